This design comes from an exercise in tuning for small area on the open sky130 flow, not from production work. RTL that was checked went through simulation tests only; none was proved equivalent to the original. The runs stand in the order in which they began. Some may have run side by side, so a run need not build on the results above it, and the first need not be the original design. Some runs may be left out. An edit can pass the tests and still lose a function that they never use. No functional check of the RTL was part of run 3. In runs 9 to 16 the design's own scripts or RTL, not TritonCTS, make the clock network. The clock port is modelled as an ideal driver, which makes a skipped or thinned clock tree look cheaper than it is; a real chip needs a root buffer or a tree.

$ cat design/flow/config.mk
export PLATFORM = sky130hd
export DESIGN_NAME = spi_screen
export DESIGN_NICKNAME = spi_screen
export VERILOG_FILES = /design/flow/design.v
export SDC_FILE = /design/flow/constraint.sdc
export NUM_CORES = 4
export LEC_CHECK = 0
export CAP_MARGIN = 20
export CORE_MARGIN = 2
export CORE_UTILIZATION = 40
export SLEW_MARGIN = 20
$ cat design/flow/constraint.sdc
create_clock -name core_clock -period 10.0 [get_ports {clk}]
set_input_delay 2.0000 -clock core_clock [delete_from_list [all_inputs] [get_ports {clk}]]
set_output_delay 2.0000 -clock core_clock [all_outputs]
set_load 0.01 [all_outputs]
$ cat design/flow/design.v
`timescale 1ps/1ps
module spi_screen(
	input clk,  
	input resetn,
	output lcd_resetn,
	output lcd_cs,
	output lcd_rs,
	output lcd_data
);
localparam MAX_CMDS = 69;
wire [8:0] init_cmd[MAX_CMDS:0];
assign init_cmd[ 0] = 9'h036;
assign init_cmd[ 1] = 9'h170;
assign init_cmd[ 2] = 9'h03A;
assign init_cmd[ 3] = 9'h105;
assign init_cmd[ 4] = 9'h0B2;
assign init_cmd[ 5] = 9'h10C;
assign init_cmd[ 6] = 9'h10C;
assign init_cmd[ 7] = 9'h100;
assign init_cmd[ 8] = 9'h133;
assign init_cmd[ 9] = 9'h133;
assign init_cmd[10] = 9'h0B7;
assign init_cmd[11] = 9'h135;
assign init_cmd[12] = 9'h0BB;
assign init_cmd[13] = 9'h119;
assign init_cmd[14] = 9'h0C0;
assign init_cmd[15] = 9'h12C;
assign init_cmd[16] = 9'h0C2;
assign init_cmd[17] = 9'h101;
assign init_cmd[18] = 9'h0C3;
assign init_cmd[19] = 9'h112;
assign init_cmd[20] = 9'h0C4;
assign init_cmd[21] = 9'h120;
assign init_cmd[22] = 9'h0C6;
assign init_cmd[23] = 9'h10F;
assign init_cmd[24] = 9'h0D0;
assign init_cmd[25] = 9'h1A4;
assign init_cmd[26] = 9'h1A1;
assign init_cmd[27] = 9'h0E0;
assign init_cmd[28] = 9'h1D0;
assign init_cmd[29] = 9'h104;
assign init_cmd[30] = 9'h10D;
assign init_cmd[31] = 9'h111;
assign init_cmd[32] = 9'h113;
assign init_cmd[33] = 9'h12B;
assign init_cmd[34] = 9'h13F;
assign init_cmd[35] = 9'h154;
assign init_cmd[36] = 9'h14C;
assign init_cmd[37] = 9'h118;
assign init_cmd[38] = 9'h10D;
assign init_cmd[39] = 9'h10B;
assign init_cmd[40] = 9'h11F;
assign init_cmd[41] = 9'h123;
assign init_cmd[42] = 9'h0E1;
assign init_cmd[43] = 9'h1D0;
assign init_cmd[44] = 9'h104;
assign init_cmd[45] = 9'h10C;
assign init_cmd[46] = 9'h111;
assign init_cmd[47] = 9'h113;
assign init_cmd[48] = 9'h12C;
assign init_cmd[49] = 9'h13F;
assign init_cmd[50] = 9'h144;
assign init_cmd[51] = 9'h151;
assign init_cmd[52] = 9'h12F;
assign init_cmd[53] = 9'h11F;
assign init_cmd[54] = 9'h11F;
assign init_cmd[55] = 9'h120;
assign init_cmd[56] = 9'h123;
assign init_cmd[57] = 9'h021;
assign init_cmd[58] = 9'h029;
assign init_cmd[59] = 9'h02A;  
assign init_cmd[60] = 9'h100;
assign init_cmd[61] = 9'h128;
assign init_cmd[62] = 9'h101;
assign init_cmd[63] = 9'h117;
assign init_cmd[64] = 9'h02B;  
assign init_cmd[65] = 9'h100;
assign init_cmd[66] = 9'h135;
assign init_cmd[67] = 9'h100;
assign init_cmd[68] = 9'h1BB;
assign init_cmd[69] = 9'h02C;  
localparam INIT_RESET   = 4'b0000;  
localparam INIT_PREPARE = 4'b0001;  
localparam INIT_WAKEUP  = 4'b0010;  
localparam INIT_SNOOZE  = 4'b0011;  
localparam INIT_WORKING = 4'b0100;  
localparam INIT_DONE    = 4'b0101;  
localparam CNT_100MS = 32'd27;
localparam CNT_120MS = 32'd32;
localparam CNT_200MS = 32'd54;
localparam SCREEN_WIDTH = 240;
localparam SCREEN_HEIGHT = 135;
localparam SCREEN_PIXEL_TOTAL = SCREEN_WIDTH * SCREEN_HEIGHT;
reg [ 3:0] init_state;
reg [ 6:0] cmd_index;
reg [31:0] clk_cnt;
reg [ 4:0] bit_loop;
reg [15:0] pixel_cnt;
reg lcd_cs_r;
reg lcd_rs_r;
reg lcd_reset_r;
reg [7:0] spi_data;
assign lcd_resetn = lcd_reset_r;
assign lcd_cs     = lcd_cs_r;
assign lcd_rs     = lcd_rs_r;
assign lcd_data   = spi_data[7];  
reg [15:0] pixel;
reg [7:0] coord_x;			 
reg [7:0] coord_y;			 
reg [4:0] r;
reg [5:0] g;
reg [4:0] b;
always@(posedge clk or negedge resetn) begin
	if (~resetn) begin
		clk_cnt <= 0;
		cmd_index <= 0;
		init_state <= INIT_RESET;
		lcd_cs_r <= 1;
		lcd_rs_r <= 1;
		lcd_reset_r <= 0;
		spi_data <= 8'hFF;
		bit_loop <= 0;
		pixel_cnt <= 0;
		coord_x <= 0;
		coord_y <= 0;
		pixel <= 16'h0000;
	end else begin
		case (init_state)
			INIT_RESET : begin
				if (clk_cnt == CNT_100MS) begin
					clk_cnt <= 0;
					init_state <= INIT_PREPARE;
					lcd_reset_r <= 1;
				end else begin
					clk_cnt <= clk_cnt + 1;
				end
			end
			INIT_PREPARE : begin
				if (clk_cnt == CNT_200MS) begin
					clk_cnt <= 0;
					init_state <= INIT_WAKEUP;
				end else begin
					clk_cnt <= clk_cnt + 1;
				end
			end
			INIT_WAKEUP : begin
				if (bit_loop == 0) begin
					lcd_cs_r <= 0;
					lcd_rs_r <= 0;
					spi_data <= 8'h11;  
					bit_loop <= bit_loop + 1;
				end else if (bit_loop == 8) begin
					lcd_cs_r <= 1;
					lcd_rs_r <= 1;
					bit_loop <= 0;
					init_state <= INIT_SNOOZE;
				end else begin
					spi_data <= { spi_data[6:0], 1'b1 };
					bit_loop <= bit_loop + 1;
				end
			end
			INIT_SNOOZE : begin
				if (clk_cnt == CNT_120MS) begin
					clk_cnt <= 0;
					init_state <= INIT_WORKING;
				end else begin
					clk_cnt <= clk_cnt + 1;
				end
			end
			INIT_WORKING : begin
				if (cmd_index == MAX_CMDS + 1) begin
					init_state <= INIT_DONE;
				end else begin
					if (bit_loop == 0) begin
						lcd_cs_r <= 0;
						lcd_rs_r <= init_cmd[cmd_index][8];
						spi_data <= init_cmd[cmd_index][7:0];
						bit_loop <= bit_loop + 1;
					end else if (bit_loop == 8) begin
						lcd_cs_r <= 1;
						lcd_rs_r <= 1;
						bit_loop <= 0;
						cmd_index <= cmd_index + 1;  
					end else begin
						spi_data <= { spi_data[6:0], 1'b1 };
						bit_loop <= bit_loop + 1;
					end
				end
			end
			INIT_DONE : begin
				if (pixel_cnt == 32400) begin
					;  
				end else begin
					if (pixel_cnt % SCREEN_WIDTH == 0) begin
						coord_y <= coord_y + 1;
						coord_x <= 0;   
					end else begin
						coord_x <= coord_x + 1;   
					end
					r = coord_x[7:3];
					g = coord_y[7:2];
					b = 5'h0;
					pixel <= { r, g, b };
					if (bit_loop == 0) begin
						lcd_cs_r <= 0;
						lcd_rs_r <= 1;
						spi_data <= pixel[15:8];
						bit_loop <= bit_loop + 1;
					end else if (bit_loop == 8) begin
						spi_data <= pixel[7:0];
						bit_loop <= bit_loop + 1;
					end else if (bit_loop == 16) begin
						lcd_cs_r <= 1;
						lcd_rs_r <= 1;
						bit_loop <= 0;
						pixel_cnt <= pixel_cnt + 1;  
					end else begin
						spi_data <= { spi_data[6:0], 1'b1 };
						bit_loop <= bit_loop + 1;
					end
				end
			end
		endcase
	end
end
endmodule
$ cat design/flow/run.sh
#!/bin/bash
# synth_recipe.tcl (not shown) runs the flow's synth.tcl, then flattens the netlist and writes it again
# the make line also repeats each setting of config.mk as NAME=value (left out here)
make -C /OpenROAD-flow-scripts/flow DESIGN_CONFIG=/design/flow/config.mk WORK_HOME=/design/flow/orfs CLKGATE_MAP_FILE= SYNTH_SCRIPT=/design/flow/synth_recipe.tcl finish
==> flow_summary.json, run 1 <==
{
  "fillers": 1781,
  "initial_core_util": 0.411,
  "synth_ff_type": "dfrtp_1",
  "grt_first_pass_wirelength_um": 30500,
  "placed_area_um2": 7580,
  "top_layer_used": "met4",
  "r2r-start": "pixel_cnt[14]",
  "post-place-ws_ns": 4.71,
  "slew_headroom": 0.363,
  "seqCellArea_um2": 2540,
  "ys_async_sr_fraction": 1.00,
  "drt-initial-drc-count": 669,
  "cts_resized": 0,
  "drt-vias-per-instance": 6.02,
  "globalplace.congestion": 0.905,
  "fin_setup_tns_ns": 0,
  "grt_max_degree": 71,
  "status": "no timing/DRC/antenna violations",
  "yosysWarnings": 1,
  "wl_met1_um": 8580,
  "clkTransAtPathRegs_ns": 0.07,
  "clockBufferDepth": 2,
  "synth_top_area_frac": 0.306,
  "finalMaxSlewViolations": 0,
  "finalWorstSetupSlack_ns": 4.60,
  "dieArea_um2": 19700,
  "wl_um": 18100,
  "synth.distinct_cells": 92,
  "num_rows": 49,
  "r2r_setup_slack_ns": 4.60,
  "synth_top_cells_by_area": "dfrtp_1 (31%), nand2_1 (6.6%), xnor2_1 (5.0%), o21ai_0 (4.3%), a21oi_1 (3.7%)",
  "crit_start": "pixel_cnt[14]",
  "cts-root-buf": "clkbuf_16",
  "syn2layout_area_growth_pct": 5.71,
  "fp.dieW_um": 140,
  "design_area_um2": 7860,
  "io_buffers": 5,
  "globalRouteTotalUtil": 0.186,
  "multiInputGateArea_um2": 4590,
  "layout-drive-gt1-share": 0.0777,
  "wl_met2_um": 8210,
  "hold_viol": 0,
  "avgSynthCellArea_um2": 8.12,
  "fin_crit_ns": 5.40,
  "diodes": 0,
  "cap_violations": 0,
  "antenna_found_initial": 0,
  "yosysSeqAreaShare": 0.342,
  "wl_per_cell_um": 16.2,
  "die_h_um": 140,
  "holdBufCountCts": 0,
  "ys_ff_latch": 101,
  "io_pins": 6,
  "hold_path_class": "reg -> reg",
  "cts_setup_buffers": 0,
  "synth-edff-count": 0,
  "first_pass_iters": 6,
  "yosysMostFrequentCell": "nand2_1",
  "cts.sinks": 101,
  "met3_length_um": 932,
  "cts_made_buffers": 9,
  "ant_nets": 0,
  "cts_tree": "yes",
  "syn_area_um2": 7430,
  "syn_inst": 915,
  "nNetsFinal": 899,
  "cp-start-kind": "register",
  "fin_cells": 1117,
  "core-area_um2": 18100,
  "cts_max_level": 3,
  "clkLatencyLatePin_ns": 0.35,
  "cp-end-kind": "register",
  "cp.required_ns": 10.23,
  "critical_path.max_fanout": 14,
  "crit_arrival_ns": 5.64,
  "grt-ovfl-total": 0,
  "hp-start": "clk_cnt[31]",
  "rsz0062_at_grt": "no",
  "skew_ns": 0.00526,
  "finalCritPeriodShare": 0.540,
  "dp_cells": 1101,
  "drc": 0,
  "tightest_slew_ns": 0.952,
  "dp_hpwl_um": 12600,
  "grt_pass1_vias": 6181,
  "vias": 6721,
  "syn_nets": 931,
  "fmax_mhz": 185,
  "worstSetupPathType": "reg -> reg",
  "finalSetupViolCount": 0,
  "yosys.area.top_type": "dfrtp_1",
  "yosys-top-cells-count": "nand2_1 (131), dfrtp_1 (91), nor2_1 (72)"
}
==> flip-flops by register name (all words and copies together), names as in the netlist <==
register and flops:
bit_loop 5, clk_cnt 32, cmd_index 7, coord_x 8
coord_y 8, init_state 3, lcd_cs_r 1, lcd_reset_r 1
lcd_rs_r 1, pixel 11, pixel_cnt 16, spi_data 8
==> layout by cell type, fill, tap and decap left out, drive strengths merged, types with 17 or more instances in the layout <==
master  synthesis  layout
nand2         131     131
nand4          18      18
dfrtp          91      91
a31oi          22      22
nor2           73      73
nor3           32      32
inv            21      22
xor2           21      21
nor4           17      17
a21oi          56      56
o21ai          70      70
xnor2          42      42
nand3          52      52
==> critical path, cell delays in order, from the launching register on <==
cell	delay (ns)
dfrtp_1	0.64
nand3_4	0.17
inv_2	0.12
ha_1	0.32
nand4b_1	0.19
mux2i_4	0.23
nor2_1	0.12
a311o_1	0.42
nor3_2	0.35
o21a_1	0.36
nor2_1	0.11
nor4_1	0.40
o2111a_1	0.35
o32ai_4	0.11
and4_1	0.22
o31ai_1	0.29
and4b_1	0.40
o21ai_1	0.14
mux2_1	0.33
==> routing by layer <==
layer  vias up  global-route usage
met1      3168               0.257
li1       3277                   -
met4         0              0.0665
met5         -                   0
met3        42              0.0335
met2       234               0.294
==> through the flow <==
stage / util / hold WS, ns
after floorplan: - / 0.441
after global placement: 0.419 / 0.459
after detailed placement: 0.419 / 0.472
after CTS: 0.434 / 0.486
after global routing: 0.434 / 0.508
final: 0.434 / 0.477
==> final cells by class <==
cell class | instances | area share
tap | 229 | 0.0365
timing repair buffer | 9 | 0.00988
sequential | 101 | 0.323
clock inverter | 3 | 0.00271
clock buffer | 13 | 0.0319
inverter | 24 | 0.0115
multi-input combinational | 738 | 0.584
==> cells by family (layout without fill, tap and decap cells) <==
kind of cell	count (synthesis)	after routing	share of synthesized area
fa+ha+maj	14	14	0.0236
flops	101	101	0.342
mux	8	8	0.0133
simple gates	400	400	0.270
buf+inv	76	49	0.0406
xor+xnor	63	63	0.0743
compound gates	253	253	0.237
==> path summary, 6_finish.rpt <==
| path | to | cells past startpoint |
|---|---|---|
| worst max-delay path | coord_y[1] | 18 |
| worst min-delay path | clk_cnt[31] | 1 |
| worst max register to register | coord_y[1] | 18 |
| worst min register to register | clk_cnt[31] | 1 |
| max in group asynchronous | pixel[14] | 2 |
| min in group asynchronous | clk_cnt[13] | 1 |
Power of run 1 is not shown: the default activity estimate is doubtful for this run.
==> run 2, diff against run 1 <==
==> design/flow/design.v (replaced) <==
`timescale 1ps/1ps
module spi_screen(
	input clk,
	input resetn,
	output lcd_resetn,
	output lcd_cs,
	output lcd_rs,
	output lcd_data
);
reg [4:0] b;
reg [7:0] s;
reg [7:0] x;
reg       done;
reg [8:0] rom;
always @(*) begin
	case (s[6:0])
		7'd53: rom = 9'h002;
		7'd54: rom = 9'h040;
		7'd58: rom = 9'h036;
		7'd59: rom = 9'h170;
		7'd60: rom = 9'h03a;
		7'd61: rom = 9'h105;
		7'd62: rom = 9'h0b2;
		7'd63: rom = 9'h10c;
		7'd64: rom = 9'h10c;
		7'd65: rom = 9'h100;
		7'd66: rom = 9'h133;
		7'd67: rom = 9'h133;
		7'd68: rom = 9'h0b7;
		7'd69: rom = 9'h135;
		7'd70: rom = 9'h0bb;
		7'd71: rom = 9'h119;
		7'd72: rom = 9'h0c0;
		7'd73: rom = 9'h12c;
		7'd74: rom = 9'h0c2;
		7'd75: rom = 9'h101;
		7'd76: rom = 9'h0c3;
		7'd77: rom = 9'h112;
		7'd78: rom = 9'h0c4;
		7'd79: rom = 9'h120;
		7'd80: rom = 9'h0c6;
		7'd81: rom = 9'h10f;
		7'd82: rom = 9'h0d0;
		7'd83: rom = 9'h1a4;
		7'd84: rom = 9'h1a1;
		7'd85: rom = 9'h0e0;
		7'd86: rom = 9'h1d0;
		7'd87: rom = 9'h104;
		7'd88: rom = 9'h10d;
		7'd89: rom = 9'h111;
		7'd90: rom = 9'h113;
		7'd91: rom = 9'h12b;
		7'd92: rom = 9'h13f;
		7'd93: rom = 9'h154;
		7'd94: rom = 9'h14c;
		7'd95: rom = 9'h118;
		7'd96: rom = 9'h10d;
		7'd97: rom = 9'h10b;
		7'd98: rom = 9'h11f;
		7'd99: rom = 9'h123;
		7'd100: rom = 9'h0e1;
		7'd101: rom = 9'h1d0;
		7'd102: rom = 9'h104;
		7'd103: rom = 9'h10c;
		7'd104: rom = 9'h111;
		7'd105: rom = 9'h113;
		7'd106: rom = 9'h12c;
		7'd107: rom = 9'h13f;
		7'd108: rom = 9'h144;
		7'd109: rom = 9'h151;
		7'd110: rom = 9'h12f;
		7'd111: rom = 9'h11f;
		7'd112: rom = 9'h11f;
		7'd113: rom = 9'h120;
		7'd114: rom = 9'h123;
		7'd115: rom = 9'h021;
		7'd116: rom = 9'h029;
		7'd117: rom = 9'h02a;
		7'd118: rom = 9'h100;
		7'd119: rom = 9'h128;
		7'd120: rom = 9'h101;
		7'd121: rom = 9'h117;
		7'd122: rom = 9'h02b;
		7'd123: rom = 9'h100;
		7'd124: rom = 9'h135;
		7'd125: rom = 9'h100;
		7'd126: rom = 9'h1bb;
		7'd127: rom = 9'h02c;
		default: rom = 9'h000;
	endcase
end
wire b8  = (b == 5'd8);
wire b16 = b[4];
wire col0 = (x == 8'd222);
wire col1 = (x == 8'd0);
wire frozen = done & (b == 5'd0) & col0 & (s == 8'd247);
always @(posedge clk or negedge resetn) begin
	if (~resetn) begin
		b <= 0;
		s <= 8'd172;
		x <= 8'd222;
		done <= 0;
	end else if (!frozen) begin
		b <= (b16 | (b8 & ~done)) ? 5'd0 : b + 5'd1;
		if (~done) begin
			if (b8) begin
				s <= s + 8'd1;
				if (s == 8'd255) done <= 1;
			end
		end else begin
			if (b8 & col0) s <= s + 8'd7;
			else if (b16 & col0) s <= s + 8'd9;
			else if (b8 & col1) s <= s + 8'd1;
		end
		if (b16) begin
			if (col0) x <= 8'd0;
			else if (col1) x <= 8'd16;
			else x <= x + 8'd17;
		end
	end
end
wire pre_cs_low = (s >= 8'd186 && !b8) || (s == 8'd181 && b >= 5'd3) || (s == 8'd182 && b <= 5'd1);
wire pre_data = rom[3'd7 - b[2:0]];
wire pre_resetn = !(s < 8'd175 || (s == 8'd175 && b == 5'd0));
reg pix_data;
always @(*) begin
	case (b)
		5'd1: pix_data = x[7] & (s != 8'd0);
		5'd2: pix_data = x[6] & (s != 8'd0);
		5'd3: pix_data = x[5] & (s != 8'd0);
		5'd4: pix_data = x[4] & (s != 8'd0);
		5'd5: pix_data = x[3] & (s != 8'd0);
		5'd6: pix_data = s[7];
		5'd7: pix_data = s[6];
		5'd8: pix_data = s[5];
		5'd9: pix_data = s[4];
		5'd10: pix_data = s[3];
		5'd11: pix_data = s[2];
		default: pix_data = 1'b0;
	endcase
end
assign lcd_resetn = done | pre_resetn;
assign lcd_cs     = done ? (b == 5'd0) : !pre_cs_low;
assign lcd_rs     = done | rom[8];
assign lcd_data   = done ? pix_data : pre_data;
endmodule
==> flow_summary.json, run 2 <==
{
  "fillers": 773,
  "drc": 0,
  "nNetsFinal": 399,
  "rsz0062_at_grt": "no",
  "cpMaxStageDelayCell": "dfrtp_1",
  "synth_top_cells_by_area": "dfrtp_1 (10%), dfstp_2 (9.1%), ha_1 (8.2%), nand2_1 (6.5%), a21oi_1 (5.7%)",
  "clkTransAtPathRegs_ns": 0.09,
  "cts_setup_buffers": 0,
  "fin_setup_tns_ns": 0,
  "hold-worst-slack_ns": 0.524,
  "avgSynthCellArea_um2": 7.24,
  "synth_top_area_frac": 0.104,
  "final_common_cell": "nand2_1",
  "cp-end-kind": "primary output",
  "grt-ovfl-total": 0,
  "core-area_um2": 7140,
  "drt-vias-per-instance": 6.36,
  "multiInputGateArea_um2": 2100,
  "clkLatencyLatePin_ns": 0.27,
  "finalWorstSetupSlack_ns": 4.34,
  "crit_family": "buffers and inverters",
  "yosys.area.top_type": "dfrtp_1",
  "hold_viol": 0,
  "path_cells": "inv_1, ha_1, inv_1, ha_1, a21oi_1, or4_1, nand3_1, a31oi_1, o22ai_1, a21o_1, clkdlybuf4s50_1",
  "syn2layout_area_growth_pct": 2.42,
  "seqCellArea_um2": 563,
  "wl_per_cell_um": 18.6,
  "synth_ff_type": "dfrtp_1",
  "fmax_mhz": 177,
  "first_pass_iters": 5,
  "cts.sinks": 22,
  "grt_max_degree": 57,
  "critical_path.max_fanout": 25,
  "dp_hpwl_um": 6030,
  "worstSetupPathType": "reg -> out",
  "holdBufCountCts": 0,
  "ys_ff_latch": 22,
  "finalCritPeriodShare": 0.566,
  "yosysSeqAreaShare": 0.194,
  "antenna_found_initial": 0,
  "diodes": 0,
  "cts_made_buffers": 3,
  "fp.dieW_um": 89.1,
  "layout_common_cells": "nand2_1 (50), a21oi_1 (33), nor2_1 (31)",
  "globalplace.congestion": 1.03,
  "status": "no timing/DRC/antenna violations",
  "finalMaxSlewViolations": 0,
  "finalSetupViolCount": 0,
  "r2r-start": "s[2]",
  "syn_inst": 400,
  "fin_util": 0.415,
  "hp-start": "x[6]",
  "synth_top_family_by_area": "compound AO/OA/AOI/OAI gates",
  "initial_core_util": 0.406,
  "io_buffers": 5,
  "hold_path_class": "reg -> reg",
  "whs_path_depth": 2,
  "wl_um": 8830,
  "grt_first_pass_wirelength_um": 14300,
  "drt-initial-drc-count": 269,
  "cp-start-kind": "register",
  "r2r_cells": 7,
  "cts_resized": 0,
  "globalRouteTotalUtil": 0.231,
  "ys_async_sr_fraction": 1.00,
  "io_pins": 6,
  "largestRegisters": "s (8), x (8), b (5)",
  "muxShareOfSynthArea": 0.0445,
  "max_stage_delay_ns": 0.85,
  "layout-drive-gt1-share": 0.0637,
  "cap_violations": 0,
  "skew_ns": 0.00781,
  "r2r_setup_slack_ns": 7.17,
  "crit_start": "s[1]",
  "slew_headroom": 0.331,
  "synth-edff-count": 0,
  "syn_nets": 421,
  "yosys-top-cells-count": "nand2_1 (50), a21oi_1 (33), nor2_1 (31)",
  "grt_pass1_vias": 2792,
  "cts-root-buf": "clkbuf_8",
  "die_h_um": 89.1,
  "syn_area_um2": 2900,
  "ant_nets": 0,
  "synth_compound_area_frac": 0.321,
  "vias": 3026,
  "cts_max_level": 1,
  "worstHoldEndpoint": "x[6]",
  "synthAdderAreaFrac": 0.0821,
  "num_rows": 31,
  "synth-simple-area-share": 0.248,
  "synth.distinct_cells": 66,
  "r2r_end": "b[2]",
  "cp.required_ns": 8.00,
  "synthXorXnorAreaFrac": 0.0303,
  "cts_tree": "yes",
  "dieArea_um2": 7930,
  "yosysMostFrequentCell": "nand2_1",
  "crit_arrival_ns": 3.66,
  "fin_crit_ns": 5.66,
  "tightest_slew_ns": 1.00,
  "post-place-ws_ns": 4.70,
  "yosysWarnings": 1,
  "clockBufferDepth": 2,
  "path_buf_inv": 3
}
[run 2: cell count changes after synthesis, moves of 14 or more]
cell and delta:
a21oi_1 -22, clkbuf_1 -26, dfrtp_1 -79, nand2_1 -81, nand3_1 -32, nor2_1 -41, nor3_1 -20, nor4_1 -14
o21ai_0 -39, xnor2_1 -34, xor2_1 -19
[run 2: tightest hold or removal path: cells and delay by family (launching register included)]
| family | cells | cell delay (ns) |
|---|---|---|
| flip-flops | 1 | 0.40 |
| AND/OR/NAND/NOR | 1 | 0.06 |
| AO/OA/AOI/OAI | 1 | 0.06 |
[run 2: final cells by class]
| type | instances | area share |
|---|---|---|
| multi-input cells | 326 | 0.708 |
| clock buffers | 4 | 0.0152 |
| well taps | 99 | 0.0418 |
| repair buffers | 7 | 0.0203 |
| flip-flops and latches | 22 | 0.190 |
| inverters | 18 | 0.0245 |
[run 2: worst max-delay path by stage]
| stage | endpoint | slack, ns | cells after the start |
|---|---|---|---|
| 3_3_place_gp | lcd_data | 4.74 | 8 |
| 2_1_floorplan | lcd_data | 5.48 | 9 |
| 5_1_grt | lcd_data | 4.05 | 11 |
| 3_5_place_dp | lcd_data | 4.70 | 8 |
| 4_1_cts | lcd_data | 4.40 | 8 |
| 6_report | lcd_data | 4.34 | 11 |
[run 2: cells by family after synthesis]
| group | Yosys count |
|---|---|
| compound gates | 139 |
| xor+xnor | 10 |
| fa+ha+maj | 19 |
| buf+inv | 52 |
| flops | 22 |
| mux | 9 |
| simple gates | 149 |
[run 2: layer usage]
metal,share of wire,global-route usage
met3,0.049,0.0212
met2,0.46,0.362
met4,0.035,0.118
met5,0,0
met1,0.45,0.318
[run 2: through the flow]
step	instance area (um^2)	instances
global route	2970	476
floorplan	2900	400
finish	2970	476
global placement	2930	472
detailed placement	2930	472
CTS	2970	476
Power of run 2 is not shown: the default activity estimate is doubtful for this run.
==> run 3, diff against run 2 <==
--- a/design/flow/design.v
+++ b/design/flow/design.v
@@ -10,7 +10,9 @@
 reg [4:0] b;
 reg [7:0] s;
 reg [7:0] x;
+reg       g;
 reg       done;
+reg [8:0] spi;
 reg [8:0] rom;
 always @(*) begin
 	case (s[6:0])
@@ -91,56 +93,33 @@
 end
 wire b8  = (b == 5'd8);
 wire b16 = b[4];
-wire col0 = (x == 8'd222);
-wire col1 = (x == 8'd0);
-wire frozen = done & (b == 5'd0) & col0 & (s == 8'd247);
+wire frozen = done & g & (b == 5'd0) & (s == 8'd247);
 always @(posedge clk or negedge resetn) begin
 	if (~resetn) begin
 		b <= 0;
 		s <= 8'd172;
-		x <= 8'd222;
+		g <= 1;
 		done <= 0;
 	end else if (!frozen) begin
 		b <= (b16 | (b8 & ~done)) ? 5'd0 : b + 5'd1;
-		if (~done) begin
-			if (b8) begin
-				s <= s + 8'd1;
-				if (s == 8'd255) done <= 1;
-			end
-		end else begin
-			if (b8 & col0) s <= s + 8'd7;
-			else if (b16 & col0) s <= s + 8'd9;
-			else if (b8 & col1) s <= s + 8'd1;
-		end
-		if (b16) begin
-			if (col0) x <= 8'd0;
-			else if (col1) x <= 8'd16;
-			else x <= x + 8'd17;
-		end
+		if (done ? g : b8) s <= s + 8'd1;
+		if (b8 & ~done & (s == 8'd255)) done <= 1;
+		if (b16) g <= ~g & (x == 8'd222);
 	end
 end
+always @(posedge clk) begin
+	x <= g ? 8'd0 : x + 8'd1;
+	if (b16)
+		spi <= {1'b0, x[7:3], s[7:5]};
+	else if (done & (b == 5'd7))
+		spi <= {spi[7], s[4:2], 5'd0};
+	else
+		spi <= {spi[7:0], 1'b0};
+end
 wire pre_cs_low = (s >= 8'd186 && !b8) || (s == 8'd181 && b >= 5'd3) || (s == 8'd182 && b <= 5'd1);
-wire pre_data = rom[3'd7 - b[2:0]];
 wire pre_resetn = !(s < 8'd175 || (s == 8'd175 && b == 5'd0));
-reg pix_data;
-always @(*) begin
-	case (b)
-		5'd1: pix_data = x[7] & (s != 8'd0);
-		5'd2: pix_data = x[6] & (s != 8'd0);
-		5'd3: pix_data = x[5] & (s != 8'd0);
-		5'd4: pix_data = x[4] & (s != 8'd0);
-		5'd5: pix_data = x[3] & (s != 8'd0);
-		5'd6: pix_data = s[7];
-		5'd7: pix_data = s[6];
-		5'd8: pix_data = s[5];
-		5'd9: pix_data = s[4];
-		5'd10: pix_data = s[3];
-		5'd11: pix_data = s[2];
-		default: pix_data = 1'b0;
-	endcase
-end
 assign lcd_resetn = done | pre_resetn;
 assign lcd_cs     = done ? (b == 5'd0) : !pre_cs_low;
 assign lcd_rs     = done | rom[8];
-assign lcd_data   = done ? pix_data : pre_data;
+assign lcd_data   = done ? spi[8] : rom[3'd7 - b[2:0]];
 endmodule
==> design/flow/flow/run.sh (new file) <==
#!/bin/bash
# Own layout flow: the standard synthesis, then the combinational logic of
# its netlist is mapped again for area by ABC (flip-flops, their names and cell
# types are kept as the standard synthesis made them), then the standard
# layout from that netlist.  Each tool writes its full output to a log here.
set -euo pipefail
R=orfs/results/$FLOW_PLATFORM/spi_screen/base
bash standard.sh synth > log_synth.txt 2>&1
cp $R/1_2_yosys.v std_synth.v
LIB=$FLOW_HOME/platforms/$FLOW_PLATFORM/lib/sky130_fd_sc_hd__tt_025C_1v80.lib
yosys -l log_reopt.txt -p "
read_liberty -ignore_miss_func $LIB
read_verilog std_synth.v
hierarchy -top $FLOW_TOP
blackbox sky130_fd_sc_hd__*df* sky130_fd_sc_hd__conb_1
flatten
opt_clean
abc -liberty $LIB -dont_use *lpflow* -dont_use *probe* -dont_use sky130_fd_sc_hd__fa_* -dont_use sky130_fd_sc_hd__ha_* -D 10000 -script $PWD/flow/area.abc
opt_clean -purge
hilomap -singleton -hicell sky130_fd_sc_hd__conb_1 HI -locell sky130_fd_sc_hd__conb_1 LO
splitnets
opt_clean -purge
stat -liberty $LIB
write_verilog -noattr -noexpr -nohex -nodec reopt.v
" > /dev/null
cp reopt.v $R/1_2_yosys.v
rm -f $R/1_synth.odb $R/1_synth.sdc
bash standard.sh finish > log_finish.txt 2>&1
==> design/flow/flow/area.abc (new file) <==
strash; balance; rewrite; refactor; balance; rewrite; rewrite -z; balance; refactor -z; rewrite -z; balance; &get -n; &deepsyn -T 60; &put; dch -f; map -a; topo
==> design/flow/standard.sh (new file) <==
#!/bin/bash
# synth_recipe.tcl (not shown) runs the flow's synth.tcl, then flattens the netlist and writes it again
# the make line also repeats each setting of config.mk as NAME=value (left out here)
make -C /OpenROAD-flow-scripts/flow DESIGN_CONFIG=/design/flow/config.mk WORK_HOME=/design/flow/orfs CLKGATE_MAP_FILE= SYNTH_SCRIPT=/design/flow/synth_recipe.tcl "${@:-finish}"
removed: design/flow/run.sh
==> flow_summary.json, run 3 <==
{
  "status": "no timing/DRC/antenna violations",
  "core-area_um2": 4750,
  "hold_path_class": "reg -> reg",
  "clkLatencyLatePin_ns": 0.29,
  "regMostFlops": "spi",
  "finalMaxSlewViolations": 0,
  "dp_hpwl_um": 4840,
  "grt_pass1_vias": 2139,
  "path_cells": "clkinv_1, nor2_1, nand2_1, nor2_1, nor2_1, clkinv_1, o211ai_1, a41oi_1, o21ai_0, nand3_1, nand2_1, a31oi_1, clkdlybuf4s50_1",
  "num_rows": 25,
  "critical_path.max_fanout": 12,
  "worstSetupPathType": "reg -> out",
  "first_pass_iters": 7,
  "avgSynthCellArea_um2": 6.57,
  "finalCritPeriodShare": 0.567,
  "cts_made_buffers": 5,
  "initial_core_util": 0.416,
  "clockBufferDepth": 2,
  "vias": 2247,
  "path_buf_inv": 3,
  "ant_nets": 0,
  "fmax_mhz": 176,
  "fin_crit_ns": 5.67,
  "drt-vias-per-instance": 5.90,
  "cp_common_cell": "nor2_1",
  "syn2layout_area_growth_pct": 11.2,
  "cp.required_ns": 8.00,
  "globalRouteTotalUtil": 0.248,
  "nNetsFinal": 315,
  "fillers": 528,
  "cts_max_level": 2,
  "largest_reg_flops": 9,
  "rsz0062_at_grt": "no",
  "tightest_slew_ns": 0.735,
  "antenna_found_initial": 0,
  "largestRegisters": "spi (9), s (8), x (8)",
  "yosysWarnings": 1,
  "dieArea_um2": 5520,
  "wl_per_cell_um": 16.5,
  "max_stage_delay_ns": 0.60,
  "cts_resized": 0,
  "io_buffers": 5,
  "final_common_cell": "nor2_1",
  "holdBufCountCts": 0,
  "cts_setup_buffers": 0,
  "fin_setup_tns_ns": 0,
  "fp.dieW_um": 74.3,
  "cp-end-kind": "primary output",
  "crit_family": "simple AND/OR/NAND/NOR gates",
  "syn_inst": 301,
  "grt-ovfl-total": 0,
  "fin_util": 0.462,
  "grt_max_degree": 16,
  "multiInputGateArea_um2": 1090,
  "cap_violations": 0,
  "grt_first_pass_wirelength_um": 10300,
  "cts_tree": "yes",
  "crit_arrival_ns": 3.67,
  "drc": 0,
  "wl_um": 6290,
  "cpMaxStageDelayCell": "dfrtp_1",
  "cts.sinks": 32,
  "layout_common_cells": "nor2_1 (76), clkinv_1 (44), nand2_1 (35)",
  "syn_area_um2": 1980,
  "globalplace.congestion": 1.00,
  "io_pins": 6,
  "seqCellArea_um2": 722,
  "clkTransAtPathRegs_ns": 0.07,
  "die_h_um": 74.3,
  "finalSetupViolCount": 0,
  "cp-start-kind": "register",
  "syn_nets": 303,
  "drt-initial-drc-count": 291,
  "skew_ns": 0.0101,
  "cts-root-buf": "clkbuf_8",
  "diodes": 0,
  "layout-drive-gt1-share": 0.0414,
  "slew_headroom": 0.508,
  "hold_viol": 0
}
[run 3: cell type report]
class,count,area share
multi-input combinational,225,0.496
sequential,32,0.328
inverter,44,0.0751
tap,67,0.0381
clock buffer,5,0.0313
timing repair buffer,5,0.0228
clock inverter,3,0.00854
[run 3: path summary, 6_finish.rpt]
kind / to / startpoint / cells past startpoint / slack (ns)
setup / recovery: lcd_data / s[4] / 13 / 4.33
hold / removal: spi[8] / spi[7] / 2 / 0.40
setup reg to reg: s[6] / s[4] / 13 / 6.62
hold reg to reg: spi[8] / spi[7] / 2 / 0.40
max in group asynchronous: s[1] / resetn / 1 / 7.39
min in group asynchronous: done / resetn / 1 / 2.15
[run 3: metrics by stage]
stage	instances	setup WS [ns]	area, um^2	hold slack (ns)
floorplan	301	5.80	1980	0.383
global placement	373	4.65	2110	0.389
detailed placement	373	4.75	2110	0.392
CTS	381	4.41	2200	0.403
global route	381	4.05	2200	0.434
finish	381	4.33	2200	0.400
[run 3: layer usage]
| metal | routed length [um] | vias up | share of wire | global-route usage |
|---|---|---|---|---|
| met2 | 2650 | 136 | 0.42 | 0.356 |
| met1 | 2660 | 1016 | 0.42 | 0.335 |
| met3 | 697 | 31 | 0.11 | 0.0678 |
| met5 | 0 | - | 0 | 0 |
| li1 | - | 1064 | - | - |
| met4 | 276 | 0 | 0.044 | 0.145 |
[run 3: worst reg2reg max path: cells and delay by family, from the launching register on]
| family | cells | cell delay [ns] |
|---|---|---|
| AOI/OAI and AO/OA | 1 | 0.44 |
| buffers and inverters | 3 | 0.81 |
| and+or+nand+nor | 9 | 1.42 |
| DFF | 1 | 0.60 |
Power of run 3 is not shown: the default activity estimate is doubtful for this run.
==> run 4, diff against run 3 <==
--- a/design/flow/design.v
+++ b/design/flow/design.v
@@ -10,9 +10,7 @@
 reg [4:0] b;
 reg [7:0] s;
 reg [7:0] x;
-reg       g;
 reg       done;
-reg [8:0] spi;
 reg [8:0] rom;
 always @(*) begin
 	case (s[6:0])
@@ -93,33 +91,56 @@
 end
 wire b8  = (b == 5'd8);
 wire b16 = b[4];
-wire frozen = done & g & (b == 5'd0) & (s == 8'd247);
+wire col0 = (x == 8'd222);
+wire col1 = (x == 8'd0);
+wire frozen = done & (b == 5'd0) & col0 & (s == 8'd247);
 always @(posedge clk or negedge resetn) begin
 	if (~resetn) begin
 		b <= 0;
 		s <= 8'd172;
-		g <= 1;
+		x <= 8'd222;
 		done <= 0;
 	end else if (!frozen) begin
 		b <= (b16 | (b8 & ~done)) ? 5'd0 : b + 5'd1;
-		if (done ? g : b8) s <= s + 8'd1;
-		if (b8 & ~done & (s == 8'd255)) done <= 1;
-		if (b16) g <= ~g & (x == 8'd222);
+		if (~done) begin
+			if (b8) begin
+				s <= s + 8'd1;
+				if (s == 8'd255) done <= 1;
+			end
+		end else begin
+			if (b8 & col0) s <= s + 8'd7;
+			else if (b16 & col0) s <= s + 8'd9;
+			else if (b8 & col1) s <= s + 8'd1;
+		end
+		if (b16) begin
+			if (col0) x <= 8'd0;
+			else if (col1) x <= 8'd16;
+			else x <= x + 8'd17;
+		end
 	end
 end
-always @(posedge clk) begin
-	x <= g ? 8'd0 : x + 8'd1;
-	if (b16)
-		spi <= {1'b0, x[7:3], s[7:5]};
-	else if (done & (b == 5'd7))
-		spi <= {spi[7], s[4:2], 5'd0};
-	else
-		spi <= {spi[7:0], 1'b0};
+wire pre_cs_low = (s >= 8'd186 && !b8) || (s == 8'd181 && b >= 5'd3) || (s == 8'd182 && b <= 5'd1);
+wire pre_data = rom[3'd7 - b[2:0]];
+wire pre_resetn = !(s < 8'd175 || (s == 8'd175 && b == 5'd0));
+reg pix_data;
+always @(*) begin
+	case (b)
+		5'd1: pix_data = x[7] & (s != 8'd0);
+		5'd2: pix_data = x[6] & (s != 8'd0);
+		5'd3: pix_data = x[5] & (s != 8'd0);
+		5'd4: pix_data = x[4] & (s != 8'd0);
+		5'd5: pix_data = x[3] & (s != 8'd0);
+		5'd6: pix_data = s[7];
+		5'd7: pix_data = s[6];
+		5'd8: pix_data = s[5];
+		5'd9: pix_data = s[4];
+		5'd10: pix_data = s[3];
+		5'd11: pix_data = s[2];
+		default: pix_data = 1'b0;
+	endcase
 end
-wire pre_cs_low = (s >= 8'd186 && !b8) || (s == 8'd181 && b >= 5'd3) || (s == 8'd182 && b <= 5'd1);
-wire pre_resetn = !(s < 8'd175 || (s == 8'd175 && b == 5'd0));
 assign lcd_resetn = done | pre_resetn;
 assign lcd_cs     = done ? (b == 5'd0) : !pre_cs_low;
 assign lcd_rs     = done | rom[8];
-assign lcd_data   = done ? spi[8] : rom[3'd7 - b[2:0]];
+assign lcd_data   = done ? pix_data : pre_data;
 endmodule
==> design/flow/flow/run.sh (replaced) <==
#!/bin/bash
# Own layout flow: the standard synthesis, then the combinational logic of
# its netlist is mapped again for area by ABC with a few scripts, keeping the
# smallest result (the flip-flops, their names and cell types stay as the
# standard synthesis made them), then the standard layout from that
# netlist. Each tool writes its full output to a log file here.
set -euo pipefail
R=orfs/results/$FLOW_PLATFORM/spi_screen/base
bash standard.sh synth > log_synth.txt 2>&1
cp $R/1_2_yosys.v std_synth.v
LIB=$FLOW_HOME/platforms/$FLOW_PLATFORM/lib/sky130_fd_sc_hd__tt_025C_1v80.lib
R2="balance; rewrite; refactor; balance; rewrite; rewrite -z; balance; refactor -z; rewrite -z; balance"
scripts=(
 "strash; $R2; &get -n; &deepsyn -T 20; &put; dch -f; amap -F 2 -A 5; topo"
 "strash; $R2; &get -n; &deepsyn -T 20; &put; dch -f; amap; topo"
 "strash; $R2; &get -n; &deepsyn -T 20 -S 3; &put; dch -f; amap -F 2 -A 5; topo"
 "strash; $R2; &get -n; &deepsyn -T 20; &put; dch -f; map -a; topo"
 "strash; $R2; &get -n; &deepsyn -T 20 -S 7; &put; dch -f; amap -m; topo"
 "strash; $R2; $R2; dch -f; amap -F 2 -A 5; topo"
 "strash; dch -f; map -a; topo"
 "strash; $R2; &get -n; &deepsyn -T 20 -S 11; &put; dch -f; map -a; topo"
)
reopt() {
  i=$1
  echo "${scripts[$i]}" > $PWD/area_$i.abc
  yosys -l log_reopt_$i.txt -p "
read_liberty -ignore_miss_func $LIB
read_verilog std_synth.v
hierarchy -top $FLOW_TOP
blackbox sky130_fd_sc_hd__*df* sky130_fd_sc_hd__conb_1
flatten
opt_clean
abc -liberty $LIB -dont_use *lpflow* -dont_use *probe* -dont_use sky130_fd_sc_hd__fa_* -dont_use sky130_fd_sc_hd__ha_* -D 10000 -script $PWD/area_$i.abc
opt_clean -purge
hilomap -singleton -hicell sky130_fd_sc_hd__conb_1 HI -locell sky130_fd_sc_hd__conb_1 LO
splitnets
opt_clean -purge
stat -liberty $LIB
write_verilog -noattr -noexpr -nohex -nodec reopt_$i.v
" > /dev/null 2>&1 || true
}
for i in 0 1 2 3; do reopt $i & done; wait
for i in 4 5 6 7; do reopt $i & done; wait
best=""; bestA=1e18
for i in 0 1 2 3 4 5 6 7; do
  a=$(grep "Chip area" log_reopt_$i.txt 2>/dev/null | awk '{print $NF}' || true)
  [ -n "$a" ] && [ -f reopt_$i.v ] || continue
  if python3 -c "import sys; sys.exit(0 if $a < $bestA else 1)"; then best=$i; bestA=$a; fi
done
echo "reopt areas:" > log_choice.txt; grep -H "Chip area" log_reopt_*.txt >> log_choice.txt || true
echo "chosen: $best ($bestA)" >> log_choice.txt
if [ -n "$best" ]; then cp reopt_$best.v $R/1_2_yosys.v; rm -f $R/1_synth.odb $R/1_synth.sdc; fi
bash standard.sh finish > log_finish.txt 2>&1
removed: design/flow/flow/area.abc
==> flow_summary.json, run 4 <==
{
  "clkLatencyLatePin_ns": 0.26,
  "holdBufCountCts": 0,
  "cp.required_ns": 8.00,
  "worstSetupPathType": "reg -> out",
  "num_rows": 24,
  "r2r_setup_slack_ns": 7.05,
  "syn2layout_area_growth_pct": 9.00,
  "critical_path.max_fanout": 13,
  "syn_nets": 278,
  "dieArea_um2": 5150,
  "antenna_found_initial": 0,
  "crit_arrival_ns": 4.23,
  "globalRouteTotalUtil": 0.278,
  "final_common_cell": "nor2_1",
  "cts_max_level": 1,
  "hp-start": "b[0]",
  "wl_per_cell_um": 19.8,
  "diodes": 0,
  "finalMaxSlewViolations": 0,
  "io_pins": 6,
  "ant_nets": 0,
  "fin_setup_tns_ns": 0,
  "dp_cells": 333,
  "cts-root-buf": "clkbuf_8",
  "cts_made_buffers": 3,
  "drc": 0,
  "fin_cells": 337,
  "finalWorstSetupSlack_ns": 3.77,
  "cap_violations": 0,
  "drt-initial-drc-count": 559,
  "avgSynthCellArea_um2": 6.65,
  "post-place-ws_ns": 4.18,
  "crit_start": "s[3]",
  "cts_tree": "yes",
  "grt_pass1_vias": 2126,
  "hold_path_class": "reg -> reg",
  "cp-start-kind": "register",
  "io_buffers": 5,
  "fmax_mhz": 160,
  "yosysWarnings": 1,
  "nNetsFinal": 288,
  "core-area_um2": 4380,
  "largestRegisters": "s (8), x (8), b (5)",
  "finalSetupViolCount": 0,
  "slew_headroom": 0.630,
  "cts.sinks": 22,
  "clkTransAtPathRegs_ns": 0.08,
  "dp_hpwl_um": 5120,
  "cp-end-kind": "primary output",
  "r2r_end": "s[7]",
  "wl_um": 6670,
  "finalCritPeriodShare": 0.623,
  "grt_max_degree": 23,
  "syn_area_um2": 1840,
  "hold_viol": 0,
  "layout_common_cells": "nor2_1 (74), clkinv_1 (39), o21ai_0 (24)",
  "crit_path_end": "lcd_data",
  "hold-worst-slack_ns": 0.498,
  "status": "no timing/DRC/antenna violations",
  "grt_first_pass_wirelength_um": 11100,
  "syn_inst": 276,
  "globalplace.congestion": 1.12,
  "cts_resized": 0,
  "drt-vias-per-instance": 6.69,
  "r2r-start": "s[1]",
  "cts_setup_buffers": 0,
  "r2r_cells": 13,
  "clockBufferDepth": 2,
  "first_pass_iters": 7,
  "fp.dieW_um": 71.7,
  "vias": 2256,
  "layout-drive-gt1-share": 0.0526,
  "fin_crit_ns": 6.23,
  "grt-ovfl-total": 0,
  "tightest_slew_ns": 0.547,
  "die_h_um": 71.7,
  "rsz0062_at_grt": "no",
  "skew_ns": 0.00295,
  "initial_core_util": 0.419
}
==> run 4: cell count changes in the layout (fill, tap and decap cells not counted), moves of 4 or more <==
cell / delta
nand4_1: -4
dfstp_2: +5
a311oi_1: +4
dfxtp_1: -17
clkinv_1: -5
nand2_1: -15
o211ai_1: -7
nand3_1: -7
nor3_1: +7
a211oi_1: +4
==> run 4: area by class of cell <==
cell class                 instances  area [um^2]
tap                               52         65.1
timing repair buffer               5         45.0
clock buffer                       4         55.1
multi-input combinational        215         1130
fill                             466         2380
inverter                          39          146
sequential                        22          563
==> run 4: worst min path at each step <==
stage,to,slack [ns],depth (start not counted)
after CTS,b[0],0.50,1
after floorplan,b[0],0.46,1
after detailed placement,b[0],0.49,1
final,b[0],0.50,1
after global placement,b[0],0.48,1
after global routing,b[0],0.54,1
==> run 4: through the flow <==
step | utilization | cell area (um^2)
after global placement | 0.445 | 1950
after CTS | 0.457 | 2010
final | 0.456 | 2000
after floorplan | - | 1840
after detailed placement | 0.445 | 1950
after global routing | 0.456 | 2000
==> run 4: worst max-delay path, cell delays in order, from the launching register on <==
cell and delay, ns:
dfstp_2 0.70, clkinv_1 0.30, nor2_1 0.38, clkinv_1 0.26
nor2_1 0.19, clkinv_1 0.15, nor2_1 0.24, clkinv_1 0.13
nor3_1 0.22, nand3b_1 0.15, a221oi_1 0.09, nor4_1 0.34
a311oi_1 0.09, a31oi_1 0.17, clkdlybuf4s50_1 0.56
==> run 4: routing by layer <==
layer	global-route usage	wire length, um
met1	0.369	2600
met3	0.0267	644
met5	0	0
met4	0.143	425
met2	0.451	3000
Power of run 4 is not shown: the default activity estimate is doubtful for this run.
==> run 5, diff against run 4 <==
--- a/design/flow/flow/run.sh
+++ b/design/flow/flow/run.sh
@@ -50,4 +50,4 @@
 echo "reopt areas:" > log_choice.txt; grep -H "Chip area" log_reopt_*.txt >> log_choice.txt || true
 echo "chosen: $best ($bestA)" >> log_choice.txt
 if [ -n "$best" ]; then cp reopt_$best.v $R/1_2_yosys.v; rm -f $R/1_synth.odb $R/1_synth.sdc; fi
-bash standard.sh finish > log_finish.txt 2>&1
+bash standard.sh "BUFFER_PORTS_ARGS=-buffer_cell sky130_fd_sc_hd__buf_1" finish > log_finish.txt 2>&1
--- a/design/flow/config.mk
+++ b/design/flow/config.mk
@@ -8,4 +8,7 @@
 export CAP_MARGIN = 20
 export CORE_MARGIN = 2
 export CORE_UTILIZATION = 40
+export CTS_BUF_LIST = sky130_fd_sc_hd__clkbuf_8
+export CTS_CLUSTER_DIAMETER = 200
+export CTS_CLUSTER_SIZE = 40
 export SLEW_MARGIN = 20
==> flow_summary.json, run 5 <==
{
  "cp.required_ns": 8.00,
  "finalSetupViolCount": 0,
  "drc": 0,
  "rsz0062_at_grt": "no",
  "vias": 2204,
  "layout-drive-gt1-share": 0.0524,
  "globalplace.congestion": 1.03,
  "globalRouteTotalUtil": 0.289,
  "dieArea_um2": 5150,
  "cts-root-buf": "clkbuf_8",
  "fmax_mhz": 170,
  "worstSetupPathType": "reg -> out",
  "ant_nets": 0,
  "wl_um": 6870,
  "max_stage_delay_ns": 0.67,
  "core-area_um2": 4380,
  "cts_setup_buffers": 0,
  "fin_crit_ns": 5.87,
  "drt-vias-per-instance": 6.52,
  "cts_tree": "yes",
  "clockBufferDepth": 2,
  "hold_viol": 0,
  "syn_nets": 278,
  "cpMaxStageDelayCell": "dfstp_2",
  "cts_resized": 0,
  "crit_family": "simple AND/OR/NAND/NOR gates",
  "status": "no timing/DRC/antenna violations",
  "drt-initial-drc-count": 471,
  "clkTransAtPathRegs_ns": 0.07,
  "slew_headroom": 0.489,
  "seqCellArea_um2": 563,
  "syn_inst": 276,
  "grt_max_degree": 23,
  "layout_common_cells": "nor2_1 (74), clkinv_1 (39), o21ai_0 (24)",
  "path_cells": "clkinv_1, nor2_1, clkinv_1, nor2_1, clkinv_1, nor2_1, clkinv_1, nor3_1, nand3b_1, a221oi_1, nor4_1, a311oi_1, a31oi_1, buf_1",
  "cp-start-kind": "register",
  "num_rows": 24,
  "die_h_um": 71.7,
  "cp_common_cell": "clkinv_1",
  "finalMaxSlewViolations": 0,
  "dp_hpwl_um": 5230,
  "io_buffers": 5,
  "grt_first_pass_wirelength_um": 11500,
  "cap_violations": 0,
  "avgSynthCellArea_um2": 6.65,
  "cts_max_level": 1,
  "syn_area_um2": 1840,
  "cp-end-kind": "primary output",
  "cts.sinks": 22,
  "skew_ns": 0.00755,
  "fp.dieW_um": 71.7,
  "grt_pass1_vias": 2110,
  "multiInputGateArea_um2": 1130,
  "yosysWarnings": 1,
  "first_pass_iters": 8,
  "critical_path.max_fanout": 13,
  "final_common_cell": "nor2_1",
  "initial_core_util": 0.419,
  "hold_path_class": "reg -> reg",
  "largestRegisters": "s (8), x (8), b (5)",
  "wl_per_cell_um": 20.3,
  "nNetsFinal": 289,
  "clkLatencyLatePin_ns": 0.26,
  "tightest_slew_ns": 0.756,
  "path_buf_inv": 5,
  "holdBufCountCts": 0,
  "diodes": 0,
  "syn2layout_area_growth_pct": 7.98,
  "finalCritPeriodShare": 0.587,
  "fillers": 464,
  "crit_arrival_ns": 3.87,
  "grt-ovfl-total": 0,
  "antenna_found_initial": 0,
  "cts_made_buffers": 3,
  "fin_setup_tns_ns": 0,
  "io_pins": 6
}
==> run 5: layer usage <==
layer / track usage / wire [um]
met3: 0.0295 / 496
met5: 0 / 0
met2: 0.480 / 3220
met1: 0.375 / 2770
met4: 0.143 / 380
==> run 5: final cells by class <==
class	count	area share
clock buffer	4	0.0278
tap	52	0.0328
multi-input combinational	215	0.568
inverter	39	0.0739
sequential	22	0.284
timing repair buffer	6	0.0133
==> run 5: worst reg2reg max path, cell delays in order (launching register included) <==
cell and delay (ns):
dfrtp_1 0.51, nor2_1 0.38, clkinv_1 0.27, nor2_1 0.33, clkinv_1 0.17, nand4_1 0.12
a31oi_1 0.09, o21ai_0 0.14, o21ai_0 0.19, nor2_1 0.17, clkinv_1 0.11, nor2_1 0.18
nor2_1 0.06, a21oi_1 0.12
==> run 5: path summary, 6_finish.rpt <==
check	start	depth (start not counted)	end	slack [ns]
setup reg to reg	s[1]	13	s[7]	7.08
hold reg to reg	x[1]	2	x[1]	0.51
min in group asynchronous	resetn	2	x[5]	1.70
hold / removal	x[1]	2	x[1]	0.51
setup / recovery	s[3]	14	lcd_data	4.13
max in group asynchronous	resetn	2	s[2]	8.03
==> run 5: stage by stage <==
stage / area, um^2 / hold slack (ns) / utilization / setup slack (ns) / std cells
after floorplan: 1840 / 0.457 / - / 5.35 / 276
after global placement: 1930 / 0.483 / 0.439 / 4.41 / 334
after detailed placement: 1930 / 0.492 / 0.439 / 4.56 / 334
after CTS: 1980 / 0.506 / 0.452 / 4.26 / 338
after global routing: 1980 / 0.534 / 0.452 / 3.83 / 338
final: 1980 / 0.507 / 0.452 / 4.13 / 338
Power of run 5 is not shown: the default activity estimate is doubtful for this run.
==> run 6, diff against run 5 <==
--- a/design/flow/config.mk
+++ b/design/flow/config.mk
@@ -8,7 +8,4 @@
 export CAP_MARGIN = 20
 export CORE_MARGIN = 2
 export CORE_UTILIZATION = 40
-export CTS_BUF_LIST = sky130_fd_sc_hd__clkbuf_8
-export CTS_CLUSTER_DIAMETER = 200
-export CTS_CLUSTER_SIZE = 40
 export SLEW_MARGIN = 20
==> flow_summary.json, run 6 <==
{
  "ant_nets": 0,
  "finalCritPeriodShare": 0.587,
  "r2r_cells": 13,
  "final_common_cell": "nor2_1",
  "largestRegisters": "s (8), x (8), b (5)",
  "io_buffers": 5,
  "syn_nets": 278,
  "rsz0062_at_grt": "no",
  "holdBufCountCts": 0,
  "die_h_um": 71.7,
  "globalplace.congestion": 1.03,
  "r2r_end": "s[7]",
  "layout-drive-gt1-share": 0.0524,
  "path_cells": "clkinv_1, nor2_1, clkinv_1, nor2_1, clkinv_1, nor2_1, clkinv_1, nor3_1, nand3b_1, a221oi_1, nor4_1, a311oi_1, a31oi_1, buf_1",
  "fin_setup_tns_ns": 0,
  "hp-start": "x[1]",
  "fin_crit_ns": 5.87,
  "fin_cells": 338,
  "yosysWarnings": 1,
  "cts_max_level": 1,
  "crit_arrival_ns": 3.87,
  "crit_cells": 14,
  "grt_max_degree": 23,
  "grt-ovfl-total": 0,
  "cts_tree": "yes",
  "finalMaxSlewViolations": 0,
  "skew_ns": 0.00755,
  "cp-start-kind": "register",
  "initial_core_util": 0.419,
  "grt_first_pass_wirelength_um": 11500,
  "clkLatencyLatePin_ns": 0.26,
  "avgSynthCellArea_um2": 6.65,
  "cts.sinks": 22,
  "tightest_slew_ns": 0.756,
  "vias": 2204,
  "drt-vias-per-instance": 6.52,
  "fp.dieW_um": 71.7,
  "placed_area_um2": 1930,
  "nNetsFinal": 289,
  "hold_path_class": "reg -> reg",
  "path_buf_inv": 5,
  "diodes": 0,
  "clockBufferDepth": 2,
  "fillers": 464,
  "max_stage_delay_ns": 0.67,
  "syn2layout_area_growth_pct": 7.98,
  "io_pins": 6,
  "num_rows": 24,
  "hold_viol": 0,
  "clkTransAtPathRegs_ns": 0.07,
  "wl_per_cell_um": 20.3,
  "critical_path.max_fanout": 13,
  "cap_violations": 0,
  "core-area_um2": 4380,
  "dp_hpwl_um": 5230,
  "crit_start": "s[3]",
  "finalSetupViolCount": 0,
  "cp-end-kind": "primary output",
  "whs_path_depth": 2,
  "wl_um": 6870,
  "globalRouteTotalUtil": 0.289,
  "first_pass_iters": 8,
  "fmax_mhz": 170,
  "grt_pass1_vias": 2110,
  "syn_area_um2": 1840,
  "dieArea_um2": 5150,
  "r2r_setup_slack_ns": 7.08,
  "hold-worst-slack_ns": 0.507,
  "seqCellArea_um2": 563,
  "worstSetupPathType": "reg -> out",
  "crit_family": "simple AND/OR/NAND/NOR gates",
  "layout_common_cells": "nor2_1 (74), clkinv_1 (39), o21ai_0 (24)",
  "cts_made_buffers": 3,
  "cts_setup_buffers": 0,
  "status": "no timing/DRC/antenna violations",
  "crit_path_end": "lcd_data",
  "multiInputGateArea_um2": 1130,
  "cp_common_cell": "clkinv_1",
  "slew_headroom": 0.489,
  "design_area_um2": 1980,
  "antenna_found_initial": 0,
  "syn_inst": 276,
  "cts_resized": 0,
  "cpMaxStageDelayCell": "dfstp_2",
  "dp_cells": 334,
  "cp.required_ns": 8.00,
  "drc": 0,
  "drt-initial-drc-count": 471,
  "cts-root-buf": "clkbuf_8",
  "r2r-start": "s[1]"
}
run 6: per-stage QoR:
step | utilization | worst slack (ns)
2_1_floorplan | - | 5.35
3_3_place_gp | 0.439 | 4.41
3_5_place_dp | 0.439 | 4.56
4_1_cts | 0.452 | 4.26
5_1_grt | 0.452 | 3.83
6_report | 0.452 | 4.13
run 6: worst register-to-register path: stages (launching register included):
cell      delay (ns)
dfrtp_1         0.51
nor2_1          0.38
clkinv_1        0.27
nor2_1          0.33
clkinv_1        0.17
nand4_1         0.12
a31oi_1         0.09
o21ai_0         0.14
o21ai_0         0.19
nor2_1          0.17
clkinv_1        0.11
nor2_1          0.18
nor2_1          0.06
a21oi_1         0.12
run 6: worst min-delay path by stage:
stage | to | slack [ns]
global route | x[1] | 0.53
global placement | b[0] | 0.48
CTS | x[1] | 0.51
floorplan | b[0] | 0.46
finish | x[1] | 0.51
detailed placement | x[1] | 0.49
run 6: metal layers:
metal | global-route usage | part of all wire
met5 | 0 | 0
met4 | 0.143 | 0.055
met2 | 0.480 | 0.47
met3 | 0.0295 | 0.072
met1 | 0.375 | 0.40
run 6: cell type report:
type / count / area share
clock buffers: 4 / 0.0278
repair buffers: 6 / 0.0133
inverters: 39 / 0.0739
well taps: 52 / 0.0328
multi-input cells: 215 / 0.568
flip-flops and latches: 22 / 0.284
Power of run 6 is not shown: the default activity estimate is doubtful for this run.
==> run 7, diff against run 6 <==
--- a/design/flow/flow/run.sh
+++ b/design/flow/flow/run.sh
@@ -50,4 +50,4 @@
 echo "reopt areas:" > log_choice.txt; grep -H "Chip area" log_reopt_*.txt >> log_choice.txt || true
 echo "chosen: $best ($bestA)" >> log_choice.txt
 if [ -n "$best" ]; then cp reopt_$best.v $R/1_2_yosys.v; rm -f $R/1_synth.odb $R/1_synth.sdc; fi
-bash standard.sh "BUFFER_PORTS_ARGS=-buffer_cell sky130_fd_sc_hd__buf_1" finish > log_finish.txt 2>&1
+bash standard.sh "BUFFER_PORTS_ARGS=-buffer_cell sky130_fd_sc_hd__buf_1" "CTS_ARGS=-buf_list sky130_fd_sc_hd__clkbuf_16 -root_buf sky130_fd_sc_hd__clkbuf_16 -dont_use_dummy_load -repair_clock_nets" finish > log_finish.txt 2>&1
==> flow_summary.json, run 7 <==
{
  "fin_crit_ns": 5.82,
  "clkLatencyLatePin_ns": 0.25,
  "fin_setup_tns_ns": 0,
  "drt-vias-per-instance": 6.52,
  "cp_common_cell": "clkinv_1",
  "die_h_um": 71.7,
  "cp.required_ns": 8.00,
  "vias": 2198,
  "holdBufCountCts": 0,
  "cp-start-kind": "register",
  "core-area_um2": 4380,
  "fmax_mhz": 172,
  "cts_resized": 0,
  "seqCellArea_um2": 563,
  "avgSynthCellArea_um2": 6.65,
  "diodes": 0,
  "multiInputGateArea_um2": 1130,
  "antenna_found_initial": 0,
  "clkTransAtPathRegs_ns": 0.05,
  "cpMaxStageDelayCell": "dfrtp_1",
  "crit_family": "simple AND/OR/NAND/NOR gates",
  "r2r-start": "s[1]",
  "status": "no timing/DRC/antenna violations",
  "cp-end-kind": "primary output",
  "grt_max_degree": 23,
  "cts_max_level": 1,
  "finalCritPeriodShare": 0.582,
  "cts_tree": "yes",
  "cts_made_buffers": 3,
  "initial_core_util": 0.419,
  "layout-drive-gt1-share": 0.0491,
  "worstSetupPathType": "reg -> out",
  "finalSetupViolCount": 0,
  "grt_first_pass_wirelength_um": 11500,
  "syn_area_um2": 1840,
  "finalMaxSlewViolations": 0,
  "syn_inst": 276,
  "slew_headroom": 0.502,
  "hp-start": "x[1]",
  "cts-root-buf": "clkbuf_16",
  "largestRegisters": "s (8), x (8), b (5)",
  "final_common_cell": "nor2_1",
  "globalRouteTotalUtil": 0.292,
  "syn2layout_area_growth_pct": 9.07,
  "io_buffers": 5,
  "dieArea_um2": 5150,
  "path_cells": "clkinv_1, nor2_1, clkinv_1, nor2_1, clkinv_1, nor2_1, clkinv_1, nor3_1, nand3b_1, a221oi_1, nor4_1, a311oi_1, a31oi_1, buf_1",
  "wl_per_cell_um": 20.4,
  "cap_violations": 0,
  "r2r_setup_slack_ns": 7.10,
  "clockBufferDepth": 2,
  "critical_path.max_fanout": 13,
  "rsz0062_at_grt": "no",
  "grt-ovfl-total": 0,
  "io_pins": 6,
  "grt_pass1_vias": 2112,
  "crit_arrival_ns": 3.82,
  "cts.sinks": 22,
  "nNetsFinal": 289,
  "yosysWarnings": 1,
  "hold_path_class": "reg -> reg",
  "ant_nets": 0,
  "drt-initial-drc-count": 480,
  "max_stage_delay_ns": 0.48,
  "fillers": 463,
  "wl_um": 6890,
  "first_pass_iters": 6,
  "syn_nets": 278,
  "fp.dieW_um": 71.7,
  "path_buf_inv": 5,
  "drc": 0,
  "hold_viol": 0,
  "tightest_slew_ns": 0.738,
  "num_rows": 24,
  "crit_start": "s[4]",
  "globalplace.congestion": 1.03,
  "dp_hpwl_um": 5230,
  "cts_setup_buffers": 0,
  "layout_common_cells": "nor2_1 (74), clkinv_1 (39), o21ai_0 (24)",
  "skew_ns": 0.00279
}
-- run 7: metrics by stage --
| step | worst slack, ns | hold slack, ns | utilization | instance area, um^2 | instances |
|---|---|---|---|---|---|
| 3_5_place_dp | 4.56 | 0.492 | 0.439 | 1930 | 334 |
| 4_1_cts | 4.28 | 0.503 | 0.457 | 2000 | 337 |
| 3_3_place_gp | 4.41 | 0.483 | 0.439 | 1930 | 334 |
| 6_report | 4.18 | 0.505 | 0.457 | 2000 | 337 |
| 5_1_grt | 3.84 | 0.530 | 0.457 | 2000 | 337 |
| 2_1_floorplan | 5.35 | 0.457 | - | 1840 | 276 |
-- run 7: tightest hold or removal path: stages (launching register included) --
cell and delay (ns):
dfstp_2 0.37, clkinv_1 0.06, a211oi_1 0.07
-- run 7: final timing paths --
kind | to | cells after the start
max in group asynchronous | x[7] | 2
hold / removal | x[1] | 2
min in group asynchronous | s[6] | 2
setup reg to reg | s[7] | 13
hold reg to reg | x[1] | 2
setup / recovery | lcd_data | 14
-- run 7: layout make-up --
cell class | count | share of cell area
clock buffer | 3 | 0.0375
inverter | 39 | 0.0731
multi-input combinational | 215 | 0.562
sequential | 22 | 0.281
tap | 52 | 0.0325
timing repair buffer | 6 | 0.0131
-- run 7: per-layer routing --
layer / routed length, um / track usage / share of wire / vias to the layer above
li1: - / - / - / 1026
met1: 2690 / 0.371 / 0.39 / 994
met2: 3290 / 0.481 / 0.48 / 143
met3: 552 / 0.0394 / 0.080 / 35
met4: 363 / 0.157 / 0.053 / 0
met5: 0 / 0 / 0 / -
Power of run 7 is not shown: the default activity estimate is doubtful for this run.
==> run 8, diff against run 7 <==
--- a/design/flow/flow/run.sh
+++ b/design/flow/flow/run.sh
@@ -50,4 +50,4 @@
 echo "reopt areas:" > log_choice.txt; grep -H "Chip area" log_reopt_*.txt >> log_choice.txt || true
 echo "chosen: $best ($bestA)" >> log_choice.txt
 if [ -n "$best" ]; then cp reopt_$best.v $R/1_2_yosys.v; rm -f $R/1_synth.odb $R/1_synth.sdc; fi
-bash standard.sh "BUFFER_PORTS_ARGS=-buffer_cell sky130_fd_sc_hd__buf_1" "CTS_ARGS=-buf_list sky130_fd_sc_hd__clkbuf_16 -root_buf sky130_fd_sc_hd__clkbuf_16 -dont_use_dummy_load -repair_clock_nets" finish > log_finish.txt 2>&1
+bash standard.sh "BUFFER_PORTS_ARGS=-buffer_cell sky130_fd_sc_hd__buf_1" "CTS_ARGS=-buf_list sky130_fd_sc_hd__clkbuf_8 -root_buf sky130_fd_sc_hd__clkbuf_8 -dont_use_dummy_load -sink_clustering_enable -sink_clustering_size 40 -sink_clustering_max_diameter 500 -repair_clock_nets" finish > log_finish.txt 2>&1
==> flow_summary.json, run 8 <==
{
  "status": "no timing/DRC/antenna violations",
  "r2r_cells": 13,
  "crit_arrival_ns": 3.86,
  "cts_max_level": 1,
  "drt-initial-drc-count": 522,
  "worstSetupPathType": "reg -> out",
  "largestRegisters": "s (8), x (8), b (5)",
  "fmax_mhz": 171,
  "finalCritPeriodShare": 0.586,
  "yosysWarnings": 1,
  "drt-vias-per-instance": 6.57,
  "ant_nets": 0,
  "vias": 2214,
  "core-area_um2": 4380,
  "finalMaxSlewViolations": 0,
  "fin_setup_tns_ns": 0,
  "slew_headroom": 0.493,
  "cap_violations": 0,
  "hold_viol": 0,
  "cp-start-kind": "register",
  "cts_tree": "yes",
  "syn2layout_area_growth_pct": 7.23,
  "grt_pass1_vias": 2097,
  "dp_hpwl_um": 5230,
  "holdBufCountCts": 0,
  "first_pass_iters": 6,
  "cts_made_buffers": 3,
  "whs_path_depth": 2,
  "initial_core_util": 0.419,
  "fp.dieW_um": 71.7,
  "cts.sinks": 22,
  "grt-ovfl-total": 0,
  "worstHoldEndpoint": "x[1]",
  "cp-end-kind": "primary output",
  "layout_common_cells": "nor2_1 (74), clkinv_1 (39), o21ai_0 (24)",
  "clkLatencyLatePin_ns": 0.26,
  "antenna_found_initial": 0,
  "syn_area_um2": 1840,
  "diodes": 0,
  "num_rows": 24,
  "cts_resized": 0,
  "wl_per_cell_um": 20.3,
  "finalSetupViolCount": 0,
  "wl_um": 6850,
  "clockBufferDepth": 2,
  "globalRouteTotalUtil": 0.292,
  "globalplace.congestion": 1.03,
  "tightest_slew_ns": 0.751,
  "cts-root-buf": "clkbuf_8",
  "fillers": 465,
  "cts_setup_buffers": 0,
  "io_buffers": 5,
  "syn_inst": 276,
  "dieArea_um2": 5150,
  "layout-drive-gt1-share": 0.0491,
  "hold-worst-slack_ns": 0.507,
  "clkTransAtPathRegs_ns": 0.07,
  "fin_crit_ns": 5.86,
  "nNetsFinal": 289,
  "grt_first_pass_wirelength_um": 11500,
  "io_pins": 6,
  "r2r_setup_slack_ns": 7.07,
  "rsz0062_at_grt": "no",
  "critical_path.max_fanout": 13,
  "hp-start": "x[1]",
  "final_common_cell": "nor2_1",
  "r2r-start": "s[1]",
  "r2r_end": "s[7]",
  "skew_ns": 0.00411,
  "hold_path_class": "reg -> reg",
  "die_h_um": 71.7,
  "drc": 0,
  "avgSynthCellArea_um2": 6.65,
  "syn_nets": 278,
  "cp.required_ns": 8.00,
  "grt_max_degree": 23
}
[run 8: worst max-delay path by stage]
stage                to  slack (ns)  cells after the start  from
2_1_floorplan  lcd_data        5.35                     13  s[3]
3_3_place_gp   lcd_data        4.41                     14  s[3]
3_5_place_dp   lcd_data        4.56                     14  s[3]
4_1_cts        lcd_data        4.26                     14  s[3]
5_1_grt        lcd_data        3.82                     14  s[3]
6_report       lcd_data        4.14                     14  s[4]
[run 8: layout make-up]
type                    count  area, um^2  area share
clock buffers               3        41.3      0.0210
inverters                  39         146      0.0744
multi-input cells         215        1130       0.572
flip-flops and latches     22         563       0.286
well taps                  52        65.1      0.0331
repair buffers              6        26.3      0.0134
[run 8: metal layers]
layer	track usage	wire length [um]
met4	0.143	385
met2	0.484	3220
met1	0.375	2740
met3	0.0380	502
met5	0	0
[run 8: through the flow]
stage	utilization	std cells	area, um^2	worst slack (ns)
final	0.449	337	1970	4.14
after global routing	0.449	337	1970	3.82
after CTS	0.449	337	1970	4.26
after detailed placement	0.439	334	1930	4.56
after global placement	0.439	334	1930	4.41
after floorplan	-	276	1840	5.35
[run 8: worst max-delay path, cell delays in order (launching register included)]
cell and delay [ns]:
dfrtp_1 0.48, clkinv_1 0.44, nor2_1 0.48, clkinv_1 0.21
nor2_1 0.19, clkinv_1 0.18, nor2_1 0.27, clkinv_1 0.13
nor3_1 0.22, nand3b_1 0.15, a221oi_1 0.10, nor4_1 0.35
a311oi_1 0.08, a31oi_1 0.16, buf_1 0.17
Power of run 8 is not shown: the default activity estimate is doubtful for this run.
==> run 9, diff against run 8 <==
--- a/design/flow/flow/run.sh
+++ b/design/flow/flow/run.sh
@@ -50,4 +50,4 @@
 echo "reopt areas:" > log_choice.txt; grep -H "Chip area" log_reopt_*.txt >> log_choice.txt || true
 echo "chosen: $best ($bestA)" >> log_choice.txt
 if [ -n "$best" ]; then cp reopt_$best.v $R/1_2_yosys.v; rm -f $R/1_synth.odb $R/1_synth.sdc; fi
-bash standard.sh "BUFFER_PORTS_ARGS=-buffer_cell sky130_fd_sc_hd__buf_1" "CTS_ARGS=-buf_list sky130_fd_sc_hd__clkbuf_8 -root_buf sky130_fd_sc_hd__clkbuf_8 -dont_use_dummy_load -sink_clustering_enable -sink_clustering_size 40 -sink_clustering_max_diameter 500 -repair_clock_nets" finish > log_finish.txt 2>&1
+bash standard.sh "BUFFER_PORTS_ARGS=-buffer_cell sky130_fd_sc_hd__buf_1" "PRE_CTS_TCL=$PWD/flow/pre_cts.tcl" finish > log_finish.txt 2>&1
==> design/flow/flow/pre_cts.tcl (new file) <==
# Clock tree of one buffer: the clock port drives one clock buffer, placed at
# the centre of the flip-flops, which drives every flip-flop's clock pin.
proc my_one_clock_buffer {cell} {
  set block [ord::get_db_block]
  set db [ord::get_db]
  set clk [$block findNet clk]
  set master [$db findMaster $cell]
  set inst [odb::dbInst_create $block $master clkbuf_root]
  set net [odb::dbNet_create $block clk_root]
  $net setSigType CLOCK
  set sx 0; set sy 0; set n 0
  foreach it [$clk getITerms] {
    set i [$it getInst]
    set x [lindex [$i getLocation] 0]; set y [lindex [$i getLocation] 1]
    incr sx $x; incr sy $y; incr n
    $it disconnect
    $it connect $net
  }
  [$inst findITerm A] connect $clk
  [$inst findITerm X] connect $net
  $inst setLocation [expr {$sx / $n}] [expr {$sy / $n}]
  $inst setPlacementStatus PLACED
  puts "one clock buffer $cell drives $n clock pins"
}
my_one_clock_buffer sky130_fd_sc_hd__clkbuf_8
# the clock tree is built above: clock_tree_synthesis has nothing left to do
proc clock_tree_synthesis {args} { puts "clock_tree_synthesis skipped: one clock buffer" }
==> flow_summary.json, run 9 <==
{
  "cp-end-kind": "primary output",
  "antenna_found_initial": 0,
  "design_area_um2": 1940,
  "cp-start-kind": "register",
  "fp.dieW_um": 71.7,
  "cp_common_cell": "clkinv_1",
  "io_buffers": 5,
  "slew_headroom": 0.516,
  "first_pass_iters": 6,
  "fin_crit_ns": 5.79,
  "grt-ovfl-total": 0,
  "drc": 0,
  "finalWorstSetupSlack_ns": 4.21,
  "vias": 2206,
  "cp.required_ns": 8.00,
  "rsz0062_at_grt": "no",
  "post-place-ws_ns": 4.56,
  "cap_violations": 0,
  "io_pins": 6,
  "avgSynthCellArea_um2": 6.65,
  "largestRegisters": "s (8), x (8), b (5)",
  "final_common_cell": "nor2_1",
  "crit_family": "simple AND/OR/NAND/NOR gates",
  "drt-initial-drc-count": 527,
  "cts_setup_buffers": 0,
  "syn_inst": 276,
  "layout_common_cells": "nor2_1 (74), clkinv_1 (39), o21ai_0 (24)",
  "finalMaxSlewViolations": 0,
  "tightest_slew_ns": 0.718,
  "cpMaxStageDelayCell": "dfstp_2",
  "drt-vias-per-instance": 6.59,
  "wl_per_cell_um": 20.4,
  "path_buf_inv": 5,
  "dieArea_um2": 5150,
  "clkTransAtPathRegs_ns": 0.12,
  "syn2layout_area_growth_pct": 5.73,
  "yosysWarnings": 1,
  "fmax_mhz": 173,
  "die_h_um": 71.7,
  "clkLatencyLatePin_ns": 0.17,
  "finalSetupViolCount": 0,
  "grt_max_degree": 23,
  "worstSetupPathType": "reg -> out",
  "layout-drive-gt1-share": 0.0424,
  "hold_viol": 0,
  "syn_area_um2": 1840,
  "cts_resized": 0,
  "grt_first_pass_wirelength_um": 11500,
  "placed_area_um2": 1930,
  "skew_ns": 0.00278,
  "status": "no timing/DRC/antenna violations",
  "syn_nets": 278,
  "crit_arrival_ns": 3.79,
  "fin_setup_tns_ns": 0,
  "dp_hpwl_um": 5230,
  "core-area_um2": 4380,
  "finalCritPeriodShare": 0.579,
  "path_cells": "clkinv_1, nor2_1, clkinv_1, nor2_1, clkinv_1, nor2_1, clkinv_1, nor3_1, nand3b_1, a221oi_1, nor4_1, a311oi_1, a31oi_1, buf_1",
  "nNetsFinal": 287,
  "globalplace.congestion": 1.03,
  "num_rows": 24,
  "wl_um": 6830,
  "fillers": 465,
  "ant_nets": 0,
  "globalRouteTotalUtil": 0.283,
  "holdBufCountCts": 0,
  "diodes": 0,
  "hold_path_class": "reg -> reg",
  "grt_pass1_vias": 2071,
  "initial_core_util": 0.419,
  "max_stage_delay_ns": 0.69,
  "critical_path.max_fanout": 13
}
[run 9: cell type report]
type                    count  area (um^2)  area share
repair buffers              6         26.3      0.0135
flip-flops and latches     22          563       0.290
well taps                  52         65.1      0.0335
plain buffers               1         13.8     0.00709
inverters                  39          146      0.0754
multi-input cells         215         1130       0.580
[run 9: per-stage QoR]
stage          utilization  cells  hold WS [ns]
2_1_floorplan            -    276         0.457
3_3_place_gp         0.439    334         0.483
3_5_place_dp         0.439    334         0.492
4_1_cts              0.443    335         0.494
5_1_grt              0.443    335         0.541
6_report             0.443    335         0.515
[run 9: per-layer routing]
metal  GRT usage  wire, um  vias to the layer above
met3      0.0197       506                       34
met1       0.376      2680                      986
met4       0.107       332                        0
met5           0         0                        -
met2       0.484      3300                      159
li1            -         -                     1027
[run 9: worst paths after layout]
check,from,endpoint,slack [ns],depth (start not counted)
hold reg to reg,x[1],x[1],0.52,2
max in group asynchronous,resetn,x[7],7.96,2
setup reg to reg,s[1],s[7],7.07,13
min in group asynchronous,resetn,s[4],1.77,2
hold / removal,x[1],x[1],0.52,2
setup / recovery,s[3],lcd_data,4.21,14
[run 9: worst reg2reg max path, cell delays in order, from the launching register on]
cell and delay (ns):
dfrtp_1 0.54, nor2_1 0.41, clkinv_1 0.28, nor2_1 0.29
clkinv_1 0.17, nand4_1 0.11, a31oi_1 0.09, o21ai_0 0.15
o21ai_0 0.19, nor2_1 0.17, clkinv_1 0.11, nor2_1 0.18
nor2_1 0.06, a21oi_1 0.12
Power of run 9 is not shown: the default activity estimate is doubtful for this run.
==> run 10, diff against run 9 <==
--- a/design/flow/flow/run.sh
+++ b/design/flow/flow/run.sh
@@ -10,15 +10,25 @@
 cp $R/1_2_yosys.v std_synth.v
 LIB=$FLOW_HOME/platforms/$FLOW_PLATFORM/lib/sky130_fd_sc_hd__tt_025C_1v80.lib
 R2="balance; rewrite; refactor; balance; rewrite; rewrite -z; balance; refactor -z; rewrite -z; balance"
+D="&get -n; &deepsyn -T 20 -S"
+M="dch -f; amap -F 2 -A 5; topo"
 scripts=(
- "strash; $R2; &get -n; &deepsyn -T 20; &put; dch -f; amap -F 2 -A 5; topo"
- "strash; $R2; &get -n; &deepsyn -T 20; &put; dch -f; amap; topo"
- "strash; $R2; &get -n; &deepsyn -T 20 -S 3; &put; dch -f; amap -F 2 -A 5; topo"
- "strash; $R2; &get -n; &deepsyn -T 20; &put; dch -f; map -a; topo"
- "strash; $R2; &get -n; &deepsyn -T 20 -S 7; &put; dch -f; amap -m; topo"
- "strash; $R2; $R2; dch -f; amap -F 2 -A 5; topo"
- "strash; dch -f; map -a; topo"
- "strash; $R2; &get -n; &deepsyn -T 20 -S 11; &put; dch -f; map -a; topo"
+ "strash; $R2; $D 0; &put; $M"
+ "strash; $R2; $D 0; &put; dch -f; amap; topo"
+ "strash; $R2; $D 3; &put; $M"
+ "strash; $R2; $D 0; &put; dch -f; map -a; topo"
+ "strash; $R2; $D 0; &put; $R2; $D 2; &put; $M"
+ "strash; $R2; $D 21; &put; $M"
+ "strash; $R2; $D 7; &put; dch -f; amap -m; topo"
+ "strash; $R2; $D 1; &put; $R2; $D 2; &put; $R2; $D 3; &put; $M"
+ "strash; $R2; $D 1; &put; $R2; $D 3; &put; $M"
+ "strash; $R2; $D 34; &put; $M"
+ "strash; $R2; $D 0; &put; $M; strash; $R2; $D 2; &put; $M"
+ "strash; $R2; $D 5; &put; $R2; $D 6; &put; $M"
+ "strash; $R2; $D 8; &put; $R2; $D 9; &put; $M"
+ "strash; $R2; $D 10; &put; $R2; $D 11; &put; $M"
+ "strash; $R2; $D 12; &put; $R2; $D 13; &put; $M"
+ "strash; $R2; $D 14; &put; $R2; $D 15; &put; $M"
 )
 reopt() {
   i=$1
@@ -39,10 +49,11 @@
 write_verilog -noattr -noexpr -nohex -nodec reopt_$i.v
 " > /dev/null 2>&1 || true
 }
-for i in 0 1 2 3; do reopt $i & done; wait
-for i in 4 5 6 7; do reopt $i & done; wait
+for k in 0 4 8 12; do
+  for i in $k $((k+1)) $((k+2)) $((k+3)); do reopt $i & done; wait
+done
 best=""; bestA=1e18
-for i in 0 1 2 3 4 5 6 7; do
+for i in $(seq 0 15); do
   a=$(grep "Chip area" log_reopt_$i.txt 2>/dev/null | awk '{print $NF}' || true)
   [ -n "$a" ] && [ -f reopt_$i.v ] || continue
   if python3 -c "import sys; sys.exit(0 if $a < $bestA else 1)"; then best=$i; bestA=$a; fi
--- a/design/flow/flow/pre_cts.tcl
+++ b/design/flow/flow/pre_cts.tcl
@@ -22,6 +22,6 @@
   $inst setPlacementStatus PLACED
   puts "one clock buffer $cell drives $n clock pins"
 }
-my_one_clock_buffer sky130_fd_sc_hd__clkbuf_8
+my_one_clock_buffer sky130_fd_sc_hd__clkbuf_16
 # the clock tree is built above: clock_tree_synthesis has nothing left to do
 proc clock_tree_synthesis {args} { puts "clock_tree_synthesis skipped: one clock buffer" }
==> flow_summary.json, run 10 <==
{
  "drc": 0,
  "dp_hpwl_um": 4650,
  "cts_setup_buffers": 0,
  "path_buf_inv": 4,
  "finalMaxSlewViolations": 0,
  "first_pass_iters": 6,
  "largestRegisters": "s (8), x (8), b (5)",
  "clkLatencyLatePin_ns": 0.15,
  "rsz0062_at_grt": "no",
  "ant_nets": 0,
  "grt-ovfl-total": 0,
  "cap_violations": 0,
  "avgSynthCellArea_um2": 6.60,
  "hp-start": "x[3]",
  "fmax_mhz": 182,
  "grt_first_pass_wirelength_um": 10200,
  "globalplace.congestion": 0.988,
  "syn_inst": 272,
  "initial_core_util": 0.415,
  "tightest_slew_ns": 0.730,
  "placed_area_um2": 1890,
  "crit_arrival_ns": 3.50,
  "fin_cells": 331,
  "path_cells": "clkinv_1, nor2_1, clkinv_1, o21ai_0, a31oi_1, nor3_1, a211oi_1, nand2_1, clkinv_1, o22ai_1, a31oi_1, o21ai_0, nand3_1, o31ai_1, buf_1",
  "syn_area_um2": 1790,
  "finalSetupViolCount": 0,
  "hold-worst-slack_ns": 0.514,
  "cts_resized": 0,
  "cp.required_ns": 8.00,
  "hold_viol": 0,
  "final_common_cell": "nor2_1",
  "core-area_um2": 4320,
  "layout_common_cells": "nor2_1 (67), clkinv_1 (42), o21ai_0 (26)",
  "fin_setup_tns_ns": 0,
  "drt-vias-per-instance": 6.53,
  "skew_ns": 0.00154,
  "fin_crit_ns": 5.50,
  "cp_common_cell": "clkinv_1",
  "globalRouteTotalUtil": 0.248,
  "grt_max_degree": 23,
  "io_pins": 6,
  "yosysWarnings": 1,
  "die_h_um": 71.0,
  "grt_pass1_vias": 2023,
  "design_area_um2": 1910,
  "finalCritPeriodShare": 0.550,
  "hold_path_class": "reg -> reg",
  "status": "no timing/DRC/antenna violations",
  "cp-end-kind": "primary output",
  "cpMaxStageDelayCell": "dfstp_2",
  "nNetsFinal": 283,
  "drt-initial-drc-count": 419,
  "dieArea_um2": 5040,
  "max_stage_delay_ns": 0.71,
  "syn_nets": 274,
  "crit_start": "s[3]",
  "crit_family": "simple AND/OR/NAND/NOR gates",
  "vias": 2160,
  "critical_path.max_fanout": 13,
  "diodes": 0,
  "slew_headroom": 0.507,
  "io_buffers": 5,
  "wl_per_cell_um": 18.6,
  "fp.dieW_um": 71.0,
  "syn2layout_area_growth_pct": 6.49,
  "dp_cells": 330,
  "antenna_found_initial": 0,
  "holdBufCountCts": 0,
  "worstSetupPathType": "reg -> out",
  "r2r-start": "s[4]",
  "clkTransAtPathRegs_ns": 0.09,
  "wl_um": 6170,
  "layout-drive-gt1-share": 0.0430,
  "cp-start-kind": "register",
  "num_rows": 24
}
## run 10: tightest hold or removal path: stages (launching register included)
cell,delay [ns]
dfstp_2,0.39
clkinv_1,0.06
a211oi_1,0.06
## run 10: final timing paths
| kind | to | slack [ns] | cells after the start |
|---|---|---|---|
| setup reg to reg | b[3] | 6.79 | 6 |
| min in group asynchronous | s[4] | 1.80 | 2 |
| hold reg to reg | x[3] | 0.51 | 2 |
| max in group asynchronous | x[1] | 7.92 | 2 |
| setup / recovery | lcd_data | 4.50 | 15 |
| hold / removal | x[3] | 0.51 | 2 |
## run 10: per-stage QoR
| step | utilization | setup WS (ns) |
|---|---|---|
| 2_1_floorplan | - | 5.56 |
| 3_3_place_gp | 0.436 | 4.61 |
| 3_5_place_dp | 0.436 | 4.84 |
| 4_1_cts | 0.442 | 4.82 |
| 5_1_grt | 0.442 | 4.23 |
| 6_report | 0.442 | 4.50 |
## run 10: cell type report
class / count / area [um^2]
Multi-Input combinational cell: 208 / 1070
Timing Repair Buffer: 6 / 26.3
Tap cell: 52 / 65.1
Sequential cell: 22 / 563
Buffer: 1 / 25.0
Fill cell: 476 / 2410
Inverter: 42 / 158
## run 10: per-layer routing
layer,GRT usage,wire length (um),vias to the layer above
li1,-,-,1009
met4,0.0881,317,0
met3,0.0185,548,39
met2,0.427,2850,156
met1,0.329,2460,956
met5,0,0,-
Power of run 10 is not shown: the default activity estimate is doubtful for this run.
==> run 11, diff against run 10 <==
--- a/design/flow/flow/run.sh
+++ b/design/flow/flow/run.sh
@@ -12,24 +12,12 @@
 R2="balance; rewrite; refactor; balance; rewrite; rewrite -z; balance; refactor -z; rewrite -z; balance"
 D="&get -n; &deepsyn -T 20 -S"
 M="dch -f; amap -F 2 -A 5; topo"
-scripts=(
- "strash; $R2; $D 0; &put; $M"
- "strash; $R2; $D 0; &put; dch -f; amap; topo"
- "strash; $R2; $D 3; &put; $M"
- "strash; $R2; $D 0; &put; dch -f; map -a; topo"
- "strash; $R2; $D 0; &put; $R2; $D 2; &put; $M"
- "strash; $R2; $D 21; &put; $M"
- "strash; $R2; $D 7; &put; dch -f; amap -m; topo"
- "strash; $R2; $D 1; &put; $R2; $D 2; &put; $R2; $D 3; &put; $M"
- "strash; $R2; $D 1; &put; $R2; $D 3; &put; $M"
- "strash; $R2; $D 34; &put; $M"
- "strash; $R2; $D 0; &put; $M; strash; $R2; $D 2; &put; $M"
- "strash; $R2; $D 5; &put; $R2; $D 6; &put; $M"
- "strash; $R2; $D 8; &put; $R2; $D 9; &put; $M"
- "strash; $R2; $D 10; &put; $R2; $D 11; &put; $M"
- "strash; $R2; $D 12; &put; $R2; $D 13; &put; $M"
- "strash; $R2; $D 14; &put; $R2; $D 15; &put; $M"
-)
+scripts=()
+for S in 0 3 21 34 7 1; do scripts+=("strash; $R2; $D $S; &put; $M"); done
+scripts+=("strash; $R2; $D 0; &put; dch -f; amap; topo")
+scripts+=("strash; $R2; $D 0; &put; dch -f; map -a; topo")
+for S in $(seq 40 79); do scripts+=("strash; $R2; $D $S; &put; $R2; $D $((S+20)); &put; $M"); done
+N=${#scripts[@]}
 reopt() {
   i=$1
   echo "${scripts[$i]}" > $PWD/area_$i.abc
@@ -49,11 +37,11 @@
 write_verilog -noattr -noexpr -nohex -nodec reopt_$i.v
 " > /dev/null 2>&1 || true
 }
-for k in 0 4 8 12; do
-  for i in $k $((k+1)) $((k+2)) $((k+3)); do reopt $i & done; wait
+for k in $(seq 0 4 $((N-1))); do
+  for i in $k $((k+1)) $((k+2)) $((k+3)); do [ $i -lt $N ] && reopt $i & done; wait
 done
 best=""; bestA=1e18
-for i in $(seq 0 15); do
+for i in $(seq 0 $((N-1))); do
   a=$(grep "Chip area" log_reopt_$i.txt 2>/dev/null | awk '{print $NF}' || true)
   [ -n "$a" ] && [ -f reopt_$i.v ] || continue
   if python3 -c "import sys; sys.exit(0 if $a < $bestA else 1)"; then best=$i; bestA=$a; fi
==> flow_summary.json, run 11 <==
{
  "core-area_um2": 4350,
  "finalSetupViolCount": 0,
  "initial_core_util": 0.414,
  "final_common_cell": "nor2_1",
  "drt-vias-per-instance": 6.53,
  "cp-end-kind": "primary output",
  "grt_pass1_vias": 2010,
  "syn_nets": 280,
  "hold_viol": 0,
  "vias": 2199,
  "layout_common_cells": "nor2_1 (70), clkinv_1 (42), o21ai_0 (28)",
  "fp.dieW_um": 71.2,
  "status": "no timing/DRC/antenna violations",
  "globalRouteTotalUtil": 0.245,
  "avgSynthCellArea_um2": 6.49,
  "fin_crit_ns": 5.89,
  "cts_resized": 0,
  "cap_violations": 0,
  "critical_path.max_fanout": 10,
  "cts_setup_buffers": 0,
  "clkTransAtPathRegs_ns": 0.09,
  "r2r-start": "s[4]",
  "io_pins": 6,
  "fin_util": 0.441,
  "fin_cells": 337,
  "wl_per_cell_um": 18.0,
  "ant_nets": 0,
  "syn_inst": 278,
  "finalCritPeriodShare": 0.589,
  "drc": 0,
  "fmax_mhz": 170,
  "fin_setup_tns_ns": 0,
  "finalMaxSlewViolations": 0,
  "hold_path_class": "reg -> reg",
  "nNetsFinal": 289,
  "r2r_end": "b[0]",
  "num_rows": 24,
  "dp_cells": 336,
  "slew_headroom": 0.604,
  "hp-start": "x[1]",
  "dieArea_um2": 5060,
  "io_buffers": 5,
  "die_h_um": 71.2,
  "syn_area_um2": 1800,
  "diodes": 0,
  "whs_path_depth": 2,
  "drt-initial-drc-count": 575,
  "dp_hpwl_um": 4700,
  "cp.required_ns": 8.00,
  "layout-drive-gt1-share": 0.0421,
  "grt_first_pass_wirelength_um": 10100,
  "syn2layout_area_growth_pct": 6.45,
  "largestRegisters": "s (8), x (8), b (5)",
  "r2r_cells": 11,
  "crit_arrival_ns": 3.89,
  "rsz0062_at_grt": "no",
  "antenna_found_initial": 0,
  "globalplace.congestion": 0.960,
  "grt-ovfl-total": 0,
  "yosysWarnings": 1,
  "cp-start-kind": "register",
  "first_pass_iters": 6,
  "worstHoldEndpoint": "x[1]",
  "skew_ns": 0.00585,
  "clkLatencyLatePin_ns": 0.15,
  "grt_max_degree": 23,
  "worstSetupPathType": "reg -> out",
  "holdBufCountCts": 0,
  "wl_um": 6060,
  "r2r_setup_slack_ns": 6.06,
  "tightest_slew_ns": 0.586
}
==> run 11: stage by stage <==
stage / hold WS [ns] / setup WS [ns] / instance area [um^2]
after floorplan: 0.453 / 5.41 / 1800
final: 0.498 / 4.11 / 1920
after detailed placement: 0.481 / 4.58 / 1900
after global placement: 0.490 / 4.41 / 1900
after global routing: 0.529 / 4.03 / 1920
after CTS: 0.481 / 4.55 / 1920
==> run 11: critical path: stages (launching register included) <==
cell,delay [ns]
dfrtp_1,0.62
clkinv_1,0.37
nor2_1,0.51
clkinv_1,0.32
nor2_1,0.32
a311oi_1,0.07
o21ai_0,0.37
nor3_1,0.08
a211oi_1,0.27
o21a_1,0.17
nor3_1,0.05
nor4_1,0.23
o32a_1,0.19
buf_1,0.15
==> run 11: metal layers <==
layer  wire length (um)  share of wire  GRT usage
met4                193          0.032     0.0755
met1               2530           0.42      0.363
met3                755           0.12     0.0342
met2               2580           0.43      0.369
met5                  0              0          0
==> run 11: worst max path at each step <==
stage	endpoint	slack [ns]	startpoint
2_1_floorplan	lcd_data	5.41	s[3]
3_3_place_gp	lcd_data	4.41	s[4]
3_5_place_dp	lcd_data	4.58	s[4]
4_1_cts	lcd_data	4.55	s[4]
5_1_grt	lcd_data	4.03	s[4]
6_report	lcd_data	4.11	s[4]
==> run 11: layout make-up <==
type	count	area, um^2
Fill cell	438	2430
Tap cell	52	65.1
Sequential cell	22	563
Buffer	1	25.0
Inverter	42	158
Timing Repair Buffer	6	26.3
Multi-Input combinational cell	214	1080
Power of run 11 is not shown: the default activity estimate is doubtful for this run.
==> run 12, diff against run 11 <==
--- a/design/flow/design.v
+++ b/design/flow/design.v
@@ -10,7 +10,6 @@
 reg [4:0] b;
 reg [7:0] s;
 reg [7:0] x;
-reg       done;
 reg [8:0] rom;
 always @(*) begin
 	case (s[6:0])
@@ -89,29 +88,26 @@
 		default: rom = 9'h000;
 	endcase
 end
+wire done = !(b[4] & (b[3] | (b[2] & b[1] & b[0])));
 wire b8  = (b == 5'd8);
-wire b16 = b[4];
+wire b16 = (b == 5'd16);
+wire b23 = (b == 5'd23);
 wire col0 = (x == 8'd222);
 wire col1 = (x == 8'd0);
-wire frozen = done & (b == 5'd0) & col0 & (s == 8'd247);
+wire frozen = (b == 5'd0) & col0 & (s == 8'd247);
 always @(posedge clk or negedge resetn) begin
 	if (~resetn) begin
-		b <= 0;
+		b <= 5'd24;
 		s <= 8'd172;
 		x <= 8'd222;
-		done <= 0;
 	end else if (!frozen) begin
-		b <= (b16 | (b8 & ~done)) ? 5'd0 : b + 5'd1;
-		if (~done) begin
-			if (b8) begin
-				s <= s + 8'd1;
-				if (s == 8'd255) done <= 1;
-			end
-		end else begin
-			if (b8 & col0) s <= s + 8'd7;
-			else if (b16 & col0) s <= s + 8'd9;
-			else if (b8 & col1) s <= s + 8'd1;
-		end
+		if (b16 | (b23 & (s == 8'd255))) b <= 5'd0;
+		else if (b == 5'd31) b <= 5'd23;
+		else b <= b + 5'd1;
+		if (b23) s <= s + 8'd1;
+		else if (b8 & col0) s <= s + 8'd7;
+		else if (b16 & col0) s <= s + 8'd9;
+		else if (b8 & col1) s <= s + 8'd1;
 		if (b16) begin
 			if (col0) x <= 8'd0;
 			else if (col1) x <= 8'd16;
@@ -119,9 +115,9 @@
 		end
 	end
 end
-wire pre_cs_low = (s >= 8'd186 && !b8) || (s == 8'd181 && b >= 5'd3) || (s == 8'd182 && b <= 5'd1);
+wire pre_cs_low = (s >= 8'd186 && !b23) || (s == 8'd181 && (b >= 5'd27 || b23)) || (s == 8'd182 && b[4:1] == 4'd12);
 wire pre_data = rom[3'd7 - b[2:0]];
-wire pre_resetn = !(s < 8'd175 || (s == 8'd175 && b == 5'd0));
+wire pre_resetn = !(s < 8'd175 || (s == 8'd175 && b == 5'd24));
 reg pix_data;
 always @(*) begin
 	case (b)
==> flow_summary.json, run 12 <==
{
  "status": "no timing/DRC/antenna violations",
  "tightest_slew_ns": 0.807,
  "cap_violations": 0,
  "fmax_mhz": 171,
  "io_buffers": 5,
  "cp-end-kind": "primary output",
  "vias": 2125,
  "skew_ns": 0.00363,
  "initial_core_util": 0.410,
  "largestRegisters": "s (8), x (8), b (5)",
  "io_pins": 6,
  "syn2layout_area_growth_pct": 6.56,
  "first_pass_iters": 5,
  "critical_path.max_fanout": 11,
  "core-area_um2": 4320,
  "avgSynthCellArea_um2": 6.79,
  "clkLatencyLatePin_ns": 0.15,
  "fin_util": 0.437,
  "finalSetupViolCount": 0,
  "crit_arrival_ns": 3.85,
  "hold_path_class": "reg -> reg",
  "crit_start": "s[1]",
  "wl_per_cell_um": 18.3,
  "cts_resized": 0,
  "whs_path_depth": 2,
  "cts_setup_buffers": 0,
  "r2r_cells": 15,
  "final_common_cell": "nor2_1",
  "finalCritPeriodShare": 0.585,
  "hp-start": "x[6]",
  "diodes": 0,
  "dieArea_um2": 4980,
  "finalWorstSetupSlack_ns": 4.15,
  "syn_nets": 263,
  "syn_area_um2": 1770,
  "worstHoldEndpoint": "x[6]",
  "fp.dieW_um": 70.6,
  "grt_max_degree": 22,
  "r2r_end": "b[0]",
  "drt-initial-drc-count": 505,
  "rsz0062_at_grt": "no",
  "nNetsFinal": 272,
  "drc": 0,
  "globalRouteTotalUtil": 0.237,
  "ant_nets": 0,
  "hold_viol": 0,
  "cp-start-kind": "register",
  "slew_headroom": 0.448,
  "holdBufCountCts": 0,
  "fin_setup_tns_ns": 0,
  "globalplace.congestion": 1.05,
  "hold-worst-slack_ns": 0.509,
  "num_rows": 24,
  "layout-drive-gt1-share": 0.0522,
  "grt_first_pass_wirelength_um": 9760,
  "clkTransAtPathRegs_ns": 0.08,
  "antenna_found_initial": 0,
  "r2r_setup_slack_ns": 6.28,
  "dp_hpwl_um": 4500,
  "wl_um": 5850,
  "yosysWarnings": 1,
  "finalMaxSlewViolations": 0,
  "grt-ovfl-total": 0,
  "fin_crit_ns": 5.85,
  "die_h_um": 70.6,
  "grt_pass1_vias": 1999,
  "worstSetupPathType": "reg -> out",
  "syn_inst": 261,
  "r2r-start": "b[0]",
  "drt-vias-per-instance": 6.64,
  "cp.required_ns": 8.00,
  "layout_common_cells": "nor2_1 (59), clkinv_1 (37), nand2_1 (27)",
  "post-place-ws_ns": 4.56
}
## run 12: worst max path at each step
stage,slack [ns],cells past startpoint,to
after floorplan,5.36,10,lcd_data
after global placement,4.47,11,lcd_data
after detailed placement,4.56,11,lcd_data
after CTS,4.55,11,lcd_data
after global routing,4.02,11,lcd_data
final,4.15,11,lcd_data
## run 12: cell type report
type | count | area, um^2
fill | 474 | 2430
multi-input combinational | 203 | 1090
sequential | 21 | 541
inverter | 37 | 139
tap | 52 | 65.1
timing repair buffer | 6 | 26.3
buffer | 1 | 25.0
## run 12: per-stage QoR
stage	area (um^2)	std cells
after floorplan	1770	261
after global placement	1860	319
after detailed placement	1860	319
after CTS	1890	320
after global routing	1890	320
final	1890	320
## run 12: per-layer routing
layer	routed length, um	share of wire	global-route usage
met1	2340	0.40	0.316
met2	2660	0.46	0.382
met3	541	0.093	0.0385
met4	297	0.051	0.105
met5	0	0	0
## run 12: worst max-delay path: stages (launching register included)
cell and delay [ns]:
dfrtp_1 0.58, clkinv_1 0.33, nor2_1 0.37, clkinv_1 0.28, o21ai_0 0.25, o21a_1 0.17
o21ai_0 0.08, a2111oi_0 0.74, o221ai_1 0.20, o311ai_0 0.34, o311ai_0 0.20, buf_1 0.16
Power of run 12 is not shown: the default activity estimate is doubtful for this run.
==> run 13, diff against run 12 <==
--- a/design/flow/flow/run.sh
+++ b/design/flow/flow/run.sh
@@ -16,7 +16,7 @@
 for S in 0 3 21 34 7 1; do scripts+=("strash; $R2; $D $S; &put; $M"); done
 scripts+=("strash; $R2; $D 0; &put; dch -f; amap; topo")
 scripts+=("strash; $R2; $D 0; &put; dch -f; map -a; topo")
-for S in $(seq 40 79); do scripts+=("strash; $R2; $D $S; &put; $R2; $D $((S+20)); &put; $M"); done
+for S in $(seq 100 187); do scripts+=("strash; $R2; $D $((S % 101)); &put; $R2; $D $(((S*37+11) % 101)); &put; $M"); done
 N=${#scripts[@]}
 reopt() {
   i=$1
==> flow_summary.json, run 13 <==
{
  "status": "no timing/DRC/antenna violations",
  "clkLatencyLatePin_ns": 0.15,
  "grt-ovfl-total": 0,
  "syn_area_um2": 1800,
  "wl_per_cell_um": 18.3,
  "max_stage_delay_ns": 0.64,
  "cp-start-kind": "register",
  "worstSetupPathType": "reg -> out",
  "crit_start": "s[5]",
  "skew_ns": 0.00411,
  "fillers": 461,
  "dieArea_um2": 5060,
  "tightest_slew_ns": 0.602,
  "vias": 2156,
  "dp_cells": 335,
  "drc": 0,
  "fin_crit_ns": 6.19,
  "seqCellArea_um2": 541,
  "critical_path.max_fanout": 16,
  "clkTransAtPathRegs_ns": 0.09,
  "drt-vias-per-instance": 6.42,
  "holdBufCountCts": 0,
  "grt_first_pass_wirelength_um": 10300,
  "syn_inst": 277,
  "hold_viol": 0,
  "io_buffers": 5,
  "layout-drive-gt1-share": 0.0493,
  "fin_cells": 336,
  "finalCritPeriodShare": 0.619,
  "cpMaxStageDelayCell": "dfstp_2",
  "multiInputGateArea_um2": 1120,
  "syn_nets": 279,
  "nNetsFinal": 288,
  "syn2layout_area_growth_pct": 6.45,
  "avgSynthCellArea_um2": 6.51,
  "finalMaxSlewViolations": 0,
  "first_pass_iters": 9,
  "globalplace.congestion": 1.05,
  "cts_setup_buffers": 0,
  "die_h_um": 71.1,
  "dp_hpwl_um": 4730,
  "hold_path_class": "reg -> reg",
  "largestRegisters": "s (8), x (8), b (5)",
  "core-area_um2": 4350,
  "r2r-start": "b[1]",
  "final_common_cell": "nor2_1",
  "fin_setup_tns_ns": 0,
  "whs_path_depth": 2,
  "r2r_cells": 16,
  "cts_resized": 0,
  "diodes": 0,
  "grt_pass1_vias": 2021,
  "io_pins": 6,
  "layout_common_cells": "nor2_1 (80), clkinv_1 (39), a21oi_1 (23)",
  "drt-initial-drc-count": 432,
  "path_buf_inv": 4,
  "grt_max_degree": 22,
  "fmax_mhz": 162,
  "initial_core_util": 0.414,
  "path_cells": "clkinv_1, nor2_1, nor2_1, clkinv_1, nand2_1, nand2_1, a22oi_1, o21ai_0, a32oi_1, a311oi_1, clkinv_1, o32ai_1, a311oi_1, o41ai_1, nor2_1, nand2b_1, buf_1",
  "cap_violations": 0,
  "wl_um": 6160,
  "slew_headroom": 0.597,
  "finalSetupViolCount": 0,
  "crit_cells": 17,
  "crit_family": "compound AO/OA/AOI/OAI gates",
  "crit_arrival_ns": 4.19,
  "rsz0062_at_grt": "no",
  "hp-start": "x[6]",
  "yosysWarnings": 1,
  "cp.required_ns": 8.00,
  "cp-end-kind": "primary output",
  "num_rows": 24,
  "globalRouteTotalUtil": 0.249,
  "ant_nets": 0,
  "fp.dieW_um": 71.1,
  "antenna_found_initial": 0
}
==> run 13: routing by layer <==
layer	up-vias	track usage	wire [um]
met5	-	0	0
met4	0	0.103	285
met3	29	0.0157	410
met2	124	0.424	2910
met1	992	0.329	2560
li1	1011	-	-
==> run 13: metrics by stage <==
step / hold slack, ns / worst slack (ns) / utilization / area [um^2]
floorplan: 0.471 / 4.90 / - / 1800
global placement: 0.488 / 4.25 / 0.435 / 1890
detailed placement: 0.493 / 4.18 / 0.435 / 1890
CTS: 0.494 / 4.16 / 0.441 / 1920
global route: 0.537 / 3.43 / 0.441 / 1920
finish: 0.504 / 3.81 / 0.441 / 1920
==> run 13: cell type report <==
cell class | count | share of cell area
inverter | 39 | 0.0763
timing repair buffer | 6 | 0.0137
sequential | 21 | 0.282
multi-input combinational | 217 | 0.581
buffer | 1 | 0.0130
tap | 52 | 0.0339
==> run 13: worst paths after layout <==
check | end | slack [ns]
max | lcd_data | 3.81
min reg2reg | x[6] | 0.50
min | x[6] | 0.50
min in group asynchronous | b[0] | 1.79
max reg2reg | b[0] | 6.27
max in group asynchronous | s[2] | 7.93
==> run 13: worst min-delay path: cells and delay by family, from the launching register on <==
kind / cells / cell delay (ns)
AO/OA/AOI/OAI: 1 / 0.06
buffers and inverters: 1 / 0.05
flip-flops: 1 / 0.39
Power of run 13 is not shown: the default activity estimate is doubtful for this run.
==> run 14, diff against run 13 <==
--- a/design/flow/design.v
+++ b/design/flow/design.v
@@ -95,13 +95,14 @@
 wire col0 = (x == 8'd222);
 wire col1 = (x == 8'd0);
 wire frozen = (b == 5'd0) & col0 & (s == 8'd247);
+wire first = (s[7:3] == 5'd0);
 always @(posedge clk or negedge resetn) begin
 	if (~resetn) begin
 		b <= 5'd24;
 		s <= 8'd172;
 		x <= 8'd222;
-	end else if (!frozen) begin
-		if (b16 | (b23 & (s == 8'd255))) b <= 5'd0;
+	end else begin
+		if (b16 | frozen | (b23 & (s == 8'd255))) b <= 5'd0;
 		else if (b == 5'd31) b <= 5'd23;
 		else b <= b + 5'd1;
 		if (b23) s <= s + 8'd1;
@@ -121,11 +122,11 @@
 reg pix_data;
 always @(*) begin
 	case (b)
-		5'd1: pix_data = x[7] & (s != 8'd0);
-		5'd2: pix_data = x[6] & (s != 8'd0);
-		5'd3: pix_data = x[5] & (s != 8'd0);
-		5'd4: pix_data = x[4] & (s != 8'd0);
-		5'd5: pix_data = x[3] & (s != 8'd0);
+		5'd1: pix_data = x[7] & !first;
+		5'd2: pix_data = x[6] & !first;
+		5'd3: pix_data = x[5] & !first;
+		5'd4: pix_data = x[4] & !first;
+		5'd5: pix_data = x[3] & !first;
 		5'd6: pix_data = s[7];
 		5'd7: pix_data = s[6];
 		5'd8: pix_data = s[5];
--- a/design/flow/flow/run.sh
+++ b/design/flow/flow/run.sh
@@ -16,7 +16,7 @@
 for S in 0 3 21 34 7 1; do scripts+=("strash; $R2; $D $S; &put; $M"); done
 scripts+=("strash; $R2; $D 0; &put; dch -f; amap; topo")
 scripts+=("strash; $R2; $D 0; &put; dch -f; map -a; topo")
-for S in $(seq 100 187); do scripts+=("strash; $R2; $D $((S % 101)); &put; $R2; $D $(((S*37+11) % 101)); &put; $M"); done
+for S in $(seq 200 287); do scripts+=("strash; $R2; $D $((S % 101)); &put; $R2; $D $(((S*37+11) % 101)); &put; $M"); done
 N=${#scripts[@]}
 reopt() {
   i=$1
==> flow_summary.json, run 14 <==
{
  "cp.required_ns": 8.00,
  "die_h_um": 71.1,
  "wl_per_cell_um": 16.1,
  "dp_hpwl_um": 4240,
  "grt_first_pass_wirelength_um": 9470,
  "fillers": 426,
  "layout_common_cells": "nor2_1 (82), clkinv_1 (33), o21ai_0 (23)",
  "finalCritPeriodShare": 0.550,
  "yosysWarnings": 1,
  "dieArea_um2": 5050,
  "grt_max_degree": 22,
  "drt-initial-drc-count": 291,
  "diodes": 0,
  "globalplace.congestion": 1.03,
  "vias": 2086,
  "cts_setup_buffers": 0,
  "grt_pass1_vias": 1899,
  "clkTransAtPathRegs_ns": 0.08,
  "layout-drive-gt1-share": 0.0493,
  "final_common_cell": "nor2_1",
  "core-area_um2": 4350,
  "holdBufCountCts": 0,
  "io_buffers": 5,
  "avgSynthCellArea_um2": 6.50,
  "initial_core_util": 0.413,
  "syn_inst": 277,
  "ant_nets": 0,
  "worstSetupPathType": "reg -> out",
  "grt-ovfl-total": 0,
  "wl_um": 5420,
  "cts_resized": 0,
  "globalRouteTotalUtil": 0.226,
  "antenna_found_initial": 0,
  "status": "no timing/DRC/antenna violations",
  "fin_crit_ns": 5.50,
  "cp-start-kind": "register",
  "fp.dieW_um": 71.1,
  "fmax_mhz": 182,
  "slew_headroom": 0.580,
  "cap_violations": 0,
  "syn2layout_area_growth_pct": 6.47,
  "finalSetupViolCount": 0,
  "first_pass_iters": 5,
  "drt-vias-per-instance": 6.21,
  "largestRegisters": "s (8), x (8), b (5)",
  "tightest_slew_ns": 0.626,
  "nNetsFinal": 288,
  "syn_nets": 279,
  "syn_area_um2": 1800,
  "io_pins": 6,
  "finalMaxSlewViolations": 0,
  "rsz0062_at_grt": "no",
  "crit_arrival_ns": 3.50,
  "hold_viol": 0,
  "drc": 0,
  "clkLatencyLatePin_ns": 0.15,
  "skew_ns": 0.00445,
  "cp-end-kind": "primary output",
  "critical_path.max_fanout": 17,
  "num_rows": 24,
  "hold_path_class": "reg -> reg",
  "fin_setup_tns_ns": 0
}
[run 14: changes by cell type in the layout (fill, tap and decap cells not counted), moves of 4 or more]
cell and change:
clkinv_1 -6, nand3_1 +6, o21ai_0 +4, a21oi_1 -6, nor4_1 +4, a311oi_1 -5
[run 14: cell type report]
type	count	area (um^2)	share of cell area
well taps	52	65.1	0.0340
plain buffers	1	25.0	0.0131
multi-input cells	223	1130	0.592
repair buffers	6	26.3	0.0137
flip-flops and latches	21	541	0.282
inverters	33	124	0.0647
[run 14: worst paths after layout]
| check | depth (start not counted) | slack, ns | to | from |
|---|---|---|---|---|
| max in group asynchronous | 2 | 7.94 | s[3] | resetn |
| min in group asynchronous | 2 | 1.79 | x[0] | resetn |
| hold / removal | 2 | 0.52 | x[3] | x[2] |
| hold reg to reg | 2 | 0.52 | x[3] | x[2] |
| setup / recovery | 17 | 4.50 | lcd_data | s[0] |
| setup reg to reg | 8 | 6.68 | b[0] | s[1] |
[run 14: worst max-delay path, stage by stage (launching register included)]
cell      delay, ns
dfrtp_1        0.69
clkinv_1       0.46
nor2_1         0.25
clkinv_1       0.18
nor2_1         0.19
clkinv_1       0.11
o22ai_1        0.17
a21oi_1        0.09
o221ai_1       0.19
o41a_1         0.17
a31oi_1        0.04
nor2_1         0.10
o21ai_0        0.08
and3_1         0.19
nor4_1         0.16
nor2_1         0.08
nand2b_1       0.07
buf_1          0.15
[run 14: metrics by stage]
| step | area [um^2] | cells | worst slack (ns) | hold WS [ns] | utilization |
|---|---|---|---|---|---|
| after floorplan | 1800 | 277 | 5.40 | 0.482 | - |
| after global placement | 1890 | 335 | 4.70 | 0.502 | 0.434 |
| after detailed placement | 1890 | 335 | 4.78 | 0.510 | 0.434 |
| after CTS | 1920 | 336 | 4.77 | 0.505 | 0.440 |
| after global routing | 1920 | 336 | 4.11 | 0.551 | 0.440 |
| final | 1920 | 336 | 4.50 | 0.518 | 0.440 |
[run 14: routing by layer]
layer,GRT usage,vias to the layer above,wire length (um),share of wire
li1,-,1013,-,-
met1,0.317,937,2360,0.43
met2,0.368,109,2480,0.46
met3,0.0228,27,371,0.068
met4,0.0692,0,209,0.039
met5,0,-,0,0
Power of run 14 is not shown: the default activity estimate is doubtful for this run.
==> run 15, diff against run 14 <==
--- a/design/flow/design.v
+++ b/design/flow/design.v
@@ -95,14 +95,13 @@
 wire col0 = (x == 8'd222);
 wire col1 = (x == 8'd0);
 wire frozen = (b == 5'd0) & col0 & (s == 8'd247);
-wire first = (s[7:3] == 5'd0);
 always @(posedge clk or negedge resetn) begin
 	if (~resetn) begin
 		b <= 5'd24;
 		s <= 8'd172;
 		x <= 8'd222;
-	end else begin
-		if (b16 | frozen | (b23 & (s == 8'd255))) b <= 5'd0;
+	end else if (!frozen) begin
+		if (b16 | (b23 & (s == 8'd255))) b <= 5'd0;
 		else if (b == 5'd31) b <= 5'd23;
 		else b <= b + 5'd1;
 		if (b23) s <= s + 8'd1;
@@ -122,11 +121,11 @@
 reg pix_data;
 always @(*) begin
 	case (b)
-		5'd1: pix_data = x[7] & !first;
-		5'd2: pix_data = x[6] & !first;
-		5'd3: pix_data = x[5] & !first;
-		5'd4: pix_data = x[4] & !first;
-		5'd5: pix_data = x[3] & !first;
+		5'd1: pix_data = x[7] & (s != 8'd0);
+		5'd2: pix_data = x[6] & (s != 8'd0);
+		5'd3: pix_data = x[5] & (s != 8'd0);
+		5'd4: pix_data = x[4] & (s != 8'd0);
+		5'd5: pix_data = x[3] & (s != 8'd0);
 		5'd6: pix_data = s[7];
 		5'd7: pix_data = s[6];
 		5'd8: pix_data = s[5];
--- a/design/flow/flow/run.sh
+++ b/design/flow/flow/run.sh
@@ -10,13 +10,15 @@
 cp $R/1_2_yosys.v std_synth.v
 LIB=$FLOW_HOME/platforms/$FLOW_PLATFORM/lib/sky130_fd_sc_hd__tt_025C_1v80.lib
 R2="balance; rewrite; refactor; balance; rewrite; rewrite -z; balance; refactor -z; rewrite -z; balance"
-D="&get -n; &deepsyn -T 20 -S"
+D="&get -n; &deepsyn -T 30 -S"
 M="dch -f; amap -F 2 -A 5; topo"
 scripts=()
 for S in 0 3 21 34 7 1; do scripts+=("strash; $R2; $D $S; &put; $M"); done
 scripts+=("strash; $R2; $D 0; &put; dch -f; amap; topo")
 scripts+=("strash; $R2; $D 0; &put; dch -f; map -a; topo")
-for S in $(seq 200 287); do scripts+=("strash; $R2; $D $((S % 101)); &put; $R2; $D $(((S*37+11) % 101)); &put; $M"); done
+for S in $(seq 300 339); do scripts+=("strash; $R2; $D $((S % 101)); &put; $R2; $D $(((S*37+11) % 101)); &put; $M"); done
+scripts+=("strash; $R2; $D 58; &put; $R2; $D 78; &put; $M")
+scripts+=("strash; $R2; $D 14; &put; $R2; $D 15; &put; $M")
 N=${#scripts[@]}
 reopt() {
   i=$1
==> flow_summary.json, run 15 <==
{
  "grt_max_degree": 22,
  "layout-drive-gt1-share": 0.0509,
  "cpMaxStageDelayCell": "a2111oi_0",
  "globalplace.congestion": 1.03,
  "globalRouteTotalUtil": 0.258,
  "dieArea_um2": 5050,
  "grt_first_pass_wirelength_um": 10500,
  "grt_pass1_vias": 2059,
  "syn_inst": 268,
  "cap_violations": 0,
  "hold_viol": 0,
  "num_rows": 24,
  "finalCritPeriodShare": 0.608,
  "fin_crit_ns": 6.08,
  "syn_nets": 270,
  "max_stage_delay_ns": 0.66,
  "nNetsFinal": 279,
  "grt-ovfl-total": 0,
  "wl_per_cell_um": 19.5,
  "die_h_um": 71.1,
  "fin_setup_tns_ns": 0,
  "crit_arrival_ns": 4.08,
  "yosysWarnings": 1,
  "cp-end-kind": "primary output",
  "path_buf_inv": 2,
  "final_common_cell": "nor2_1",
  "vias": 2233,
  "drt-initial-drc-count": 543,
  "clkTransAtPathRegs_ns": 0.08,
  "crit_family": "compound AO/OA/AOI/OAI gates",
  "placed_area_um2": 1890,
  "drt-vias-per-instance": 6.83,
  "hold_path_class": "reg -> reg",
  "syn_area_um2": 1800,
  "critical_path.max_fanout": 14,
  "worstSetupPathType": "reg -> out",
  "ant_nets": 0,
  "drc": 0,
  "dp_hpwl_um": 4820,
  "initial_core_util": 0.414,
  "tightest_slew_ns": 0.723,
  "first_pass_iters": 8,
  "clkLatencyLatePin_ns": 0.15,
  "fp.dieW_um": 71.1,
  "finalSetupViolCount": 0,
  "cp.required_ns": 8.00,
  "slew_headroom": 0.506,
  "cts_setup_buffers": 0,
  "wl_um": 6360,
  "holdBufCountCts": 0,
  "path_cells": "clkinv_1, nand2_1, nand2_1, o21ai_0, a21oi_1, a2111oi_0, nor2_1, o31ai_1, a311o_1, nand3_1, o31ai_1, buf_1",
  "rsz0062_at_grt": "no",
  "antenna_found_initial": 0,
  "cts_resized": 0,
  "skew_ns": 0.00710,
  "status": "no timing/DRC/antenna violations",
  "fmax_mhz": 164,
  "finalMaxSlewViolations": 0,
  "io_buffers": 5,
  "syn2layout_area_growth_pct": 6.46,
  "layout_common_cells": "nor2_1 (64), clkinv_1 (36), o21ai_0 (21)",
  "core-area_um2": 4350,
  "diodes": 0,
  "largestRegisters": "s (8), x (8), b (5)",
  "io_pins": 6,
  "avgSynthCellArea_um2": 6.72,
  "design_area_um2": 1920,
  "cp-start-kind": "register"
}
run 15: worst paths after layout:
| kind | start | cells past startpoint | slack, ns | endpoint |
|---|---|---|---|---|
| min in group asynchronous | resetn | 2 | 1.80 | x[0] |
| worst max register to register | b[0] | 14 | 6.42 | b[0] |
| worst min-delay path | x[1] | 2 | 0.52 | x[1] |
| max in group asynchronous | resetn | 2 | 7.93 | s[7] |
| worst min register to register | x[1] | 2 | 0.52 | x[1] |
| worst max-delay path | s[4] | 12 | 3.92 | lcd_data |
run 15: worst register-to-register path: stages, from the launching register on:
cell,delay (ns)
dfrtp_1,0.50
nor2_1,0.35
nand2_1,0.20
nand4b_1,0.22
nor4_1,0.42
nor2_1,0.13
o32ai_1,0.25
o21ai_0,0.23
o21bai_1,0.24
a21oi_1,0.18
nand2_1,0.09
nand2b_1,0.12
o21ai_0,0.12
a41o_1,0.29
o22ai_1,0.16
run 15: through the flow:
step | hold slack, ns | utilization | instances | worst slack (ns)
2_1_floorplan | 0.470 | - | 268 | 5.52
3_3_place_gp | 0.501 | 0.434 | 326 | 4.16
3_5_place_dp | 0.509 | 0.434 | 326 | 4.46
4_1_cts | 0.512 | 0.440 | 327 | 4.46
5_1_grt | 0.549 | 0.440 | 327 | 3.84
6_report | 0.521 | 0.440 | 327 | 3.92
run 15: final cells by class:
class / instances / area (um^2)
fillers: 461 / 2440
repair buffers: 6 / 26.3
plain buffers: 1 / 25.0
well taps: 52 / 65.1
multi-input cells: 211 / 1120
flip-flops and latches: 21 / 541
inverters: 36 / 135
run 15: layer usage:
metal,vias up,share of wire,wire length [um],track usage
li1,1011,-,-,-
met1,990,0.38,2390,0.343
met2,185,0.47,2970,0.433
met3,47,0.093,590,0.0199
met4,0,0.064,410,0.107
met5,-,0,0,0
Power of run 15 is not shown: the default activity estimate is doubtful for this run.
==> run 16, diff against run 15 <==
--- a/design/flow/flow/run.sh
+++ b/design/flow/flow/run.sh
@@ -10,15 +10,13 @@
 cp $R/1_2_yosys.v std_synth.v
 LIB=$FLOW_HOME/platforms/$FLOW_PLATFORM/lib/sky130_fd_sc_hd__tt_025C_1v80.lib
 R2="balance; rewrite; refactor; balance; rewrite; rewrite -z; balance; refactor -z; rewrite -z; balance"
-D="&get -n; &deepsyn -T 30 -S"
+D="&get -n; &deepsyn -T 20 -S"
 M="dch -f; amap -F 2 -A 5; topo"
 scripts=()
 for S in 0 3 21 34 7 1; do scripts+=("strash; $R2; $D $S; &put; $M"); done
 scripts+=("strash; $R2; $D 0; &put; dch -f; amap; topo")
 scripts+=("strash; $R2; $D 0; &put; dch -f; map -a; topo")
-for S in $(seq 300 339); do scripts+=("strash; $R2; $D $((S % 101)); &put; $R2; $D $(((S*37+11) % 101)); &put; $M"); done
-scripts+=("strash; $R2; $D 58; &put; $R2; $D 78; &put; $M")
-scripts+=("strash; $R2; $D 14; &put; $R2; $D 15; &put; $M")
+for S in $(seq 0 39); do scripts+=("strash; $R2; $D $(((S*13+5) % 101)); &put; $R2; $D $(((S*29+47) % 101)); &put; $M"); done
 N=${#scripts[@]}
 reopt() {
   i=$1
==> flow_summary.json, run 16 <==
{
  "dieArea_um2": 5100,
  "first_pass_iters": 6,
  "dp_hpwl_um": 4740,
  "skew_ns": 0.00488,
  "grt-ovfl-total": 0,
  "crit_arrival_ns": 3.98,
  "cp.required_ns": 8.00,
  "cp-end-kind": "primary output",
  "wl_per_cell_um": 18.4,
  "seqCellArea_um2": 541,
  "die_h_um": 71.4,
  "num_rows": 24,
  "hold-worst-slack_ns": 0.499,
  "worstSetupPathType": "reg -> out",
  "fp.dieW_um": 71.4,
  "multiInputGateArea_um2": 1140,
  "hold_viol": 0,
  "grt_max_degree": 22,
  "hp-start": "x[1]",
  "syn2layout_area_growth_pct": 6.40,
  "fin_cells": 333,
  "cp-start-kind": "register",
  "syn_inst": 274,
  "fillers": 459,
  "cap_violations": 0,
  "clkTransAtPathRegs_ns": 0.08,
  "r2r-start": "b[0]",
  "fin_crit_ns": 5.98,
  "tightest_slew_ns": 0.575,
  "drt-vias-per-instance": 6.52,
  "finalSetupViolCount": 0,
  "final_common_cell": "nor2_1",
  "ant_nets": 0,
  "critical_path.max_fanout": 12,
  "io_buffers": 5,
  "grt_first_pass_wirelength_um": 9970,
  "grt_pass1_vias": 1965,
  "syn_area_um2": 1820,
  "yosysWarnings": 1,
  "globalRouteTotalUtil": 0.242,
  "diodes": 0,
  "globalplace.congestion": 1.03,
  "finalCritPeriodShare": 0.598,
  "drc": 0,
  "fin_setup_tns_ns": 0,
  "rsz0062_at_grt": "no",
  "largestRegisters": "s (8), x (8), b (5)",
  "drt-initial-drc-count": 256,
  "crit_start": "s[0]",
  "layout_common_cells": "nor2_1 (70), clkinv_1 (35), o21ai_0 (25)",
  "slew_headroom": 0.613,
  "dp_cells": 332,
  "syn_nets": 276,
  "cts_setup_buffers": 0,
  "fmax_mhz": 167,
  "hold_path_class": "reg -> reg",
  "layout-drive-gt1-share": 0.0498,
  "io_pins": 6,
  "status": "no timing/DRC/antenna violations",
  "avgSynthCellArea_um2": 6.63,
  "nNetsFinal": 285,
  "vias": 2171,
  "finalMaxSlewViolations": 0,
  "antenna_found_initial": 0,
  "initial_core_util": 0.417,
  "wl_um": 6130,
  "cts_resized": 0,
  "holdBufCountCts": 0,
  "clkLatencyLatePin_ns": 0.15,
  "core-area_um2": 4350
}
run 16: cell type report:
type / count / area share
well taps: 52 / 0.0337
flip-flops and latches: 21 / 0.280
inverters: 35 / 0.0680
repair buffers: 6 / 0.0136
plain buffers: 1 / 0.0129
multi-input cells: 218 / 0.592
run 16: critical path: stages (launching register included):
cell and delay (ns):
dfrtp_1 0.64, clkinv_1 0.39, nor2_1 0.52, clkinv_1 0.18
nand3_1 0.15, o221ai_1 0.12, a2111oi_0 0.30, nor2_1 0.09
a311oi_1 0.47, a31oi_1 0.15, nor3_1 0.18, o21ai_0 0.10
o21ai_0 0.08, o211a_1 0.15, nor2_1 0.05, a21o_1 0.15
buf_1 0.12
run 16: path summary, 6_finish.rpt:
| check | slack [ns] | endpoint | cells past startpoint |
|---|---|---|---|
| min in group asynchronous | 1.79 | b[0] | 2 |
| worst max-delay path | 4.02 | lcd_data | 16 |
| worst max register to register | 5.87 | s[7] | 18 |
| max in group asynchronous | 7.93 | s[2] | 2 |
| worst min register to register | 0.50 | x[1] | 2 |
| worst min-delay path | 0.50 | x[1] | 2 |
run 16: stage by stage:
step                      cell area [um^2]  utilization  setup WS, ns
after global routing                  1930        0.444          3.65
after CTS                             1930        0.444          4.36
final                                 1930        0.444          4.02
after global placement                1910        0.438          4.20
after detailed placement              1910        0.438          4.37
after floorplan                       1820            -          5.16
run 16: per-layer routing:
metal,share of wire,up-vias,track usage
met2,0.48,109,0.426
li1,-,1035,-
met1,0.40,1001,0.311
met4,0.040,0,0.0901
met5,0,-,0
met3,0.078,26,0.0183
Power of run 16 is not shown: the default activity estimate is doubtful for this run.

[afterwards: timing with drivers on the ports]
The results above use ideal ports. As a check the final layouts listed here were re-extracted and re-timed, cells and wires unchanged.
Step 1: set_driving_cell puts a clkbuf_16 on clk and a buf_2 on each other input, an assumption about the parent block.
Step 2 also shifts input and output timing later by t, the mid clock arrival at the registers, as if the neighbouring blocks saw the same clock.
Three values: ideal, step 1, step 2; two values: the first two.
| run | t (ns) | setup WS [ns] | worst hold slack (ns) | worst register clock-pin slew, ns |
|---|---|---|---|---|
| run 1 | 0.388 | 4.598 / 4.598 / 4.598 | 0.477 / 0.477 / 0.477 | 0.07 / 0.07 |
| run 2 | 0.293 | 4.340 / 4.313 / 4.606 | 0.524 / 0.524 / 0.524 | 0.09 / 0.09 |
| run 3 | 0.309 | 4.326 / 4.298 / 4.607 | 0.400 / 0.400 / 0.400 | 0.07 / 0.07 |
| run 4 | 0.288 | 3.768 / 3.742 / 4.030 | 0.498 / 0.498 / 0.498 | 0.08 / 0.08 |
| run 5 | 0.284 | 4.127 / 4.102 / 4.387 | 0.507 / 0.507 / 0.507 | 0.08 / 0.08 |
| run 6 | 0.284 | 4.127 / 4.102 / 4.387 | 0.507 / 0.507 / 0.507 | 0.08 / 0.08 |
| run 7 | 0.278 | 4.180 / 4.150 / 4.428 | 0.505 / 0.505 / 0.505 | 0.05 / 0.05 |
| run 8 | 0.282 | 4.142 / 4.118 / 4.400 | 0.507 / 0.507 / 0.507 | 0.07 / 0.07 |
| run 9 | 0.197 | 4.212 / 4.189 / 4.385 | 0.515 / 0.515 / 0.515 | 0.12 / 0.12 |
| run 10 | 0.179 | 4.504 / 4.476 / 4.655 | 0.514 / 0.514 / 0.514 | 0.09 / 0.09 |
| run 11 | 0.179 | 4.113 / 4.084 / 4.263 | 0.498 / 0.498 / 0.498 | 0.09 / 0.09 |
| run 12 | 0.176 | 4.152 / 4.122 / 4.298 | 0.509 / 0.509 / 0.509 | 0.08 / 0.08 |
| run 13 | 0.174 | 3.810 / 3.784 / 3.958 | 0.504 / 0.504 / 0.504 | 0.09 / 0.09 |
| run 14 | 0.175 | 4.501 / 4.473 / 4.648 | 0.518 / 0.518 / 0.518 | 0.08 / 0.08 |
| run 15 | 0.175 | 3.916 / 3.888 / 4.064 | 0.521 / 0.521 / 0.521 | 0.09 / 0.09 |
| run 16 | 0.173 | 4.019 / 3.991 / 4.165 | 0.499 / 0.499 / 0.499 | 0.08 / 0.08 |
After both steps setup and hold are still met in every run listed.
